From an optimization exercise on the open Yosys and OpenROAD flow, aimed at small area; shortcuts taken in it are not production practice.
At most, simulation tests tie the RTL to the original design; equivalence was not proved.
Runs are listed by start time; runs that overlapped did not see each other's results, and the first one shown may already differ from the original design.
Not every run is shown, and edits may drop behaviour that the tests do not exercise.
The RTL of run 8 was laid out without a check of its function.
The clock cells of runs 5 to 9 come from the design's own scripts or RTL, not from TritonCTS.
The clock input has no modelled driver; a real chip could not lean on it and would need a root buffer or a full tree.
Power figures rest on the tool's default switching activity, not on a simulated workload.

## config.mk

```make
export PLATFORM = sky130hd
export DESIGN_NAME = uart_main
export DESIGN_NICKNAME = uart_main
export VERILOG_FILES = /design/flow/design.v
export SDC_FILE = /design/flow/constraint.sdc
export NUM_CORES = 4
export LEC_CHECK = 0
export CAP_MARGIN = 20
export CORE_MARGIN = 2
export CORE_UTILIZATION = 40
export SLEW_MARGIN = 20
```

## constraint.sdc

```tcl
create_clock -name core_clock -period 20.0 [get_ports {clkInput}]
set_input_delay 4.0000 -clock core_clock [delete_from_list [all_inputs] [get_ports {clkInput}]]
set_output_delay 4.0000 -clock core_clock [all_outputs]
set_load 0.01 [all_outputs]
```

## design.v

```verilog
`timescale 1ns / 1ps
module Uart_Rx_Module(clk_input, rst, rx_pin, data_output, rx_complete, baudRate);
	input clk_input;		
	input rst;
	input rx_pin;
	input[31:0] baudRate;
	output reg[7:0] data_output;
	output reg rx_complete;
	reg[1:0] rxCaseIndex;
	reg[9:0] rxData;
	reg[3:0] recvCnt;	
	reg[31:0] rxBaudTimer;
	always@(negedge clk_input) begin
	if(rst) begin
		data_output <= 8'h0;
		rx_complete <= 1;
		rxCaseIndex = 0;
		rxData <= 10'h0;
		recvCnt = 0;
		rxBaudTimer = 0;
	end
	else begin
		case(rxCaseIndex)
			0: begin
				recvCnt = 0;
				rxData <= 9'h0;
				rxBaudTimer = (baudRate / 2); 		 
				rx_complete <= 1;
				if(!rx_pin) begin
					rxCaseIndex = 1;
				end
			end
			1: begin				
				if(rxBaudTimer > baudRate) begin
					rxBaudTimer = 31'h0;
					rxData[recvCnt] <= rx_pin;
					rxCaseIndex = 2;
					recvCnt = recvCnt + 1;
				end
			end
			2:	begin
				if(recvCnt == 10) begin
					rxCaseIndex = 0;
					data_output <= ((rxData >> 1) & 9'h0FF);
					rx_complete <= 0;
				end
				else
					rxCaseIndex = 1;
			end
		endcase	
		rxBaudTimer = rxBaudTimer + 1;
	end
	end
endmodule
`timescale 1ns / 1ps
module Uart_Tx_Module(clk_input, rst, tx_pin, data_input, data_load,
							 tx_complete, baudRate );
	input[7:0] data_input;	
	input data_load;
	input clk_input;	
	input rst;
	output reg tx_pin;
	output reg tx_complete;
	input[31:0] baudRate;
	reg[1:0] caseIndex;
	reg[8:0] txData;
	reg[3:0] sendCnt;
	reg[31:0] baudTimer;
	always@(negedge clk_input) begin
	if(rst) begin
		tx_pin <= 1;
		tx_complete <= 1;
		caseIndex = 0;
		txData <= 9'h0;
		sendCnt <= 0;
		baudTimer = 0;
	end
	else begin
		case (caseIndex)
			0: begin
				tx_pin <= 1;			
				tx_complete <= 1;	
				if(!data_load)
					caseIndex = 1;
			end
			1: begin
				txData <= {data_input, 1'h0};  
				sendCnt <= 0;
				baudTimer = 0;
				caseIndex = 2;
			end
			2: begin
				tx_pin <= txData[sendCnt];
				if(baudTimer > baudRate) begin
					baudTimer = 0;
					sendCnt <= (sendCnt + 1);
					caseIndex = 3;			
				end
			end
			3: begin
				if(sendCnt == 9) begin
					caseIndex = 0;
					tx_complete <= 0;			
				end
				else begin
					caseIndex = 2;
				end
			end
		endcase
	baudTimer = baudTimer + 1;
	end
end
endmodule
`timescale 1ns / 1ps
module uart_main(clkInput, rstInput, rxInput, recvData, recvCompFlag,  
					  txOutput, sendData, sendStart, sendCompFlag);
	input clkInput;
	input rstInput;	 
	input rxInput;	
	output [7:0] recvData;
	output recvCompFlag;
	output txOutput;
	input[7:0] sendData;	
	input sendStart;		
	output sendCompFlag;
	wire ecoWire;
	wire[7:0] dataWire;
	wire txrxwire;
	parameter baudRateWanted = 115200;	 
	parameter xtall_freq = 50*1000000;	 
	parameter baudRateVal = xtall_freq / baudRateWanted;  
	Uart_Rx_Module Uart_Rx(.clk_input(clkInput), .rst(rstInput), .rx_pin(rxInput), .data_output(recvData), 
							  .rx_complete(recvCompFlag), .baudRate(baudRateVal));
	Uart_Tx_Module Uart_Tx(.clk_input(clkInput), .rst(rstInput), .tx_pin(ecoWire), .data_input(sendData), 
							  .tx_complete(sendCompFlag), .data_load(sendStart) , .baudRate(baudRateVal));
	assign txOutput = ecoWire; 	 
endmodule
```

## run.sh

```bash
#!/bin/bash
# synth_recipe.tcl (not shown) runs the flow's synth.tcl, then flattens the netlist and writes it again
# the make line also repeats each setting of config.mk as NAME=value (left out here)
make -C /OpenROAD-flow-scripts/flow DESIGN_CONFIG=/design/flow/config.mk WORK_HOME=/design/flow/orfs CLKGATE_MAP_FILE= SYNTH_SCRIPT=/design/flow/synth_recipe.tcl finish
```

==> impl_summary.txt, run 1 <==
----------------------------------------------------
[Final layout]
  Layout-stage area growth over the synthesis result ... 19.6%
  Most common cell after layout, fill and taps aside ... inv_1
  Diode insertion count for antenna repair ... 0
  Design Area, Final ... 0.00607 mm^2
  Count of nets after finishing ... 718
  Final std cells w/o fill ... 869
  Most frequent cells in the layout ... 116 x inv_1, 103 x dfxtp_1, 97 x nor2_1, 44 x nand2_1, 28 x xnor2_1
  Final core utilization ... 48.5%
  Fraction of final layout cells sized beyond drive strength 1 ... 7.03%
  Number of filler instances in the final layout ... 1276

[Global routing]
  Global-route wire length before repair ... 19500 um
  Sum of overflow across all layers after global routing ... 0
  Global-route met2 utilization ... 28.2%
  Via count of the first global-routing pass ... 4480
  Global-route met1 utilization ... 20.8%
  Grt peak-use layer ... met2
  Antenna violations before repair ... 0
  Maximum number of pins on one net before global-route repair ... 53
  Overall routing resource usage ... 18.0%
  Met3 Use GR ... 7.21%

[Clock network]
  Post-cts gate resize count ... 0
  CTS Buf Count ... 9
  Depth of the CTS H-tree ... 3
  Clock latency reported for the late side of the worst-skew pair ... 0.42 ns
  CTS tree ... built
  Buffer depth of the longest clock path ... 2
  Clock-pin slew of the registers on the worst-case setup and hold paths ... 0.03 ns
  CTS Hold Bufs ... 0
  Total number of clock tree sinks ... 103
  Post CTS Setup Buffer Count ... 0
  Root buffer selected by CTS ... clkbuf_16

[Power and ir drop]
  Static leakage ... 2.50 nW
  Power Dens Cells ... 93.2 mW/mm^2
  VDD IR-drop max ... 0.0411 mV
  Proportion of power drawn by combinational gates ... 15.1%
  Sequential group share of total power ... 40.1%
  Switching portion of total power ... 34.6%
  Part of the total power dissipated in the clock network ... 44.8%
  Internal power summed over all cells ... 370 uW
  Power dissipated by switching net loads ... 196 uW
  Post-route total power ... 566 uW

[Setup path]
  CP startpoint kind ... input port
  Kind of critical path ... in -> reg
  Kind of end point of the critical path ... flip-flop
  Required time of the critical path ... 10.29 ns
  Critical Path Fanout Max ... 52
  CP Data Arrival Time ... 5.80 ns

[STA]
  Normalized max-slew margin ... 41.2%
  RSZ-0062 raised after global routing ... no
  Minimum hold slack ... 0.441 ns
  Final Hold Violating Endpoints ... 0
  Total negative slack for setup checks ... 0 ns
  Least-Margin Pin Slew ... 0.881 ns
  Min setup slack post-route ... 4.49 ns
  Final setup violating endpoints ... 0
  Max Slew Vio Count ... 0
  Clock skew ... 0.0253 ns

[Floorplanning]
  Core box area ... 0.0125 mm^2
  Area enclosed by the die boundary ... 0.0136 mm^2
  Overall die height ... 117 um
  # IOs ... 23
  Die span in x ... 117 um
  Number of standard-cell rows in the floorplan ... 41
  Starting Density ... 40.6%

[Synth]
  Yosys warnings ... 2
  Post-Syn Nets ... 608
  Number of synthesized register bits ... 103
  Ys async rst share ... 0%
  Mean cell area of the mapped netlist ... 8.71 um^2
  Yosys cell types ... 74
  Fraction of the yosys area taken by sequential cells ... 40.6%
  Cell area after synthesis ... 0.00508 mm^2
  EDFF count, synth ... 0
  Leading register cell type out of synthesis ... dfxtp_1
  Synthesized netlist cell count ... 583

[Run]
  Max_cap viols ... 0

[Route]
  Overall routed net length ... 11500 um
  Via count ... 4488
  Number of remaining DRC errors ... 0
  Ratio of routed vias to standard cells ... 5.16
  Post-detailed-route count of antenna-violating nets ... 0
  Number of DRC violations after detailed-routing iteration 0 ... 211
  Detailed-routing iteration count for the pre-antenna-repair pass ... 4
  Avg WL per Cell ... 13.3 um

[Placement]
  Port buffer count ... 22
  Number of placed instances, taps included ... 752
  Setup slack after placement ... 4.09 ns
  Post-DP HPWL ... 7470 um
  Placed inst area ... 0.00541 mm^2
  Final RePlAce weighted congestion ... 0.841

[Hold path]
  Path category of the worst min-delay check ... reg -> reg

[Status]
  Result of the run ... timing/DRC/antenna clean

----------------------------------------------------
[state kept, by name, indices dropped and copies added, names as in the netlist]
signal	flops
Uart_Rx.data_output	8
Uart_Rx.recvCnt	4
Uart_Rx.rxBaudTimer	32
Uart_Rx.rxCaseIndex	2
Uart_Rx.rxData	8
Uart_Rx.rx_complete	1
Uart_Tx.baudTimer	32
Uart_Tx.caseIndex	2
Uart_Tx.sendCnt	4
Uart_Tx.txData	8
Uart_Tx.tx_complete	1
Uart_Tx.tx_pin	1
[layer usage]
metal | up-vias | part of all wire [%]
met2 | 89 | 48
li1 | 2267 | -
met5 | - | 0
met1 | 2116 | 46
met4 | 0 | 2.1
met3 | 16 | 4.3
[worst paths after layout]
path | to | depth (start not counted) | slack, ns | start
setup / recovery | Uart_Rx.rxData[6] | 6 | 4.49 | rstInput
hold / removal | Uart_Rx.rx_complete | 2 | 0.44 | Uart_Rx.rx_complete
setup reg to reg | Uart_Tx.baudTimer[26] | 14 | 15.23 | Uart_Tx.caseIndex[0]
hold reg to reg | Uart_Rx.rx_complete | 2 | 0.44 | Uart_Rx.rx_complete
[cell usage after synthesis (8+ instances only)]
cell type  number  area share (%)
dfxtp_1       103              41
nor2_1         97             7.2
nand2_1        44             3.3
xnor2_1        28             4.8
a21oi_1        27             2.7
xor2_1         27             4.7
nand3_1        25             2.5
mux2i_1        18             3.5
nand4_1        17             2.1
clkbuf_1       16             1.2
inv_1          14             1.0
and3_1         13             1.6
ha_1           13             3.2
nor3_1         12             1.2
nor4_1         12             1.5
o21ai_0         8            0.79
[worst max-delay path, stage by stage]
cell	delay, ns
buf_2	0.08
buf_4	0.48
inv_1	0.38
o21ai_1	0.44
nor3_1	0.15
a31o_2	0.27
[logic make-up after synthesis]
logic type / Yosys count / synth area share [%]
AND/OR/NAND/NOR: 272 / 27.8
flip-flops: 103 / 40.6
AO/OA/AOI/OAI: 77 / 11.0
buffers and inverters: 41 / 3.23
multiplexers: 22 / 4.66
XOR/XNOR: 55 / 9.49
adder cells (fa/ha/maj): 13 / 3.20
[power groups by stage]
stage	combinational (mW)	sequential, mW	clock (mW)
floorplan	0.0693	0.226	0.0315
global placement	0.0842	0.229	0.0315
CTS	0.0860	0.227	0.267
finish	0.0855	0.227	0.253
detailed placement	0.0853	0.230	0.0315
global route	0.0945	0.228	0.289
[area by class of cell]
cell class	count	area [um^2]	share of cell area [%]
flip-flops and latches	103	2060	34.0
multi-input cells	439	2850	47.0
inverters	14	52.6	0.865
clock buffers	9	225	3.71
repair buffers	23	223	3.67
well taps	172	215	3.54
clock inverters	109	444	7.31
==> inputs of run 2 (changes only) <==
==> design.v (replaced) <==
`timescale 1ns / 1ps
module Uart_Rx_Module(clk_input, rst, rx_pin, data_output, rx_complete);
	input clk_input;
	input rst;
	input rx_pin;
	output reg [7:0] data_output;
	output rx_complete;
	reg [3:0] cnt;
	reg [8:0] tmr;		 
	reg [7:0] shreg;
	wire idle = (cnt >= 4'd11);
	wire zero = (tmr == 9'd0);
	always @(negedge clk_input) begin
		if (rst) begin
			cnt <= 4'd12;
			data_output <= 8'h0;
		end
		else begin
			if (idle)
				cnt <= rx_pin ? 4'd12 : 4'd0;
			else if (cnt == 4'd10) begin
				cnt <= 4'd11;
				data_output <= shreg;
			end
			else if (zero)
				cnt <= cnt + 4'd1;
		end
		tmr <= idle ? 9'd217 : (zero ? 9'd434 : tmr - 9'd1);
		if (zero && cnt <= 4'd8)
			shreg <= {rx_pin, shreg[7:1]};
	end
	assign rx_complete = ~(cnt == 4'd11);
endmodule
`timescale 1ns / 1ps
module Uart_Tx_Module(clk_input, rst, tx_pin, data_input, data_load, tx_complete);
	input [7:0] data_input;
	input data_load;
	input clk_input;
	input rst;
	output reg tx_pin;
	output tx_complete;
	reg [3:0] cnt;
	reg [8:0] tmr;		 
	reg [7:0] txData;
	wire idle = (cnt[3:1] == 3'd0);
	wire load = (cnt == 4'd2);
	wire zero = (tmr == 9'd0);
	always @(negedge clk_input) begin
		if (rst) begin
			cnt <= 4'd1;
			tx_pin <= 1'b1;
		end
		else begin
			if (idle)
				cnt <= data_load ? 4'd1 : 4'd2;
			else if (load)
				cnt <= 4'd7;
			else if (zero)
				cnt <= cnt + 4'd1;
			tx_pin <= cnt[3] ? txData[cnt[2:0]] : (cnt != 4'd7);
		end
		tmr <= load ? 9'd435 : (zero ? 9'd434 : tmr - 9'd1);
		if (load)
			txData <= data_input;
	end
	assign tx_complete = ~(cnt == 4'd0);
endmodule
`timescale 1ns / 1ps
module uart_main(clkInput, rstInput, rxInput, recvData, recvCompFlag,
					  txOutput, sendData, sendStart, sendCompFlag);
	input clkInput;
	input rstInput;	 
	input rxInput;
	output [7:0] recvData;
	output recvCompFlag;
	output txOutput;
	input [7:0] sendData;
	input sendStart;
	output sendCompFlag;
	Uart_Rx_Module Uart_Rx(.clk_input(clkInput), .rst(rstInput), .rx_pin(rxInput),
							  .data_output(recvData), .rx_complete(recvCompFlag));
	Uart_Tx_Module Uart_Tx(.clk_input(clkInput), .rst(rstInput), .tx_pin(txOutput),
							  .data_input(sendData), .data_load(sendStart), .tx_complete(sendCompFlag));
endmodule
==> run 2 against run 1 <==
Still clean on timing, DRC and antenna. Sequential power down 41%. Utilization up 2.8 points. Via count down 59%. Sequential cell count is 52 lower. Clock power fell by 62%. Die area fell by 55%. Final cell count fell by 59%. Critical path type is now reg -> out.
==> impl_summary.txt, run 2 <==
----------------------------------------------------
[Route]
  Detailed-routing iteration count for the pre-antenna-repair pass ... 4 (unchanged)
  Number of DRC violations after detailed-routing iteration 0 ... 75 (-64%)
  Avg WL per Cell ... 12.3 um (-7.4%)
  Ratio of routed vias to standard cells ... 5.16 (-0.17%)
  Overall routed net length ... 4340 um (-62%)
  Via count ... 1820 (-59%)
  Number of remaining DRC errors ... 0 (unchanged)
  Post-detailed-route count of antenna-violating nets ... 0 (unchanged)

[STA]
  Least-Margin Pin Slew ... 0.923 ns (+0.0415 ns)
  Total negative slack for setup checks ... 0 ns (unchanged)
  Max Slew Vio Count ... 0 (unchanged)
  Final Hold Violating Endpoints ... 0 (unchanged)
  RSZ-0062 raised after global routing ... no
  Clock skew ... 0.0265 ns (+0.00128 ns)
  Final setup violating endpoints ... 0 (unchanged)
  Normalized max-slew margin ... 38.2% (-3.0 points)

[Final layout]
  Diode insertion count for antenna repair ... 0 (unchanged)
  Most frequent cells in the layout ... 64 x inv_1, 35 x dfxtp_1, 22 x clkdlybuf4s50_1, 16 x edfxtp_1, 14 x nor2_1
  Count of nets after finishing ... 301 (-58%)
  Fraction of final layout cells sized beyond drive strength 1 ... 7.12% (+0.087 points)
  Layout-stage area growth over the synthesis result ... 26.0%
  Final core utilization ... 51.3% (+2.8 points)
  Most common cell after layout, fill and taps aside ... inv_1

[Power and ir drop]
  VDD IR-drop max ... 0.0421 mV (+2.2%)
  Static leakage ... 1.18 nW (-53%)
  Power Dens Cells ... 95.0 mW/mm^2 (+2.0%)

[Setup path]
  Critical Path Fanout Max ... 6 (-88%)
  Number of cell instances on the worst register-to-register path ... 5 (-9)
  Required time of the critical path ... 16.00 ns (+5.71 ns)
  Kind of critical path ... reg -> out
  CP Data Arrival Time ... 11.74 ns (+5.94 ns)
  CP startpoint kind ... flip-flop
  Kind of end point of the critical path ... output pin
  Reg-to-reg slack, setup ... 17.40 ns (+2.17 ns)

[Synth]
  EDFF count, synth ... 16 (+16)
  Dominant combinational cell family by area after synthesis ... simple AND/OR/NAND/NOR gates
  Most numerous cell in the Yosys netlist ... dfxtp_1
  Post-Synth XOR/XNOR Area ... 1.98% (-7.5 points)
  Cell area after synthesis ... 0.00221 mm^2 (-56%)
  Post-Syn Nets ... 225 (-63%)
  Synthesized netlist cell count ... 204 (-65%)
  Fraction of the yosys area taken by sequential cells ... 53.4% (+13 points)
  Fraction of synthesized cell area taken by the top area cell type ... 31.7% (-9.0 points)
  Post-synthesis compound-gate area fraction ... 12.2% (+1.1 points)
  Main area contributors after synthesis ... dfxtp_1 32%, edfxtp_1 22%, ha_1 5.1%
  Mean cell area of the mapped netlist ... 10.8 um^2 (+25%)
  Top cells by instance count after synthesis ... 35 x dfxtp_1, 16 x edfxtp_1, 14 x nor2_1
  Number of synthesized register bits ... 51 (-50%)
  Simple-gate share of the synthesized area ... 18.0% (-9.8 points)
  Leading register cell type out of synthesis ... dfxtp_1
  Yosys cell types ... 49 (-34%)
  Yosys warnings ... 2 (unchanged)
  Area share of fa/ha/maj cells after synthesis ... 5.09% (+1.9 points)
  Cell accounting for the most synthesized area ... dfxtp_1
  Ys async rst share ... 0% (unchanged)
  Multiplexer area fraction after synthesis ... 6.11% (+1.4 points)

[Global routing]
  Global-route wire length before repair ... 7560 um (-61%)
  Via count of the first global-routing pass ... 1860 (-58%)
  Sum of overflow across all layers after global routing ... 0 (unchanged)
  Maximum number of pins on one net before global-route repair ... 16 (-70%)
  Antenna violations before repair ... 0 (unchanged)
  Overall routing resource usage ... 15.4% (-2.7 points)

[Floorplanning]
  # IOs ... 23 (unchanged)
  Die span in x ... 78.4 um (-33%)
  Area enclosed by the die boundary ... 0.00614 mm^2 (-55%)
  Core box area ... 0.00544 mm^2 (-57%)
  Number of standard-cell rows in the floorplan ... 27 (-34%)
  Overall die height ... 78.4 um (-33%)
  Starting Density ... 40.7% (+0.13 points)

[Clock network]
  Post-cts gate resize count ... 0 (unchanged)
  Buffer depth of the longest clock path ... 2 (unchanged)
  CTS Buf Count ... 5 (-4)
  Post CTS Setup Buffer Count ... 0 (unchanged)
  Depth of the CTS H-tree ... 2 (-1)
  Clock latency reported for the late side of the worst-skew pair ... 0.38 ns (-0.04 ns)
  CTS tree ... built
  Clock-pin slew of the registers on the worst-case setup and hold paths ... 0.03 ns (about the same)
  Root buffer selected by CTS ... clkbuf_8
  Total number of clock tree sinks ... 51 (-50%)
  CTS Hold Bufs ... 0 (unchanged)

[Placement]
  Post-DP HPWL ... 2840 um (-62%)
  Final RePlAce weighted congestion ... 0.768 (-8.7%)
  Port buffer count ... 22 (unchanged)

[Status]
  Result of the run ... timing/DRC/antenna clean

[Run]
  Max_cap viols ... 0 (unchanged)

[Hold path]
  Path category of the worst min-delay check ... reg -> reg
  Cell depth of the worst min-delay path ... 0 (-2)

----------------------------------------------------
==> run 2: cell count changes after synthesis, sizes merged, moves of 19 or more <==
cell   change
nor2      -84
xor2      -26
nand3     -19
dfxtp     -68
nand2     -36
xnor2     -24
==> run 2: layer usage <==
metal,up-vias,global-route usage [%],wire length [um],part of all wire [%]
li1,914,-,-,-
met1,851,18.6,2070,48
met2,53,22.2,1990,46
met3,2,8.28,275,6.3
met4,0,7.72,14,0.32
met5,-,0,0,0
==> run 2: cells by family (layout without fill, tap and decap cells) <==
| group | after synthesis | count (layout) |
|---|---|---|
| AO/OA/AOI/OAI | 42 | 42 |
| XOR/XNOR | 5 | 5 |
| adder cells (fa/ha/maj) | 9 | 9 |
| buffers and inverters | 18 | 95 |
| flip-flops | 51 | 51 |
| multiplexers | 11 | 11 |
| AND/OR/NAND/NOR | 68 | 68 |
==> run 2: critical path: stages, from the launching register on <==
cell and delay (ns):
dfxtp_1 0.46, inv_1 0.13, ha_1 0.21, nand2_1 0.05
clkdlybuf4s50_1 0.52
==> run 2: final timing paths <==
check              startpoint               end
min reg2reg  Uart_Rx.shreg[6]  Uart_Rx.shreg[5]
min          Uart_Rx.shreg[6]  Uart_Rx.shreg[5]
max reg2reg    Uart_Rx.tmr[0]  Uart_Rx.shreg[0]
max            Uart_Tx.cnt[0]      sendCompFlag
==> run 2: stage by stage <==
step | hold WS, ns | area (um^2) | setup slack [ns] | power, mW | std cells
final | 0.443 | 2790 | 4.26 | 0.265 | 353
after global routing | 0.475 | 2790 | 4.14 | 0.288 | 353
after CTS | 0.443 | 2780 | 4.23 | 0.271 | 352
after detailed placement | 0.436 | 2510 | 4.58 | 0.185 | 294
after global placement | 0.434 | 2510 | 4.62 | 0.183 | 294
after floorplan | 0.426 | 2210 | 5.21 | 0.173 | 204
==> run 2: layout make-up <==
cell class,count,area (um^2)
timing repair buffer,24,233
clock inverter,54,205
clock buffer,5,68.8
multi-input combinational,135,966
fill,526,2650
sequential,51,1180
tap,72,90.1
inverter,12,45.0
==> run 2: power by group <==
group          leakage, nW  switching, mW  internal (mW)
logic                0.433         0.0169         0.0177
registers            0.431         0.0137          0.119
clock network        0.313         0.0604         0.0370
total                 1.18         0.0911          0.174
==> inputs of run 3 (changes only) <==
--- a/design.v
+++ b/design.v
@@ -5,11 +5,24 @@
 	input rx_pin;
 	output reg [7:0] data_output;
 	output rx_complete;
+	function [8:0] tstep(input [8:0] s);
+		tstep = {s[7:4], s[8] ^ (~s[6] | s[7]), s[2:0], s[3] ^ s[2]};
+	endfunction
+	function [8:0] tadv(input [8:0] s, input integer n);
+		integer i;
+		begin
+			tadv = s;
+			for (i = 0; i < n; i = i + 1)
+				tadv = tstep(tadv);
+		end
+	endfunction
+	localparam [8:0] T_IDLE = 9'h1FF;			 
+	localparam [8:0] T_SAMP = tadv(T_IDLE, 217);	 
 	reg [3:0] cnt;
-	reg [8:0] tmr;		 
+	reg [8:0] tmr;
 	reg [7:0] shreg;
 	wire idle = (cnt >= 4'd11);
-	wire zero = (tmr == 9'd0);
+	wire samp = (tmr == T_SAMP);
 	always @(negedge clk_input) begin
 		if (rst) begin
 			cnt <= 4'd12;
@@ -22,11 +35,11 @@
 				cnt <= 4'd11;
 				data_output <= shreg;
 			end
-			else if (zero)
+			else if (samp)
 				cnt <= cnt + 4'd1;
 		end
-		tmr <= idle ? 9'd217 : (zero ? 9'd434 : tmr - 9'd1);
-		if (zero && cnt <= 4'd8)
+		tmr <= idle ? T_IDLE : tstep(tmr);
+		if (samp && cnt <= 4'd8)
 			shreg <= {rx_pin, shreg[7:1]};
 	end
 	assign rx_complete = ~(cnt == 4'd11);
@@ -39,12 +52,16 @@
 	input rst;
 	output reg tx_pin;
 	output tx_complete;
+	function [8:0] tstep(input [8:0] s);
+		tstep = {s[7:4], s[8] ^ (~s[6] | s[7]), s[2:0], s[3] ^ s[2]};
+	endfunction
+	localparam [8:0] T_IDLE = 9'h1FF;	 
 	reg [3:0] cnt;
-	reg [8:0] tmr;		 
+	reg [8:0] tmr;
 	reg [7:0] txData;
 	wire idle = (cnt[3:1] == 3'd0);
-	wire load = (cnt == 4'd2);
-	wire zero = (tmr == 9'd0);
+	wire load = (cnt == 4'd5);
+	wire step = (tmr == T_IDLE);
 	always @(negedge clk_input) begin
 		if (rst) begin
 			cnt <= 4'd1;
@@ -52,14 +69,12 @@
 		end
 		else begin
 			if (idle)
-				cnt <= data_load ? 4'd1 : 4'd2;
-			else if (load)
-				cnt <= 4'd7;
-			else if (zero)
+				cnt <= data_load ? 4'd1 : 4'd5;
+			else if (cnt == 4'd5 || cnt == 4'd6 || step)
 				cnt <= cnt + 4'd1;
-			tx_pin <= cnt[3] ? txData[cnt[2:0]] : (cnt != 4'd7);
+			tx_pin <= cnt[3] ? txData[cnt[2:0]] : ~(cnt[2] & cnt[1]);
 		end
-		tmr <= load ? 9'd435 : (zero ? 9'd434 : tmr - 9'd1);
+		tmr <= (idle || load) ? T_IDLE : tstep(tmr);
 		if (load)
 			txData <= data_input;
 	end
==> flow/run.sh (new file) <==
#!/bin/bash
# Standard ORFS layout with two changes: the port buffers are the smallest
# buffer, and the clock inverter in front of the falling-edge registers is
# not cloned before clock tree synthesis.
set -euo pipefail
W=$(pwd)
export BUFFER_PORTS_ARGS="-buffer_cell sky130_fd_sc_hd__buf_1"
export PRE_CTS_TCL=$W/flow/pre_cts.tcl
bash standard.sh > $W/standard.log 2>&1
==> flow/pre_cts.tcl (new file) <==
proc repair_clock_inverters { args } {
  puts "repair_clock_inverters skipped"
}
==> standard.sh (new file) <==
#!/bin/bash
# synth_recipe.tcl (not shown) runs the flow's synth.tcl, then flattens the netlist and writes it again
# the make line also repeats each setting of config.mk as NAME=value (left out here)
make -C /OpenROAD-flow-scripts/flow DESIGN_CONFIG=/design/flow/config.mk WORK_HOME=/design/flow/orfs CLKGATE_MAP_FILE= SYNTH_SCRIPT=/design/flow/synth_recipe.tcl "${@:-finish}"
removed: run.sh
==> run 3 against run 2 <==
Global-route usage is 2.4 points lower. Non-clock buffer count is 2 lower. Combinational power is 55% higher. Final area is 18% lower. Final cell count is 24% lower.
==> impl_summary.txt, run 3 <==
----------------------------------------------------
[Global routing]
  Global-route wire length before repair ... 5980 um (-21%)
  Sum of overflow across all layers after global routing ... 0 (unchanged)
  Antenna violations before repair ... 0 (unchanged)
  Overall routing resource usage ... 13.0% (-2.4 points)
  Maximum number of pins on one net before global-route repair ... 17 (+1)
  Via count of the first global-routing pass ... 1279 (-31%)

[Setup path]
  Kind of end point of the critical path ... output pin
  Critical Path Fanout Max ... 8 (+2)
  CP Data Arrival Time ... 11.59 ns (-0.15 ns)
  CP cell instances ... inv_1, ha_1, nand2_1, buf_1
  Standard cell with the maximum stage delay on the critical path ... dfxtp_1
  CP startpoint kind ... flip-flop
  Kind of critical path ... reg -> out
  Delay contributed by the slowest stage of the critical path ... 0.58 ns (+0.06 ns)
  Required time of the critical path ... 16.00 ns (about the same)

[Status]
  Result of the run ... timing/DRC/antenna clean

[Clock network]
  CTS tree ... built
  Clock-pin slew of the registers on the worst-case setup and hold paths ... 0.09 ns (+0.06 ns)
  Clock latency reported for the late side of the worst-skew pair ... 0.43 ns (+0.05 ns)
  CTS Hold Bufs ... 0 (unchanged)
  Post CTS Setup Buffer Count ... 0 (unchanged)
  Post-cts gate resize count ... 0 (unchanged)
  CTS Buf Count ... 5 (unchanged)
  Total number of clock tree sinks ... 51 (unchanged)

[Synth]
  Mean cell area of the mapped netlist ... 11.6 um^2 (+7.4%)
  Area share of fa/ha/maj cells after synthesis ... 5.43% (+0.34 points)
  Cell area after synthesis ... 0.00207 mm^2 (-6.3%)
  Simple-gate share of the synthesized area ... 17.7% (-0.29 points)
  Main area contributors after synthesis ... dfxtp_1 34%, edfxtp_1 23%, ha_1 5.4%
  Dominant combinational cell family by area after synthesis ... simple AND/OR/NAND/NOR gates
  Most numerous cell in the Yosys netlist ... dfxtp_1
  Yosys warnings ... 2 (unchanged)
  Ys async rst share ... 0% (unchanged)
  Multiplexer area fraction after synthesis ... 6.94% (+0.84 points)
  Top cells by instance count after synthesis ... 35 x dfxtp_1, 16 x edfxtp_1, 13 x nor2_1
  Post-Synth XOR/XNOR Area ... 0.845% (-1.1 points)
  Fraction of the yosys area taken by sequential cells ... 57.0% (+3.6 points)
  Synthesized netlist cell count ... 178 (-13%)
  EDFF count, synth ... 16 (unchanged)
  Leading register cell type out of synthesis ... dfxtp_1
  Cell accounting for the most synthesized area ... dfxtp_1
  Post-Syn Nets ... 199 (-12%)
  Fraction of synthesized cell area taken by the top area cell type ... 33.8% (+2.1 points)
  Yosys cell types ... 47 (-4.1%)
  Post-synthesis compound-gate area fraction ... 8.09% (-4.1 points)
  Number of synthesized register bits ... 51 (unchanged)

[STA]
  RSZ-0062 raised after global routing ... no
  Max Slew Vio Count ... 0 (unchanged)
  Final setup violating endpoints ... 0 (unchanged)
  Final Hold Violating Endpoints ... 0 (unchanged)
  Clock skew ... 0.00619 ns (-0.0204 ns)
  Normalized max-slew margin ... 45.8% (+7.6 points)
  Minimum hold slack ... 0.438 ns (-0.00547 ns)
  Least-Margin Pin Slew ... 0.808 ns (-0.115 ns)
  Min setup slack post-route ... 4.41 ns (+0.151 ns)
  Total negative slack for setup checks ... 0 ns (unchanged)

[Route]
  Ratio of routed vias to standard cells ... 4.90 (-5.0%)
  Number of remaining DRC errors ... 0 (unchanged)
  Via count ... 1317 (-28%)
  Number of DRC violations after detailed-routing iteration 0 ... 81 (+8.0%)
  Overall routed net length ... 3340 um (-23%)
  Post-detailed-route count of antenna-violating nets ... 0 (unchanged)
  Avg WL per Cell ... 12.4 um (+0.92%)
  Detailed-routing iteration count for the pre-antenna-repair pass ... 5 (+1)

[Run]
  Max_cap viols ... 0 (unchanged)

[Floorplanning]
  Area enclosed by the die boundary ... 0.00578 mm^2 (-6.0%)
  Core box area ... 0.00504 mm^2 (-7.3%)
  Starting Density ... 41.1% (+0.42 points)
  Die span in x ... 76.0 um (-3.0%)
  Number of standard-cell rows in the floorplan ... 26 (-3.7%)
  Overall die height ... 76.0 um (-3.0%)
  # IOs ... 23 (unchanged)

[Placement]
  Final RePlAce weighted congestion ... 0.744 (-3.1%)
  Setup slack after placement ... 4.70 ns (+0.124 ns)
  Number of placed instances, taps included ... 261 (-11%)
  Port buffer count ... 22 (unchanged)
  Post-DP HPWL ... 2290 um (-19%)

[Hold path]
  Path category of the worst min-delay check ... reg -> reg

[Power and ir drop]
  Power Dens Cells ... 111 mW/mm^2 (+17%)
  Static leakage ... 0.843 nW (-28%)
  VDD IR-drop max ... 0.0610 mV (+45%)

[Final layout]
  Layout-stage area growth over the synthesis result ... 10.5%
  Most common cell after layout, fill and taps aside ... dfxtp_1
  Most frequent cells in the layout ... 35 x dfxtp_1, 22 x buf_1, 16 x edfxtp_1, 13 x nor2_1, 11 x mux2i_1
  Fraction of final layout cells sized beyond drive strength 1 ... 5.53% (-1.6 points)
  Diode insertion count for antenna repair ... 0 (unchanged)
  Final std cells w/o fill ... 269 (-24%)
  Number of filler instances in the final layout ... 481 (-8.6%)
  Count of nets after finishing ... 219 (-27%)

----------------------------------------------------
## run 3: logic make-up (layout without fill, tap and decap cells)
family	after synthesis	in the layout
muxes	13	13
and+or+nand+nor	64	64
DFF	51	51
buffers and inverters	17	38
adders and majority gates	9	9
AOI/OAI and AO/OA	22	22
xor gates and xnor gates	2	2
## run 3: worst max-delay path: cells and delay by family, from the launching register on
family	cells	cell delay, ns
buffers and inverters	2	0.30
adders and majority gates	1	0.22
and+or+nand+nor	1	0.06
DFF	1	0.58
## run 3: area by class of cell
cell class	instances	area [um^2]	area share [%]
Sequential cell	51	1180	51.6
Timing Repair Buffer	22	82.6	3.60
Multi-Input combinational cell	110	810	35.3
Inverter	8	30.0	1.31
Clock buffer	8	100	4.37
Tap cell	70	87.6	3.82
## run 3: path summary, 6_finish.rpt
kind	from	slack [ns]	to	cells past startpoint
setup reg to reg	Uart_Rx.tmr[2]	18.11	Uart_Rx.shreg[0]	5
hold / removal	Uart_Rx.tmr[1]	0.44	Uart_Rx.tmr[2]	1
hold reg to reg	Uart_Rx.tmr[1]	0.44	Uart_Rx.tmr[2]	1
setup / recovery	Uart_Tx.cnt[0]	4.41	sendCompFlag	4
## run 3: report_power, final
part	switching, mW	internal, mW
Clock	0.0331	0.0318
Sequential	0.0139	0.123
Combinational	0.0288	0.0246
## run 3: metal layers
| layer | GRT usage [%] | vias to the layer above | part of all wire (%) |
|---|---|---|---|
| li1 | - | 667 | - |
| met5 | 0 | - | 0 |
| met2 | 18.5 | 28 | 44 |
| met3 | 5.09 | 2 | 5.0 |
| met1 | 17.9 | 620 | 50 |
| met4 | 4.91 | 0 | 0.75 |
## run 3: stage by stage
step	util, %	area (um^2)	total power [mW]
floorplan	-	2070	0.197
finish	45.4	2290	0.255
detailed placement	43.4	2190	0.208
global placement	43.4	2190	0.209
global route	45.4	2290	0.274
CTS	45.4	2290	0.258
==> inputs of run 4 (changes only) <==
==> flow/run.sh (replaced) <==
#!/bin/bash
# The standard ORFS layout with two changes made through ORFS's own hooks:
# the port buffers use the smallest buffer cell, and the clock tree is a single
# inverter (the one synthesis puts in front of the falling-edge registers),
# sized to drive every register, instead of cloned inverters plus a buffer tree.
set -euo pipefail
W=$(pwd)
export BUFFER_PORTS_ARGS="-buffer_cell sky130_fd_sc_hd__buf_1"
export PRE_CTS_TCL=$W/flow/pre_cts.tcl
export CLK_INV_CELL=${CLK_INV_CELL:-sky130_fd_sc_hd__inv_8}
bash standard.sh > $W/standard.log 2>&1
==> flow/pre_cts.tcl (replaced) <==
# Sourced by ORFS's cts.tcl before it clones clock inverters and runs CTS.
# The clock port drives one inverter, which drives every register; upsize that
# inverter so it alone drives the clock pins, and skip the cloning and the tree.
proc repair_clock_inverters { args } {
  puts "repair_clock_inverters: skipped (single clock inverter)"
}
proc clock_tree_synthesis { args } {
  set block [ord::get_db_block]
  set clk_port [lindex [sdc::get_port_or_pin_names [get_ports -of_objects [get_clocks]]] 0]
  set net [[$block findBTerm $clk_port] getNet]
  set loads [$net getITerms]
  if { [llength $loads] != 1 } { error "clock port drives [llength $loads] pins, expected 1" }
  set inst [[lindex $loads 0] getInst]
  set master [[$inst getMaster] getName]
  if { ![string match "sky130_fd_sc_hd__*inv*" $master] } { error "clock port drives $master" }
  puts "clock inverter [$inst getName]: $master -> $::env(CLK_INV_CELL)"
  replace_cell [$inst getName] $::env(CLK_INV_CELL)
  set onet [[$inst findITerm Y] getNet]
  $onet setSigType CLOCK
  $net setSigType CLOCK
  puts "clock inverter drives [llength [$onet getITerms]] pins"
}
==> run 4 against run 3 <==
The flow now stops in clock tree synthesis (4_1_cts). Synthesized area did not move. Synthesized cell count unchanged.
==> impl_summary.txt, run 4 <==
----------------------------------------------------
[Floorplanning]
  # IOs ... 23 (unchanged)
  Number of standard-cell rows in the floorplan ... 26 (unchanged)
  Starting Density ... 41.1% (unchanged)
  Overall die height ... 76.0 um (unchanged)
  Die span in x ... 76.0 um (unchanged)

[Synth]
  Mean cell area of the mapped netlist ... 11.6 um^2 (unchanged)
  Main area contributors after synthesis ... dfxtp_1 34%, edfxtp_1 23%, ha_1 5.4%
  Number of synthesized register bits ... 51 (unchanged)
  Yosys cell types ... 47 (unchanged)
  Ys async rst share ... 0% (unchanged)
  Synthesized netlist cell count ... 178 (unchanged)
  Cell area after synthesis ... 0.00207 mm^2 (unchanged)
  Yosys warnings ... 2 (unchanged)
  Post-Syn Nets ... 199 (unchanged)
  Top cells by instance count after synthesis ... 35 x dfxtp_1, 16 x edfxtp_1, 13 x nor2_1
  Most numerous cell in the Yosys netlist ... dfxtp_1
  EDFF count, synth ... 16 (unchanged)
  Cell accounting for the most synthesized area ... dfxtp_1
  Fraction of synthesized cell area taken by the top area cell type ... 33.8% (unchanged)
  Leading register cell type out of synthesis ... dfxtp_1
  Fraction of the yosys area taken by sequential cells ... 57.0% (unchanged)

[Status]
  Step where the flow halted ... clock tree synthesis (4_1_cts)
  Result of the run ... aborted with a tool error
  First error in the log ... Error: cts.tcl, 36 invalid command name "sdc::get_port_or_pin_names"

[Placement]
  Port buffer count ... 22 (unchanged)
  Final RePlAce weighted congestion ... 0.744 (unchanged)
  Setup slack after placement ... 4.70 ns (unchanged)
  Post-DP HPWL ... 2290 um (unchanged)

----------------------------------------------------
-- run 4: metrics by stage --
step	util [%]	instance area [um^2]	std cells
3_3_place_gp	43.4	2190	261
2_1_floorplan	-	2070	178
3_5_place_dp	43.4	2190	261
-- run 4: cell families after synthesis --
| kind of cell | count (synthesis) | share of synthesized area [%] |
|---|---|---|
| DFF | 51 | 57.0 |
| and+or+nand+nor | 64 | 17.7 |
| muxes | 13 | 6.94 |
| xor gates and xnor gates | 2 | 0.845 |
| AOI/OAI and AO/OA | 22 | 8.09 |
| buffers and inverters | 17 | 3.98 |
| adders and majority gates | 9 | 5.43 |
-- run 4: how the worst max path moves through the flow --
| stage | startpoint | depth (start not counted) | to | slack (ns) |
|---|---|---|---|---|
| after detailed placement | rstInput | 3 | Uart_Rx.cnt[2] | 4.70 |
| after global placement | rstInput | 3 | Uart_Rx.cnt[2] | 4.72 |
| after floorplan | rstInput | 3 | Uart_Tx.cnt[2] | 5.14 |
-- run 4: power by group through the flow --
stage | clock network [mW] | logic, mW | registers (mW)
2_1_floorplan | 0.0157 | 0.0516 | 0.130
3_3_place_gp | 0.0157 | 0.0539 | 0.139
3_5_place_dp | 0.0157 | 0.0535 | 0.139
==> inputs of run 5 (changes only) <==
==> flow/run.sh (replaced) <==
#!/bin/bash
# The standard ORFS layout (standard.sh) with these changes:
#  - after the standard synthesis, the combinational logic between the
#    registers is mapped again by ABC with an area-oriented script (the
#    registers, their cells and names are kept); the result is checked
#    equivalent to the standard netlist with Yosys, else the standard one is used;
#  - the port buffers use the smallest buffer cell;
#  - the clock tree is the single inverter that synthesis puts in front of
#    the falling-edge registers, sized to drive every register clock pin,
#    instead of cloned inverters and a buffer tree (see pre_cts.tcl).
# Each tool's output goes to a log file in the work folder.
set -euo pipefail
W=$(pwd)
R=$W/orfs/results/sky130hd/uart_main/base
export BUFFER_PORTS_ARGS="-buffer_cell sky130_fd_sc_hd__buf_1"
export PRE_CTS_TCL=$W/flow/pre_cts.tcl
export CLK_INV_CELLS="inv_4 inv_6 inv_8 clkinv_8 inv_12 inv_16 clkinv_16"
export CLK_SLEW_NS=0.095
export RESYN_LIB=$FLOW_HOME/platforms/sky130hd/lib/sky130_fd_sc_hd__tt_025C_1v80.lib

bash standard.sh synth > $W/synth.log 2>&1
cp $R/1_2_yosys.v $W/std_netlist.v
export RESYN_IN=$W/std_netlist.v RESYN_OUT=$W/resyn_netlist.v RESYN_ABC=$W/flow/area.abc
if yosys -c $W/flow/resyn.tcl > $W/resyn.log 2>&1 \
   && python3 $W/flow/cutregs.py $RESYN_IN $RESYN_IN.cut.v \
   && python3 $W/flow/cutregs.py $RESYN_OUT $RESYN_OUT.cut.v \
   && yosys -c $W/flow/equiv.tcl > $W/equiv.log 2>&1; then
  cp $W/resyn_netlist.v $R/1_2_yosys.v
  rm -f $R/1_synth.odb $R/1_synth.sdc
  echo "using the re-mapped netlist" > $W/resyn.result
else
  echo "re-mapping failed or not equivalent: using the standard netlist" > $W/resyn.result
fi
bash standard.sh > $W/standard.log 2>&1
==> flow/area.abc (new file) <==
strash
&get -n
&deepsyn -T 30
&put
strash
dch -f
amap
==> flow/cutregs.py (new file) <==
# Turn a flat netlist into a combinational one for an equivalence check: each
# register cell is removed, its output net becomes an input port and each of
# its input nets an output port, named after the register instance.
import re, sys
src = open(sys.argv[1]).read()
m = re.search(r'module\s+(\w+)\s*\((.*?)\);', src, re.S)
ports = [p.strip() for p in m.group(2).split(',') if p.strip()]
body = src[m.end():src.rindex('endmodule')]
inst_re = re.compile(r'(sky130_fd_sc_hd__(?:dfxtp|edfxtp|dfrtn|dfrtp|dfstp|dfxbp|dfbbn|sdfxtp)_\d+)\s+(\\\S+\s|\S+)\s*\((.*?)\);', re.S)
decls, assigns = [], []
names = {}
def pname(inst, pin):
    base = re.sub(r'[^A-Za-z0-9_]', '_', inst.strip().lstrip('\\'))
    return f"r_{base}_{pin}"
def repl(mm):
    cell, inst, pins = mm.groups()
    for pin, net in re.findall(r'\.(\w+)\(([^()]*)\)', pins):
        net = net.strip()
        if net.startswith('\\'):
            net = net + ' '
        if pin == 'CLK':
            continue
        n = pname(inst, pin)
        ports.append(n)
        if pin in ('Q', 'Q_N'):
            decls.append(f"  input {n};")
            if net: assigns.append(f"  assign {net} = {n};" if pin == 'Q' else f"  assign {net} = ~{n};")
        else:
            decls.append(f"  output {n};")
            assigns.append(f"  assign {n} = {net};")
    return ''
body2 = inst_re.sub(repl, body)
out = f"module {m.group(1)}({', '.join(ports)});\n" + "\n".join(decls) + "\n" + body2 + "\n" + "\n".join(assigns) + "\nendmodule\n"
open(sys.argv[2], 'w').write(out)
==> flow/equiv.tcl (new file) <==
# Check the re-mapped netlist against the standard one. Registers are cut
# (cutregs.py: outputs become inputs, inputs become outputs, named after the
# register instance, which both netlists share), cells are read as their
# library functions, and a SAT proof shows every output equal.
yosys read_liberty -ignore_miss_func $::env(RESYN_LIB)
yosys read_verilog $::env(RESYN_IN).cut.v
yosys rename uart_main gold
yosys read_verilog $::env(RESYN_OUT).cut.v
yosys rename uart_main gate
yosys flatten -noscopeinfo gold gate
yosys opt_clean
yosys miter -equiv -flatten -make_assert -ignore_gold_x gold gate miter
yosys hierarchy -top miter
yosys sat -verify -prove-asserts -show-ports miter
==> flow/pre_cts.tcl (replaced) <==
# Sourced by ORFS's cts.tcl before it clones clock inverters and runs CTS.
# The clock port drives one inverter, which drives every register. Instead of
# cloning that inverter and building a buffer tree after it, give it the
# smallest cell whose slew at the register clock pins stays under CLK_SLEW_NS
# (with placement parasitics), so it alone drives the clock pins.
proc repair_clock_inverters { args } {
  puts "repair_clock_inverters: skipped (single clock inverter)"
}
proc clk_worst_slew { net } {
  set mx 0
  foreach p [get_pins -of_objects $net] {
    if { [get_property $p direction] == "input" } {
      set s [get_property $p slew_max]
      if { $s > $mx } { set mx $s }
    }
  }
  return $mx
}
proc clock_tree_synthesis { args } {
  set block [ord::get_db_block]
  set net [[$block findBTerm clkInput] getNet]
  set loads [$net getITerms]
  if { [llength $loads] != 1 } { error "clock port drives [llength $loads] pins, expected 1" }
  set inst [[lindex $loads 0] getInst]
  set name [$inst getName]
  set master [[$inst getMaster] getName]
  if { ![string match "sky130_fd_sc_hd__*inv*" $master] } { error "clock port drives $master" }
  set onet [[$inst findITerm Y] getNet]
  $onet setSigType CLOCK
  $net setSigType CLOCK
  set_propagated_clock [all_clocks]
  set snet [get_nets -of_objects [get_pins $name/Y]]
  foreach c $::env(CLK_INV_CELLS) {
    replace_cell $name sky130_fd_sc_hd__$c
    estimate_parasitics -placement
    set s [clk_worst_slew $snet]
    puts "clock inverter $name as $c: [llength [$onet getITerms]] pins, worst clock-pin slew $s"
    if { $s <= $::env(CLK_SLEW_NS) } { break }
  }
  unset_propagated_clock [all_clocks]
}
==> flow/resyn.tcl (new file) <==
# Re-map the combinational logic of the standard netlist with ABC; registers
# are black boxes, so they keep their cells and names.
yosys read_liberty -ignore_miss_func $::env(RESYN_LIB)
yosys blackbox sky130_fd_sc_hd__dfxtp_1 sky130_fd_sc_hd__dfxtp_2 sky130_fd_sc_hd__dfxtp_4 sky130_fd_sc_hd__edfxtp_1 sky130_fd_sc_hd__dfrtn_1 sky130_fd_sc_hd__dfrtp_1 sky130_fd_sc_hd__dfstp_1 sky130_fd_sc_hd__dfxbp_1 sky130_fd_sc_hd__dfbbn_1
yosys read_verilog $::env(RESYN_IN)
yosys hierarchy -top uart_main
yosys flatten -noscopeinfo
yosys opt_clean
set du {}
foreach c {probe_p_8 probec_p_8 lpflow_bleeder_1 lpflow_clkbufkapwr_1 lpflow_clkbufkapwr_16 lpflow_clkbufkapwr_2 lpflow_clkbufkapwr_4 lpflow_clkbufkapwr_8 lpflow_clkinvkapwr_1 lpflow_clkinvkapwr_16 lpflow_clkinvkapwr_2 lpflow_clkinvkapwr_4 lpflow_clkinvkapwr_8 lpflow_decapkapwr_12 lpflow_decapkapwr_3 lpflow_decapkapwr_4 lpflow_decapkapwr_6 lpflow_decapkapwr_8 lpflow_inputiso0n_1 lpflow_inputiso0p_1 lpflow_inputiso1n_1 lpflow_inputiso1p_1 lpflow_inputisolatch_1 lpflow_isobufsrc_1 lpflow_isobufsrc_16 lpflow_isobufsrc_2 lpflow_isobufsrc_4 lpflow_isobufsrc_8 lpflow_isobufsrckapwr_16 lpflow_lsbuf_lh_hl_isowell_tap_1 lpflow_lsbuf_lh_hl_isowell_tap_2 lpflow_lsbuf_lh_hl_isowell_tap_4 lpflow_lsbuf_lh_isowell_4 lpflow_lsbuf_lh_isowell_tap_1 lpflow_lsbuf_lh_isowell_tap_2 lpflow_lsbuf_lh_isowell_tap_4} {
  lappend du -dont_use sky130_fd_sc_hd__$c
}
yosys abc -liberty $::env(RESYN_LIB) {*}$du -script $::env(RESYN_ABC)
yosys opt_clean -purge
yosys hilomap -singleton -hicell sky130_fd_sc_hd__conb_1 HI -locell sky130_fd_sc_hd__conb_1 LO
yosys splitnets
yosys opt_clean -purge
yosys tee -o $::env(RESYN_OUT).stat stat -liberty $::env(RESYN_LIB)
yosys write_verilog -noattr -noexpr -nohex -nodec $::env(RESYN_OUT)
--- a/config.mk
+++ b/config.mk
@@ -7,5 +7,5 @@
 export LEC_CHECK = 0
 export CAP_MARGIN = 20
 export CORE_MARGIN = 2
-export CORE_UTILIZATION = 40
+export CORE_UTILIZATION = 70
 export SLEW_MARGIN = 20
==> run 5 against run 4 <==
The run now finishes clean. Synthesized area fell by 16%. Synthesized cell count shrank 16%.
==> impl_summary.txt, run 5 <==
----------------------------------------------------
[Clock network]
  Post CTS Setup Buffer Count ... 0
  Post-cts gate resize count ... 0
  Clock-pin slew of the registers on the worst-case setup and hold paths ... 0.10 ns
  CTS Hold Bufs ... 0
  Clock latency reported for the late side of the worst-skew pair ... 0.09 ns

[Run]
  Max_cap viols ... 0

[Placement]
  Post-DP HPWL ... 2090 um (-8.7%)
  Placed inst area ... 0.00186 mm^2 (-15%)
  Port buffer count ... 22 (unchanged)
  Final RePlAce weighted congestion ... 0.886 (+19%)

[Final layout]
  Count of nets after finishing ... 185
  Most common cell after layout, fill and taps aside ... dfxtp_1
  Reg area ... 0.00118 mm^2
  Area of combinational cells with multiple inputs ... 515 um^2
  Number of filler instances in the final layout ... 153
  Diode insertion count for antenna repair ... 0
  Fraction of final layout cells sized beyond drive strength 1 ... 1.17%
  Most frequent cells in the layout ... 35 x dfxtp_1, 22 x buf_1, 17 x nand2_1, 16 x edfxtp_1, 14 x or2_0
  Layout-stage area growth over the synthesis result ... 8.70%
  Design Area, Final ... 0.00189 mm^2

[Setup path]
  Kind of end point of the critical path ... flip-flop
  CP cell instances ... buf_1, clkinv_1, nand3_1, clkinv_1, a32o_1
  WP buf/inv ... 3
  CP startpoint kind ... input port
  End of the worst register-to-register path ... Uart_Rx.data_output[5]
  Standard cell with the maximum stage delay on the critical path ... nand3_1
  Critical Path Fanout Max ... 15
  Kind of critical path ... in -> reg
  CP Data Arrival Time ... 5.43 ns
  RR Startpoint ... Uart_Rx.cnt[3]
  Reg-to-reg slack, setup ... 18.03 ns
  Required time of the critical path ... 9.99 ns
  Delay contributed by the slowest stage of the critical path ... 0.39 ns
  Number of cell instances on the worst register-to-register path ... 6
  Top Family by Delay on Critical Path ... buffers and inverters
  Most common cell type on the critical path ... clkinv_1

[Status]
  Result of the run ... timing/DRC/antenna clean

[Hold path]
  Cell depth of the worst min-delay path ... 2
  Path category of the worst min-delay check ... reg -> reg
  Capture endpoint of the worst hold path ... Uart_Rx.tmr[3]
  Min-Delay Startpoint ... Uart_Rx.tmr[2]

[Synth]
  Cell area after synthesis ... 0.00174 mm^2 (-16%)
  Synthesized netlist cell count ... 149 (-16%)
  Yosys warnings ... 2 (unchanged)
  Mean cell area of the mapped netlist ... 11.7 um^2 (+0.29%)
  Post-Syn Nets ... 161 (-19%)

[Global routing]
  Sum of overflow across all layers after global routing ... 0
  Via count of the first global-routing pass ... 1002
  Global-route wire length before repair ... 4280 um
  Maximum number of pins on one net before global-route repair ... 52
  Overall routing resource usage ... 19.5%
  Antenna violations before repair ... 0

[Route]
  Post-detailed-route count of antenna-violating nets ... 0
  Overall routed net length ... 2700 um
  Number of DRC violations after detailed-routing iteration 0 ... 20
  Ratio of routed vias to standard cells ... 5.71
  Avg WL per Cell ... 13.4 um
  Number of remaining DRC errors ... 0
  Via count ... 1147
  Detailed-routing iteration count for the pre-antenna-repair pass ... 4

[Floorplanning]
  Overall die height ... 53.9 um (-29%)
  Area enclosed by the die boundary ... 0.00290 mm^2
  Number of standard-cell rows in the floorplan ... 18 (-31%)
  # IOs ... 23 (unchanged)
  Die span in x ... 53.9 um (-29%)
  Starting Density ... 72.2% (+31 points)
  Core box area ... 0.00241 mm^2

[Power and ir drop]
  Sequential group share of total power ... 66.1%
  Proportion of power drawn by combinational gates ... 19.7%
  Power dissipated by switching net loads ... 55.3 uW
  Part of the total power dissipated in the clock network ... 14.2%
  Internal power summed over all cells ... 140 uW
  Switching portion of total power ... 28.3%
  Static leakage ... 0.642 nW
  Power Dens Cells ... 103 mW/mm^2
  VDD IR-drop max ... 0.139 mV

[STA]
  Max Slew Vio Count ... 0
  RSZ-0062 raised after global routing ... no
  Final setup violating endpoints ... 0
  Total negative slack for setup checks ... 0 ns
  Normalized max-slew margin ... 56.4%
  Final Hold Violating Endpoints ... 0
  Least-Margin Pin Slew ... 0.650 ns
  Clock skew ... 0.00646 ns

----------------------------------------------------
## run 5: worst max path at each step
stage               startpoint                endpoint  slack (ns)  cells after the start
finish                rstInput  Uart_Rx.data_output[5]        4.56                      5
global route          rstInput  Uart_Rx.data_output[4]        4.33                      5
CTS                   rstInput  Uart_Rx.data_output[4]        4.44                      5
global placement      rstInput  Uart_Rx.data_output[2]        4.55                      5
floorplan             rstInput  Uart_Rx.data_output[0]        4.93                      4
detailed placement    rstInput  Uart_Rx.data_output[5]        4.45                      5
## run 5: routing by layer
| metal | track usage [%] | vias to the layer above | wire length [um] |
|---|---|---|---|
| met5 | 0 | - | 0 |
| met3 | 0.278 | 0 | 35 |
| met1 | 28.5 | 546 | 1270 |
| met4 | 3.42 | 0 | 0 |
| met2 | 33.1 | 16 | 1400 |
| li1 | - | 585 | - |
## run 5: stage by stage
stage | setup WS [ns] | std cells | total power [mW] | hold slack [ns] | utilization, %
after global routing | 4.33 | 201 | 0.206 | 0.471 | 78.5
after global placement | 4.55 | 201 | 0.183 | 0.428 | 77.2
after detailed placement | 4.45 | 201 | 0.185 | 0.432 | 77.2
final | 4.56 | 201 | 0.196 | 0.446 | 78.5
after CTS | 4.44 | 201 | 0.190 | 0.430 | 78.3
after floorplan | 4.93 | 149 | 0.174 | 0.418 | -
## run 5: layout make-up
class                      count  area share (%)
tap                           30            1.98
multi-input combinational     85            27.2
timing repair buffer          22            4.37
inverter                      13            3.97
sequential                    51            62.4
## run 5: tightest hold or removal path: cells and delay by family, from the launching register on
family        cells  cell delay, ns
flops             1            0.31
simple gates      1            0.05
buf+inv           1            0.06
## run 5: power by group through the flow
stage	sequential [mW]	clock, mW	combinational (mW)
finish	0.129	0.0278	0.0385
CTS	0.132	0.0203	0.0381
floorplan	0.129	0.0157	0.0296
global placement	0.131	0.0157	0.0361
global route	0.131	0.0316	0.0440
detailed placement	0.132	0.0157	0.0379
==> inputs of run 6 (changes only) <==
--- a/config.mk
+++ b/config.mk
@@ -6,6 +6,6 @@
 export NUM_CORES = 4
 export LEC_CHECK = 0
 export CAP_MARGIN = 20
-export CORE_MARGIN = 2
-export CORE_UTILIZATION = 70
+export CORE_AREA = 2.5 2.5 61.5 61.5
+export DIE_AREA = 0 0 64 64
 export SLEW_MARGIN = 20
==> run 6 against run 5 <==
Still clean on timing, DRC and antenna. Sequential share of layout area shrank 0.73 points. Worst setup slack lost 0.054 ns. Combinational power grew 4%. Clock power grew 6%. Routed wire length grew 6.0%. Final area grew 1.2%. Critical path depth is the same. Clock skew grew 0.00097 ns. Critical path type unchanged.
==> impl_summary.txt, run 6 <==
----------------------------------------------------
[Final layout]
  Fraction of final layout cells sized beyond drive strength 1 ... 1.16% (-0.0068 points)
  Most frequent cells in the layout ... 35 x dfxtp_1, 22 x buf_1, 17 x nand2_1, 16 x edfxtp_1, 14 x or2_0
  Count of nets after finishing ... 186 (+0.54%)
  Reg area ... 0.00118 mm^2 (unchanged)
  Area of combinational cells with multiple inputs ... 510 um^2 (-0.97%)
  Number of filler instances in the final layout ... 313 (+100%)
  Final std cells w/o fill ... 218 (+8.5%)
  Layout-stage area growth over the synthesis result ... 9.99%
  Most common cell after layout, fill and taps aside ... dfxtp_1
  Design Area, Final ... 0.00191 mm^2 (+1.2%)
  Diode insertion count for antenna repair ... 0 (unchanged)

[Global routing]
  Global-route wire length before repair ... 4930 um (+15%)
  Sum of overflow across all layers after global routing ... 0 (unchanged)
  Overall routing resource usage ... 14.3% (-5.2 points)
  Via count of the first global-routing pass ... 1155 (+15%)
  Antenna violations before repair ... 0 (unchanged)
  Maximum number of pins on one net before global-route repair ... 52 (unchanged)

[Setup path]
  WP buf/inv ... 3 (unchanged)
  CP startpoint kind ... input port
  Critical Path Fanout Max ... 15 (unchanged)
  Kind of critical path ... in -> reg
  Standard cell with the maximum stage delay on the critical path ... nand3_1
  Required time of the critical path ... 10.00 ns (about the same)
  Kind of end point of the critical path ... flip-flop
  Delay contributed by the slowest stage of the critical path ... 0.41 ns (+0.02 ns)
  Top Family by Delay on Critical Path ... buffers and inverters
  CP Data Arrival Time ... 5.49 ns (+0.06 ns)
  Most common cell type on the critical path ... clkinv_1
  CP cell instances ... buf_1, clkinv_1, nand3_1, clkinv_1, a32o_1

[STA]
  RSZ-0062 raised after global routing ... no
  Max Slew Vio Count ... 0 (unchanged)
  Normalized max-slew margin ... 56.1% (-0.28 points)
  Clock skew ... 0.00743 ns (+0.000966 ns)
  Minimum hold slack ... 0.450 ns (+0.00430 ns)
  Least-Margin Pin Slew ... 0.658 ns (+0.00780 ns)
  Min setup slack post-route ... 4.50 ns (-0.0538 ns)
  Total negative slack for setup checks ... 0 ns (unchanged)
  Final setup violating endpoints ... 0 (unchanged)
  Final Hold Violating Endpoints ... 0 (unchanged)

[Placement]
  Final RePlAce weighted congestion ... 0.759 (-14%)
  Port buffer count ... 22 (unchanged)
  Post-DP HPWL ... 2200 um (+5.6%)
  Setup slack after placement ... 4.41 ns (-0.0476 ns)
  Placed inst area ... 0.00189 mm^2 (+1.5%)
  Number of placed instances, taps included ... 218 (+8.5%)

[Hold path]
  Path category of the worst min-delay check ... reg -> reg

[Synth]
  Yosys warnings ... 2 (unchanged)
  Synthesized netlist cell count ... 149 (unchanged)
  Cell area after synthesis ... 0.00174 mm^2 (unchanged)
  Mean cell area of the mapped netlist ... 11.7 um^2 (unchanged)
  Post-Syn Nets ... 161 (unchanged)

[Floorplanning]
  Starting Density ... 52.2% (-20 points)
  Core box area ... 0.00334 mm^2 (+38%)
  Number of standard-cell rows in the floorplan ... 21 (+3)
  Area enclosed by the die boundary ... 0.00410 mm^2 (+41%)
  Die span in x ... 64 um (+19%)
  # IOs ... 23 (unchanged)
  Overall die height ... 64 um (+19%)

[Run]
  Max_cap viols ... 0 (unchanged)

[Power and ir drop]
  Static leakage ... 0.646 nW (+0.60%)
  Internal power summed over all cells ... 141 uW (+0.51%)
  Part of the total power dissipated in the clock network ... 14.9% (+0.7 points)
  Power dissipated by switching net loads ... 58.0 uW (+4.7%)
  Sequential group share of total power ... 65.0% (-1.1 points)
  Switching portion of total power ... 29.1% (+0.84 points)
  Proportion of power drawn by combinational gates ... 20.1% (+0.4 points)
  VDD IR-drop max ... 0.144 mV (+3.6%)
  Power Dens Cells ... 104 mW/mm^2 (+0.51%)

[Route]
  Detailed-routing iteration count for the pre-antenna-repair pass ... 4 (unchanged)
  Avg WL per Cell ... 13.1 um (-2.3%)
  Ratio of routed vias to standard cells ... 5.37 (-5.9%)
  Number of DRC violations after detailed-routing iteration 0 ... 61 (+200%)
  Number of remaining DRC errors ... 0 (unchanged)
  Post-detailed-route count of antenna-violating nets ... 0 (unchanged)
  Via count ... 1171 (+2.1%)
  Overall routed net length ... 2860 um (+6.0%)

[Clock network]
  Post-cts gate resize count ... 0 (unchanged)
  CTS Hold Bufs ... 0 (unchanged)
  Clock-pin slew of the registers on the worst-case setup and hold paths ... 0.11 ns (about the same)
  Clock latency reported for the late side of the worst-skew pair ... 0.09 ns (about the same)
  Post CTS Setup Buffer Count ... 0 (unchanged)

[Status]
  Result of the run ... timing/DRC/antenna clean

----------------------------------------------------
run 6: tightest hold or removal path, delay by kind of cell, from the launching register on:
| kind | cells | cell delay, ns |
|---|---|---|
| buffers and inverters | 1 | 0.06 |
| and+or+nand+nor | 1 | 0.04 |
| DFF | 1 | 0.32 |
run 6: power groups by stage:
stage	clock network [mW]	registers, mW	logic (mW)
finish	0.0296	0.129	0.0401
global route	0.0344	0.131	0.0456
detailed placement	0.0157	0.132	0.0399
CTS	0.0203	0.132	0.0401
global placement	0.0157	0.131	0.0386
floorplan	0.0157	0.129	0.0296
run 6: worst paths after layout:
path | to | cells past startpoint | slack (ns) | startpoint
min reg2reg | Uart_Rx.tmr[3] | 2 | 0.45 | Uart_Rx.tmr[2]
min | Uart_Rx.tmr[3] | 2 | 0.45 | Uart_Rx.tmr[2]
max | Uart_Rx.data_output[1] | 5 | 4.50 | rstInput
max reg2reg | Uart_Rx.cnt[2] | 10 | 18.01 | Uart_Rx.tmr[2]
run 6: routing by layer:
| layer | track usage, % | share of wire, % |
|---|---|---|
| met1 | 19.3 | 47 |
| met2 | 26.4 | 49 |
| met3 | 0.528 | 3.1 |
| met4 | 1.63 | 0.52 |
| met5 | 0 | 0 |
run 6: through the flow:
| stage | utilization (%) | power (mW) |
|---|---|---|
| global route | 57.4 | 0.211 |
| finish | 57.4 | 0.199 |
| CTS | 57.4 | 0.192 |
| detailed placement | 56.6 | 0.187 |
| global placement | 56.6 | 0.185 |
| floorplan | - | 0.174 |
run 6: final cells by class:
| class | count | share of cell area [%] |
|---|---|---|
| inverters | 13 | 3.92 |
| multi-input cells | 85 | 26.7 |
| flip-flops and latches | 51 | 61.7 |
| well taps | 46 | 3.01 |
| repair buffers | 23 | 4.71 |
==> inputs of run 7 (changes only) <==
--- a/design.v
+++ b/design.v
@@ -16,13 +16,15 @@
 				tadv = tstep(tadv);
 		end
 	endfunction
-	localparam [8:0] T_IDLE = 9'h1FF;			 
-	localparam [8:0] T_SAMP = tadv(T_IDLE, 217);	 
+	localparam [8:0] TPOL = 9'b101010101;
+	localparam [8:0] T_SAMP = ~TPOL;			 
+	localparam [8:0] T_IDLE = tadv(T_SAMP, 435 - 217);	 
 	reg [3:0] cnt;
 	reg [8:0] tmr;
 	reg [7:0] shreg;
+	wire [8:0] tv = tmr ^ TPOL;
 	wire idle = (cnt >= 4'd11);
-	wire samp = (tmr == T_SAMP);
+	wire samp = (tmr == 9'h1FF);
 	always @(negedge clk_input) begin
 		if (rst) begin
 			cnt <= 4'd12;
@@ -38,7 +40,7 @@
 			else if (samp)
 				cnt <= cnt + 4'd1;
 		end
-		tmr <= idle ? T_IDLE : tstep(tmr);
+		tmr <= (idle ? T_IDLE : tstep(tv)) ^ TPOL;
 		if (samp && cnt <= 4'd8)
 			shreg <= {rx_pin, shreg[7:1]};
 	end
@@ -55,13 +57,15 @@
 	function [8:0] tstep(input [8:0] s);
 		tstep = {s[7:4], s[8] ^ (~s[6] | s[7]), s[2:0], s[3] ^ s[2]};
 	endfunction
-	localparam [8:0] T_IDLE = 9'h1FF;	 
+	localparam [8:0] TPOL = 9'b101011010;
+	localparam [8:0] T_IDLE = ~TPOL;	 
 	reg [3:0] cnt;
 	reg [8:0] tmr;
 	reg [7:0] txData;
+	wire [8:0] tv = tmr ^ TPOL;
 	wire idle = (cnt[3:1] == 3'd0);
 	wire load = (cnt == 4'd5);
-	wire step = (tmr == T_IDLE);
+	wire step = (tmr == 9'h1FF);
 	always @(negedge clk_input) begin
 		if (rst) begin
 			cnt <= 4'd1;
@@ -74,7 +78,7 @@
 				cnt <= cnt + 4'd1;
 			tx_pin <= cnt[3] ? txData[cnt[2:0]] : ~(cnt[2] & cnt[1]);
 		end
-		tmr <= (idle || load) ? T_IDLE : tstep(tmr);
+		tmr <= ((idle || load) ? T_IDLE : tstep(tv)) ^ TPOL;
 		if (load)
 			txData <= data_input;
 	end
==> flow/run.sh (replaced) <==
#!/bin/bash
# The standard ORFS layout (standard.sh) with these changes:
#  - after the standard synthesis, the combinational logic between the
#    registers is mapped again by ABC with several area-oriented scripts
#    (flow/recipes/*.abc); registers, their cells and names are kept. Each
#    result is proved equivalent to the standard netlist (flow/equiv.tcl) and
#    the smallest proved one is used; if none is proved, the standard one is;
#  - the port buffers use the smallest buffer cell;
#  - the clock tree is the single inverter that synthesis puts in front of
#    the falling-edge registers, sized to drive every register clock pin,
#    instead of cloned inverters and a buffer tree (see pre_cts.tcl).
# Each tool's output goes to a log file in the work folder.
set -euo pipefail
W=$(pwd)
R=$W/orfs/results/sky130hd/uart_main/base
export BUFFER_PORTS_ARGS="-buffer_cell sky130_fd_sc_hd__buf_1"
export PRE_CTS_TCL=$W/flow/pre_cts.tcl
export CLK_INV_CELLS="inv_4 inv_6 inv_8 clkinv_8 inv_12 inv_16 clkinv_16"
export CLK_SLEW_NS=0.095
export RESYN_LIB=$FLOW_HOME/platforms/sky130hd/lib/sky130_fd_sc_hd__tt_025C_1v80.lib

bash standard.sh synth > $W/synth.log 2>&1
cp $R/1_2_yosys.v $W/std_netlist.v
python3 $W/flow/cutregs.py $W/std_netlist.v $W/std_netlist.v.cut.v

remap() {
  local k=$1
  RESYN_IN=$W/std_netlist.v RESYN_OUT=$W/remap_$k.v RESYN_ABC=$W/flow/recipes/$k.abc \
    yosys -c $W/flow/resyn.tcl > $W/remap_$k.log 2>&1 || return 0
  python3 $W/flow/cutregs.py $W/remap_$k.v $W/remap_$k.v.cut.v || return 0
  RESYN_IN=$W/std_netlist.v RESYN_OUT=$W/remap_$k.v \
    yosys -c $W/flow/equiv.tcl > $W/equiv_$k.log 2>&1 || return 0
  awk '/Chip area/ {print $NF}' $W/remap_$k.v.stat > $W/remap_$k.area
}
for f in $W/flow/recipes/*.abc; do
  remap $(basename $f .abc) &
  while [ $(jobs -r | wc -l) -ge ${NUM_CORES:-4} ]; do sleep 1; done
done
wait
best=$(for a in $W/remap_*.area; do [ -s $a ] && echo "$(cat $a) $(basename $a .area)"; done | sort -g | head -1 | awk '{print $2}')
if [ -n "$best" ]; then
  cp $W/$best.v $R/1_2_yosys.v
  rm -f $R/1_synth.odb $R/1_synth.sdc
  echo "using $best ($(cat $W/$best.area) um2)" > $W/remap.result
else
  echo "no re-mapped netlist was proved equivalent: using the standard netlist" > $W/remap.result
fi
bash standard.sh > $W/standard.log 2>&1
==> flow/recipes/a1.abc (new file) <==
strash
&get -n
&deepsyn -T 20
&put
strash
dch -f
amap
==> flow/recipes/a2.abc (new file) <==
strash
dc2
&get -n
&deepsyn -T 20
&put
strash
dch -f
amap
==> flow/recipes/a3.abc (new file) <==
strash
&get -n
&deepsyn -T 20
&dch -f
&nf -a -R 1000
&put
==> flow/recipes/a4.abc (new file) <==
strash
&get -n
&deepsyn -T 20
&put
strash
dch -f
map -a
amap
==> flow/recipes/a5.abc (new file) <==
strash
balance
rewrite
refactor
balance
rewrite
rewrite -z
balance
refactor -z
rewrite -z
balance
dch -f
amap
==> flow/recipes/a6.abc (new file) <==
strash
&get -n
&deepsyn -T 20 -I 4
&put
strash
dch -f
amap
==> flow/recipes/a7.abc (new file) <==
strash
dc2
dch -f
amap
==> flow/recipes/a8.abc (new file) <==
strash
&get -n
&deepsyn -T 40
&put
strash
dc2
dch -f
amap
--- a/flow/resyn.tcl
+++ b/flow/resyn.tcl
@@ -4,6 +4,7 @@
 yosys blackbox sky130_fd_sc_hd__dfxtp_1 sky130_fd_sc_hd__dfxtp_2 sky130_fd_sc_hd__dfxtp_4 sky130_fd_sc_hd__edfxtp_1 sky130_fd_sc_hd__dfrtn_1 sky130_fd_sc_hd__dfrtp_1 sky130_fd_sc_hd__dfstp_1 sky130_fd_sc_hd__dfxbp_1 sky130_fd_sc_hd__dfbbn_1
 yosys read_verilog $::env(RESYN_IN)
 yosys hierarchy -top uart_main
+yosys rename -hide c:_*_
 yosys flatten -noscopeinfo
 yosys opt_clean
 set du {}
removed: flow/area.abc
==> run 7 against run 6 <==
Worst setup slack worse by 0.23 ns. Sequential cell count did not move. Via count grew 1.5%. Clock power fell by 4%. Final area fell by 2.1%. Clock skew increased by 0.0082 ns. Register-to-register slack worse by 0.33 ns. Power grew 2.9%. Die area is the same. Synthesized area down 1.9%. Routed wire length shrank 4.8%. Critical endpoint is now Uart_Rx.data_output[2].
==> impl_summary.txt, run 7 <==
----------------------------------------------------
[Final layout]
  Most frequent cells in the layout ... 35 x dfxtp_1, 32 x nor2_1, 22 x buf_1, 18 x nand2_1, 16 x edfxtp_1
  Most common cell after layout, fill and taps aside ... dfxtp_1
  Diode insertion count for antenna repair ... 0 (unchanged)
  Design Area, Final ... 0.00187 mm^2 (-2.1%)
  Final std cells w/o fill ... 225 (+3.2%)
  Count of nets after finishing ... 193 (+3.8%)
  Fraction of final layout cells sized beyond drive strength 1 ... 0.559% (-0.60 points)
  Layout-stage area growth over the synthesis result ... 9.74%

[STA]
  Clock skew ... 0.0157 ns (+0.00823 ns)
  Max Slew Vio Count ... 0 (unchanged)
  RSZ-0062 raised after global routing ... no
  Total negative slack for setup checks ... 0 ns (unchanged)
  Final Hold Violating Endpoints ... 0 (unchanged)
  Normalized max-slew margin ... 32.2% (-24 points)
  Least-Margin Pin Slew ... 1.01 ns (+0.351 ns)
  Minimum hold slack ... 0.393 ns (-0.0571 ns)
  Final setup violating endpoints ... 0 (unchanged)
  Min setup slack post-route ... 4.27 ns (-0.229 ns)

[Synth]
  Mean cell area of the mapped netlist ... 10.9 um^2 (-6.9%)
  Cell area after synthesis ... 0.00171 mm^2 (-1.9%)
  Synthesized netlist cell count ... 157 (+5.4%)
  Yosys warnings ... 2 (unchanged)
  Post-Syn Nets ... 169 (+5.0%)

[Floorplanning]
  Area enclosed by the die boundary ... 0.00410 mm^2 (unchanged)
  Number of standard-cell rows in the floorplan ... 21 (unchanged)
  Core box area ... 0.00334 mm^2 (unchanged)
  Overall die height ... 64 um (unchanged)
  Die span in x ... 64 um (unchanged)
  Starting Density ... 51.2% (-0.97 points)
  # IOs ... 23 (unchanged)

[Setup path]
  Kind of critical path ... in -> reg
  Top Family by Delay on Critical Path ... buffers and inverters
  CP cell instances ... buf_1, clkinv_1, nand2_1, nor2_1, clkinv_1, a32o_1
  CP startpoint kind ... input port
  Delay contributed by the slowest stage of the critical path ... 0.48 ns (+0.07 ns)
  Critical Path Fanout Max ... 11 (-4)
  CP Data Arrival Time ... 5.72 ns (+0.23 ns)
  Kind of end point of the critical path ... flip-flop
  WP buf/inv ... 3 (unchanged)
  Standard cell with the maximum stage delay on the critical path ... nor2_1
  Most common cell type on the critical path ... clkinv_1
  Required time of the critical path ... 9.99 ns (about the same)

[Placement]
  Port buffer count ... 22 (unchanged)
  Number of placed instances, taps included ... 225 (+3.2%)
  Setup slack after placement ... 4.17 ns (-0.239 ns)
  Placed inst area ... 0.00185 mm^2 (-2.1%)
  Final RePlAce weighted congestion ... 0.900 (+18%)
  Post-DP HPWL ... 2070 um (-6.2%)

[Route]
  Number of DRC violations after detailed-routing iteration 0 ... 79 (+30%)
  Ratio of routed vias to standard cells ... 5.28 (-1.7%)
  Via count ... 1188 (+1.5%)
  Avg WL per Cell ... 12.1 um (-7.7%)
  Detailed-routing iteration count for the pre-antenna-repair pass ... 4 (unchanged)
  Overall routed net length ... 2720 um (-4.8%)
  Post-detailed-route count of antenna-violating nets ... 0 (unchanged)
  Number of remaining DRC errors ... 0 (unchanged)

[Power and ir drop]
  Static leakage ... 0.634 nW (-1.8%)
  Power Dens Cells ... 109 mW/mm^2 (+5.1%)
  VDD IR-drop max ... 0.127 mV (-12%)

[Status]
  Result of the run ... timing/DRC/antenna clean

[Global routing]
  Maximum number of pins on one net before global-route repair ... 52 (unchanged)
  Global-route wire length before repair ... 4630 um (-6.2%)
  Via count of the first global-routing pass ... 1078 (-6.7%)
  Antenna violations before repair ... 0 (unchanged)
  Sum of overflow across all layers after global routing ... 0 (unchanged)
  Overall routing resource usage ... 13.3% (-1.0 points)

[Clock network]
  Post-cts gate resize count ... 0 (unchanged)
  CTS Hold Bufs ... 0 (unchanged)
  Clock latency reported for the late side of the worst-skew pair ... 0.09 ns (about the same)
  Clock-pin slew of the registers on the worst-case setup and hold paths ... 0.11 ns (about the same)
  Post CTS Setup Buffer Count ... 0 (unchanged)

[Hold path]
  Path category of the worst min-delay check ... reg -> reg

[Run]
  Max_cap viols ... 0 (unchanged)

----------------------------------------------------
==> run 7: cell types whose count changed in the layout (fill, tap and decap cells not counted), moves of 2 or more <==
cell,before,now
a21oi_1,0,4
a22oi_1,2,0
clkinv_1,12,14
nand3_1,1,3
nor2_1,13,32
nor4_1,0,2
o22ai_1,5,2
or2_0,14,0
or3_1,0,3
==> run 7: stage by stage <==
step,power [mW],utilization [%]
floorplan,0.183,-
global placement,0.193,55.4
detailed placement,0.194,55.4
CTS,0.199,56.2
global route,0.219,56.2
finish,0.205,56.2
==> run 7: path summary, 6_finish.rpt <==
kind                        from                      to  slack [ns]  cells after the start
hold reg to reg   Uart_Tx.tmr[0]          Uart_Tx.tmr[1]        0.39                      1
setup / recovery        rstInput  Uart_Rx.data_output[2]        4.27                      6
setup reg to reg  Uart_Rx.cnt[3]  Uart_Rx.data_output[2]       17.68                      7
hold / removal    Uart_Tx.tmr[0]          Uart_Tx.tmr[1]        0.39                      1
==> run 7: area by class of cell <==
type	instances	area (um^2)
fill	300	1460
sequential	51	1180
multi-input combinational	91	470
timing repair buffer	22	82.6
inverter	15	82.6
tap	46	57.6
==> run 7: per-layer routing <==
metal / part of all wire (%) / GRT usage (%)
met1: 48 / 19.4
met2: 47 / 23.2
met3: 3.6 / 0
met4: 0.51 / 1.63
met5: 0 / 0
==> run 7: power by group <==
group / switching (mW) / internal, mW
logic: 0.0263 / 0.0158
registers: 0.00951 / 0.125
clock network: 0.0236 / 0.00491
total: 0.0594 / 0.145
==> run 7: worst register-to-register path, stage by stage (launching register included) <==
cell,delay [ns]
dfxtp_1,0.34
nand2_1,0.14
o22ai_1,0.24
clkinv_1,0.19
nand2_1,0.11
nor2_1,0.48
clkinv_1,0.39
a32o_1,0.34
==> inputs of run 8 (changes only) <==
--- a/design.v
+++ b/design.v
@@ -23,7 +23,9 @@
 	reg [8:0] tmr;
 	reg [7:0] shreg;
 	wire [8:0] tv = tmr ^ TPOL;
-	wire idle = (cnt >= 4'd11);
+	wire idle = cnt[3] & cnt[2];			 
+	wire done = cnt[3] & cnt[1];			 
+	wire stop = cnt[3] & cnt[0];			 
 	wire samp = (tmr == 9'h1FF);
 	always @(negedge clk_input) begin
 		if (rst) begin
@@ -33,18 +35,18 @@
 		else begin
 			if (idle)
 				cnt <= rx_pin ? 4'd12 : 4'd0;
-			else if (cnt == 4'd10) begin
-				cnt <= 4'd11;
+			else if (done) begin
+				cnt <= 4'd13;
 				data_output <= shreg;
 			end
 			else if (samp)
 				cnt <= cnt + 4'd1;
 		end
 		tmr <= (idle ? T_IDLE : tstep(tv)) ^ TPOL;
-		if (samp && cnt <= 4'd8)
+		if (samp && !stop)
 			shreg <= {rx_pin, shreg[7:1]};
 	end
-	assign rx_complete = ~(cnt == 4'd11);
+	assign rx_complete = ~(cnt[3] & cnt[2] & cnt[0]);
 endmodule
 `timescale 1ns / 1ps
 module Uart_Tx_Module(clk_input, rst, tx_pin, data_input, data_load, tx_complete);
@@ -63,8 +65,9 @@
 	reg [8:0] tmr;
 	reg [7:0] txData;
 	wire [8:0] tv = tmr ^ TPOL;
-	wire idle = (cnt[3:1] == 3'd0);
-	wire load = (cnt == 4'd5);
+	wire idle = ~cnt[3] & ~cnt[2];			 
+	wire load = ~cnt[3] & cnt[2] & ~cnt[1];		 
+	wire hold = ~cnt[3] & ~(cnt[2] & cnt[1]);	 
 	wire step = (tmr == 9'h1FF);
 	always @(negedge clk_input) begin
 		if (rst) begin
@@ -74,15 +77,15 @@
 		else begin
 			if (idle)
 				cnt <= data_load ? 4'd1 : 4'd5;
-			else if (cnt == 4'd5 || cnt == 4'd6 || step)
+			else if ((~cnt[3] && ~(cnt[1] & cnt[0])) || step)	 
 				cnt <= cnt + 4'd1;
 			tx_pin <= cnt[3] ? txData[cnt[2:0]] : ~(cnt[2] & cnt[1]);
 		end
-		tmr <= ((idle || load) ? T_IDLE : tstep(tv)) ^ TPOL;
+		tmr <= (hold ? T_IDLE : tstep(tv)) ^ TPOL;
 		if (load)
 			txData <= data_input;
 	end
-	assign tx_complete = ~(cnt == 4'd0);
+	assign tx_complete = cnt[3] | cnt[2] | cnt[0];
 endmodule
 `timescale 1ns / 1ps
 module uart_main(clkInput, rstInput, rxInput, recvData, recvCompFlag,
--- a/flow/run.sh
+++ b/flow/run.sh
@@ -16,7 +16,7 @@
 export BUFFER_PORTS_ARGS="-buffer_cell sky130_fd_sc_hd__buf_1"
 export PRE_CTS_TCL=$W/flow/pre_cts.tcl
 export CLK_INV_CELLS="inv_4 inv_6 inv_8 clkinv_8 inv_12 inv_16 clkinv_16"
-export CLK_SLEW_NS=0.095
+export CLK_SLEW_NS=0.118
 export RESYN_LIB=$FLOW_HOME/platforms/sky130hd/lib/sky130_fd_sc_hd__tt_025C_1v80.lib
 
 bash standard.sh synth > $W/synth.log 2>&1
--- a/config.mk
+++ b/config.mk
@@ -8,4 +8,5 @@
 export CAP_MARGIN = 20
 export CORE_AREA = 2.5 2.5 61.5 61.5
 export DIE_AREA = 0 0 64 64
+export PLACE_DENSITY = 0.9
 export SLEW_MARGIN = 20
==> run 8 against run 7 <==
Clock skew increased by 0.0050 ns. Routed wire length shrank 6.2%. Clock power is essentially flat. Final cell count shrank 4.4%. Power shrank 15%. Combinational power decreased by about 50%. Die area did not move. First-iteration DRC count shrank 29%. Hold slack worse by 0.012 ns. Largest cell class unchanged.
==> impl_summary.txt, run 8 <==
----------------------------------------------------
[STA]
  Least-Margin Pin Slew ... 1.07 ns (+0.0590 ns)
  Normalized max-slew margin ... 28.2% (-4.0 points)
  Min setup slack post-route ... 4.00 ns (-0.269 ns)
  RSZ-0062 raised after global routing ... no
  Max Slew Vio Count ... 0 (unchanged)
  Clock skew ... 0.0207 ns (+0.00503 ns)
  Total negative slack for setup checks ... 0 ns (unchanged)
  Final setup violating endpoints ... 0 (unchanged)
  Final Hold Violating Endpoints ... 0 (unchanged)

[Placement]
  Number of placed instances, taps included ... 215 (-4.4%)
  Setup slack after placement ... 3.90 ns (-0.264 ns)
  Final RePlAce weighted congestion ... 0.738 (-18%)
  Post-DP HPWL ... 1960 um (-5.1%)
  Port buffer count ... 22 (unchanged)

[Global routing]
  Maximum number of pins on one net before global-route repair ... 52 (unchanged)
  Antenna violations before repair ... 0 (unchanged)
  Via count of the first global-routing pass ... 1067 (-1.0%)
  Overall routing resource usage ... 13.2% (-0.16 points)
  Global-route wire length before repair ... 4550 um (-1.6%)
  Sum of overflow across all layers after global routing ... 0 (unchanged)

[Setup path]
  Kind of critical path ... in -> reg
  Required time of the critical path ... 9.99 ns (about the same)
  CP Data Arrival Time ... 5.99 ns (+0.27 ns)
  CP startpoint kind ... input port
  Kind of end point of the critical path ... flip-flop
  Critical Path Fanout Max ... 11 (unchanged)

[Clock network]
  Clock-pin slew of the registers on the worst-case setup and hold paths ... 0.11 ns (about the same)
  Post CTS Setup Buffer Count ... 0 (unchanged)
  Post-cts gate resize count ... 0 (unchanged)
  Clock latency reported for the late side of the worst-skew pair ... 0.09 ns (about the same)
  CTS Hold Bufs ... 0 (unchanged)

[Synth]
  Synthesized netlist cell count ... 147 (-6.4%)
  Mean cell area of the mapped netlist ... 11.4 um^2 (+5.0%)
  Post-Syn Nets ... 159 (-5.9%)
  Yosys warnings ... 2 (unchanged)
  Cell area after synthesis ... 0.00168 mm^2 (-1.7%)

[Route]
  Total length of routed met2 wires ... 1250 um (-3.3%)
  Number of remaining DRC errors ... 0 (unchanged)
  Detailed-routing wirelength on met1 ... 1250 um (-5.7%)
  Overall routed net length ... 2550 um (-6.2%)
  Number of DRC violations after detailed-routing iteration 0 ... 56 (-29%)
  Via count ... 1091 (-8.2%)
  Top sig layer ... met4
  Post-detailed-route count of antenna-violating nets ... 0 (unchanged)
  Ratio of routed vias to standard cells ... 5.07 (-3.9%)
  Detailed-routing iteration count for the pre-antenna-repair pass ... 4 (unchanged)
  Length of routed met3 wiring ... 43 um (-56%)
  Avg WL per Cell ... 11.9 um (-1.9%)

[Power and ir drop]
  VDD IR-drop max ... 0.127 mV (+0.15%)
  Post-route total power ... 175 uW (-15%)
  Power Dens Cells ... 94.3 mW/mm^2 (-14%)
  Static leakage ... 0.635 nW (+0.17%)

[Final layout]
  Fraction of final layout cells sized beyond drive strength 1 ... 1.18% (+0.62 points)
  Reg area ... 0.00118 mm^2 (unchanged)
  Number of filler instances in the final layout ... 297 (-1.0%)
  Most frequent cells in the layout ... 35 x dfxtp_1, 23 x nor2_1, 22 x buf_1, 18 x nand2_1, 16 x edfxtp_1
  Final std cells w/o fill ... 215 (-4.4%)
  Area of combinational cells with multiple inputs ... 469 um^2 (-0.27%)
  Most common cell after layout, fill and taps aside ... dfxtp_1
  Diode insertion count for antenna repair ... 0 (unchanged)
  Count of nets after finishing ... 183 (-5.2%)
  Layout-stage area growth over the synthesis result ... 10.2%

[Floorplanning]
  # IOs ... 23 (unchanged)
  Number of standard-cell rows in the floorplan ... 21 (unchanged)
  Die span in x ... 64 um (unchanged)
  Starting Density ... 50.3% (-0.86 points)
  Area enclosed by the die boundary ... 0.00410 mm^2 (unchanged)
  Overall die height ... 64 um (unchanged)
  Core box area ... 0.00334 mm^2 (unchanged)

[Status]
  Result of the run ... timing/DRC/antenna clean

[Hold path]
  Path category of the worst min-delay check ... reg -> reg

[Run]
  Max_cap viols ... 0 (unchanged)

----------------------------------------------------
==> run 8: changes by cell type in the layout (fill, tap and decap cells not counted), sizes merged, moves of 3 or more <==
cell	before	now
clkinv	15	9
a22oi	0	3
a22o	1	8
or2	0	4
nor3	4	11
or3	3	0
nor2	32	23
a32o	8	0
==> run 8: final timing paths <==
path | slack (ns) | cells past startpoint | from | to
setup / recovery | 4.00 | 6 | rstInput | Uart_Rx.data_output[1]
hold / removal | 0.38 | 1 | Uart_Rx.tmr[1] | Uart_Rx.tmr[2]
setup reg to reg | 17.34 | 7 | Uart_Rx.cnt[3] | Uart_Rx.data_output[1]
hold reg to reg | 0.38 | 1 | Uart_Rx.tmr[1] | Uart_Rx.tmr[2]
==> run 8: power breakdown <==
group	internal [mW]	total [mW]	switching, mW	leakage (nW)
sequential	0.118	0.125	0.00695	0.434
combinational	0.00798	0.0212	0.0132	0.190
clock	0.00491	0.0285	0.0236	0.0114
total	0.131	0.175	0.0437	0.635
==> run 8: worst max-delay path: stages <==
cell and delay (ns):
buf_1 0.17, nor2_1 0.19, clkinv_1 0.10, nor3_1 0.86
nor2_1 0.34, a22o_1 0.32
==> run 8: area by class of cell <==
type                    instances  share of cell area (%)
flip-flops and latches         51                    63.8
multi-input cells              87                    25.4
repair buffers                 22                    4.46
inverters                       9                    3.25
well taps                      46                    3.11
==> run 8: per-stage QoR <==
stage          util, %  hold WS [ns]  area, um^2
3_5_place_dp      54.5         0.371        1820
5_1_grt           55.5         0.411        1850
2_1_floorplan        -         0.358        1680
3_3_place_gp      54.5         0.364        1820
4_1_cts           55.3         0.371        1850
6_report          55.5         0.382        1850
==> run 8: layer usage <==
metal | global-route usage [%] | up-vias
met5 | 0 | -
met4 | 1.09 | 0
met3 | 0.176 | 2
met2 | 25.1 | 16
met1 | 17.3 | 507
li1 | - | 566
==> inputs of run 9 (changes only) <==
--- a/design.v
+++ b/design.v
@@ -19,7 +19,9 @@
 	localparam [8:0] TPOL = 9'b101010101;
 	localparam [8:0] T_SAMP = ~TPOL;			 
 	localparam [8:0] T_IDLE = tadv(T_SAMP, 435 - 217);	 
-	reg [3:0] cnt;
+	reg [3:0] cq;		 
+	localparam [3:0] CPOL = 4'd4;
+	wire [3:0] cnt = cq ^ CPOL;
 	reg [8:0] tmr;
 	reg [7:0] shreg;
 	wire [8:0] tv = tmr ^ TPOL;
@@ -29,18 +31,18 @@
 	wire samp = (tmr == 9'h1FF);
 	always @(negedge clk_input) begin
 		if (rst) begin
-			cnt <= 4'd12;
+			cq <= (4'd12) ^ CPOL;
 			data_output <= 8'h0;
 		end
 		else begin
 			if (idle)
-				cnt <= rx_pin ? 4'd12 : 4'd0;
+				cq <= (rx_pin ? 4'd12 : 4'd0) ^ CPOL;
 			else if (done) begin
-				cnt <= 4'd13;
+				cq <= (4'd13) ^ CPOL;
 				data_output <= shreg;
 			end
 			else if (samp)
-				cnt <= cnt + 4'd1;
+				cq <= (cnt + 4'd1) ^ CPOL;
 		end
 		tmr <= (idle ? T_IDLE : tstep(tv)) ^ TPOL;
 		if (samp && !stop)
@@ -61,7 +63,9 @@
 	endfunction
 	localparam [8:0] TPOL = 9'b101011010;
 	localparam [8:0] T_IDLE = ~TPOL;	 
-	reg [3:0] cnt;
+	reg [3:0] cq;		 
+	localparam [3:0] CPOL = 4'd5;
+	wire [3:0] cnt = cq ^ CPOL;
 	reg [8:0] tmr;
 	reg [7:0] txData;
 	wire [8:0] tv = tmr ^ TPOL;
@@ -71,14 +75,14 @@
 	wire step = (tmr == 9'h1FF);
 	always @(negedge clk_input) begin
 		if (rst) begin
-			cnt <= 4'd1;
+			cq <= (4'd1) ^ CPOL;
 			tx_pin <= 1'b1;
 		end
 		else begin
 			if (idle)
-				cnt <= data_load ? 4'd1 : 4'd5;
+				cq <= (data_load ? 4'd1 : 4'd5) ^ CPOL;
 			else if ((~cnt[3] && ~(cnt[1] & cnt[0])) || step)	 
-				cnt <= cnt + 4'd1;
+				cq <= (cnt + 4'd1) ^ CPOL;
 			tx_pin <= cnt[3] ? txData[cnt[2:0]] : ~(cnt[2] & cnt[1]);
 		end
 		tmr <= (hold ? T_IDLE : tstep(tv)) ^ TPOL;
--- a/flow/run.sh
+++ b/flow/run.sh
@@ -16,7 +16,7 @@
 export BUFFER_PORTS_ARGS="-buffer_cell sky130_fd_sc_hd__buf_1"
 export PRE_CTS_TCL=$W/flow/pre_cts.tcl
 export CLK_INV_CELLS="inv_4 inv_6 inv_8 clkinv_8 inv_12 inv_16 clkinv_16"
-export CLK_SLEW_NS=0.118
+export CLK_SLEW_NS=0.095
 export RESYN_LIB=$FLOW_HOME/platforms/sky130hd/lib/sky130_fd_sc_hd__tt_025C_1v80.lib
 
 bash standard.sh synth > $W/synth.log 2>&1
==> flow/recipes/d0.abc (new file) <==
strash
&get -n
&deepsyn -S 0 -T 20
&put
strash
dch -f
amap
==> flow/recipes/d1.abc (new file) <==
strash
&get -n
&deepsyn -S 1 -T 20
&put
strash
dch -f
amap
==> flow/recipes/d2.abc (new file) <==
strash
&get -n
&deepsyn -S 2 -T 20
&put
strash
dch -f
amap
==> flow/recipes/d3.abc (new file) <==
strash
&get -n
&deepsyn -S 3 -T 20
&put
strash
dch -f
amap
==> flow/recipes/d4.abc (new file) <==
strash
&get -n
&deepsyn -S 4 -T 20
&put
strash
dch -f
amap
==> flow/recipes/d5.abc (new file) <==
strash
&get -n
&deepsyn -S 5 -T 20
&put
strash
dch -f
amap
==> flow/recipes/e0.abc (new file) <==
strash
dc2
&get -n
&deepsyn -S 10 -T 30
&put
strash
dc2
dch -f
amap
==> flow/recipes/e1.abc (new file) <==
strash
dc2
&get -n
&deepsyn -S 11 -T 30
&put
strash
dc2
dch -f
amap
==> flow/recipes/e2.abc (new file) <==
strash
dc2
&get -n
&deepsyn -S 12 -T 30
&put
strash
dc2
dch -f
amap
==> flow/recipes/e3.abc (new file) <==
strash
dc2
&get -n
&deepsyn -S 13 -T 30
&put
strash
dc2
dch -f
amap
==> flow/recipes/f0.abc (new file) <==
strash
&get -n
&deepsyn -T 20
&dch -f
&nf -a -R 1000
&put
--- a/config.mk
+++ b/config.mk
@@ -8,5 +8,4 @@
 export CAP_MARGIN = 20
 export CORE_AREA = 2.5 2.5 61.5 61.5
 export DIE_AREA = 0 0 64 64
-export PLACE_DENSITY = 0.9
 export SLEW_MARGIN = 20
removed: flow/recipes/a1.abc
removed: flow/recipes/a2.abc
removed: flow/recipes/a3.abc
removed: flow/recipes/a4.abc
removed: flow/recipes/a5.abc
removed: flow/recipes/a6.abc
removed: flow/recipes/a7.abc
removed: flow/recipes/a8.abc
==> run 9 against run 8 <==
Critical endpoint is now Uart_Rx.data_output[5]. Clock power about the same. Hold slack better by 0.013 ns. Power down 3.5%. Utilization down 0.19 points. Via count up 2.1%. Sequential cell count unchanged.
==> impl_summary.txt, run 9 <==
----------------------------------------------------
[Hold path]
  Cell depth of the worst min-delay path ... 1 (unchanged)
  Capture endpoint of the worst hold path ... Uart_Tx.tmr[5]
  Path category of the worst min-delay check ... reg -> reg
  Min-Delay Startpoint ... Uart_Tx.tmr[4]

[Placement]
  Final RePlAce weighted congestion ... 0.748 (+1.4%)
  Number of placed instances, taps included ... 211 (-1.9%)
  Setup slack after placement ... 3.83 ns (-0.0772 ns)
  Post-DP HPWL ... 2120 um (+7.8%)
  Port buffer count ... 22 (unchanged)

[Final layout]
  Number of filler instances in the final layout ... 300 (+1.0%)
  Fraction of final layout cells sized beyond drive strength 1 ... 0.606% (-0.58 points)
  Final std cells w/o fill ... 211 (-1.9%)
  Most common cell after layout, fill and taps aside ... dfxtp_1
  Diode insertion count for antenna repair ... 0 (unchanged)
  Layout-stage area growth over the synthesis result ... 9.92%
  Most frequent cells in the layout ... 35 x dfxtp_1, 22 x buf_1, 19 x nand2_1, 16 x edfxtp_1, 15 x nor2_1
  Count of nets after finishing ... 179 (-2.2%)
  Area of combinational cells with multiple inputs ... 452 um^2 (-3.7%)
  Reg area ... 0.00118 mm^2 (unchanged)

[Route]
  Avg WL per Cell ... 13.0 um (+9.0%)
  Number of remaining DRC errors ... 0 (unchanged)
  Via count ... 1114 (+2.1%)
  Ratio of routed vias to standard cells ... 5.28 (+4.0%)
  Number of DRC violations after detailed-routing iteration 0 ... 89 (+59%)
  Detailed-routing iteration count for the pre-antenna-repair pass ... 4 (unchanged)
  Overall routed net length ... 2730 um (+7.0%)
  Post-detailed-route count of antenna-violating nets ... 0 (unchanged)

[Clock network]
  CTS Hold Bufs ... 0 (unchanged)
  Post-cts gate resize count ... 0 (unchanged)
  Post CTS Setup Buffer Count ... 0 (unchanged)
  Clock-pin slew of the registers on the worst-case setup and hold paths ... 0.10 ns (about the same)
  Clock latency reported for the late side of the worst-skew pair ... 0.09 ns (about the same)

[STA]
  Normalized max-slew margin ... 32.2% (+4.0 points)
  RSZ-0062 raised after global routing ... no
  Min setup slack post-route ... 3.84 ns (-0.159 ns)
  Final setup violating endpoints ... 0 (unchanged)
  Clock skew ... 0.00978 ns (-0.0109 ns)
  Least-Margin Pin Slew ... 1.01 ns (-0.0594 ns)
  Final Hold Violating Endpoints ... 0 (unchanged)
  Max Slew Vio Count ... 0 (unchanged)
  Minimum hold slack ... 0.395 ns (+0.0132 ns)
  Total negative slack for setup checks ... 0 ns (unchanged)

[Setup path]
  Reg-to-reg slack, setup ... 17.66 ns (+0.32 ns)
  Critical Path Fanout Max ... 12 (+1)
  Most common cell type on the critical path ... clkinv_1
  Standard cell with the maximum stage delay on the critical path ... nor3_1
  Required time of the critical path ... 9.99 ns (about the same)
  Top Family by Delay on Critical Path ... buffers and inverters
  RR Startpoint ... Uart_Rx.cq[3]
  CP cell instances ... buf_1, clkinv_1, nand2_1, nor3_1, clkinv_1, a32o_1
  CP Data Arrival Time ... 6.15 ns (+0.16 ns)
  WP buf/inv ... 3 (+1)
  Kind of critical path ... in -> reg
  Kind of end point of the critical path ... flip-flop
  Number of cell instances on the worst register-to-register path ... 4 (-3)
  Worst Setup SP ... rstInput
  Delay contributed by the slowest stage of the critical path ... 0.78 ns (-0.08 ns)
  CP startpoint kind ... input port
  End of the worst register-to-register path ... Uart_Rx.data_output[5]

[Global routing]
  Antenna violations before repair ... 0 (unchanged)
  Via count of the first global-routing pass ... 1036 (-2.9%)
  Sum of overflow across all layers after global routing ... 0 (unchanged)
  Maximum number of pins on one net before global-route repair ... 52 (unchanged)
  Overall routing resource usage ... 13.7% (+0.56 points)
  Global-route wire length before repair ... 4730 um (+3.8%)

[Power and ir drop]
  Sequential group share of total power ... 72.8% (+1.2 points)
  Internal power summed over all cells ... 128 uW (-2.5%)
  VDD IR-drop max ... 0.128 mV (+1.2%)
  Part of the total power dissipated in the clock network ... 16.8% (+0.5 points)
  Switching portion of total power ... 24.2% (-0.80 points)
  Static leakage ... 0.615 nW (-3.2%)
  Power dissipated by switching net loads ... 40.8 uW (-6.6%)
  Power Dens Cells ... 91.3 mW/mm^2 (-3.2%)
  Proportion of power drawn by combinational gates ... 10.4% (-1.7 points)

[Floorplanning]
  Die span in x ... 64 um (unchanged)
  Core box area ... 0.00334 mm^2 (unchanged)
  Area enclosed by the die boundary ... 0.00410 mm^2 (unchanged)
  # IOs ... 23 (unchanged)
  Number of standard-cell rows in the floorplan ... 21 (unchanged)
  Overall die height ... 64 um (unchanged)
  Starting Density ... 50.3% (about the same)

[Synth]
  Synthesized netlist cell count ... 143 (-2.7%)
  Mean cell area of the mapped netlist ... 11.7 um^2 (+2.7%)
  Post-Syn Nets ... 155 (-2.5%)
  Cell area after synthesis ... 0.00168 mm^2 (about the same)
  Yosys warnings ... 2 (unchanged)

[Run]
  Max_cap viols ... 0 (unchanged)

[Status]
  Result of the run ... timing/DRC/antenna clean

----------------------------------------------------
[run 9: cell count changes in the layout (fill, tap and decap cells not counted), sizes merged, moves of 3 or more]
| cell | previous run | this run |
|---|---|---|
| a22o | 8 | 0 |
| a32o | 0 | 8 |
| nor2 | 23 | 15 |
| nor3 | 11 | 7 |
| or2 | 4 | 0 |
| a22oi | 3 | 0 |
| clkinv | 9 | 12 |
| o21ai | 1 | 4 |
[run 9: worst max-delay path by stage]
stage                        endpoint  slack [ns]  cells after the start
2_1_floorplan  Uart_Rx.data_output[0]        4.48                      5
4_1_cts        Uart_Rx.data_output[5]        3.83                      6
5_1_grt        Uart_Rx.data_output[0]        3.67                      6
3_5_place_dp   Uart_Rx.data_output[5]        3.83                      6
3_3_place_gp   Uart_Rx.data_output[3]        3.99                      6
6_report       Uart_Rx.data_output[5]        3.84                      6
[run 9: final cells by class]
| class | count | area share [%] |
|---|---|---|
| Tap cell | 46 | 3.12 |
| Inverter | 12 | 3.87 |
| Multi-Input combinational cell | 80 | 24.5 |
| Sequential cell | 51 | 64.0 |
| Timing Repair Buffer | 22 | 4.48 |
[run 9: worst register-to-register path, cell delays in order (launching register included)]
cell and delay [ns]:
dfxtp_1 0.38, clkinv_1 0.13, nor3_1 0.83, clkinv_1 0.52
a32o_1 0.38
[run 9: through the flow]
step	power, mW	cell area (um^2)	util (%)
finish	0.168	1840	55.3
floorplan	0.152	1680	-
CTS	0.163	1840	55.3
detailed placement	0.158	1820	54.5
global route	0.178	1840	55.3
global placement	0.158	1820	54.5
[run 9: power groups by stage]
| stage | logic (mW) | clock network [mW] | registers, mW |
|---|---|---|---|
| global route | 0.0203 | 0.0341 | 0.124 |
| CTS | 0.0178 | 0.0203 | 0.125 |
| global placement | 0.0174 | 0.0157 | 0.125 |
| finish | 0.0175 | 0.0282 | 0.123 |
| detailed placement | 0.0177 | 0.0157 | 0.125 |
| floorplan | 0.0131 | 0.0157 | 0.123 |
[run 9: routing by layer]
layer  global-route usage, %  wire length (um)  vias up
met5                       0                 0        -
met2                    23.6              1300       19
li1                        -                 -      569
met1                    20.9              1370      526
met4                       0                 0        0
met3                   0.176                60        0
